What follows belongs to an exercise in optimizing a design on an open flow for small area, a short achievable clock period and few clock cycles; a production flow would make more cautious choices.
Only simulation tests tie the RTL to the original design; equivalence was not proved.
Runs are listed by start time; runs that overlapped did not see each other's results, and the first one shown may already differ from the original design.
Some runs may be left out. An edit can pass the tests and still lose a function that they never use.
No activity file was given, so power comes from the tool's default toggle rates.

## flow/config.mk

```make
export PLATFORM = sky130hd
export DESIGN_NAME = cpu
export DESIGN_NICKNAME = cpu
export VERILOG_FILES = /design/flow/design.v
export SDC_FILE = /design/flow/constraint.sdc
export NUM_CORES = 4
export LEC_CHECK = 0
export CAP_MARGIN = 20
export CORE_MARGIN = 2
export CORE_UTILIZATION = 45
export PLACE_DENSITY = 0.6
export SLEW_MARGIN = 20
```

## flow/constraint.sdc

```tcl
create_clock -name core_clock -period 12.0 [get_ports {sysclk}]
set_input_delay 2.4000 -clock core_clock [delete_from_list [all_inputs] [get_ports {sysclk}]]
set_output_delay 2.4000 -clock core_clock [all_outputs]
set_load 0.01 [all_outputs]
```

## flow/design.v

```verilog
`timescale 1ns / 1ps
module fetch(
    input wire [31:0]next_pc,
    input wire clk,
    input wire en,
    input wire reset,
    output wire [31:0]imem_addr,
    input wire [31:0]imem_rdata,
    output reg [31:0]ir,
    output reg [31:0]pc1
    );
    assign imem_addr = next_pc;
    always@(posedge clk) if (en) begin
       ir <= imem_rdata;
        pc1 <= next_pc;
    end
endmodule
`timescale 1ns / 1ps
module decoder(
    input wire [31:0] ir,            
    input wire clk,
    input wire en,
    input wire [31:0] pc1,
    output reg [4:0] srcreg1_num,   
    output reg [4:0] srcreg2_num,   
    output reg [4:0] dstreg_num,    
    output reg signed [31:0] imm,           
    output reg [3:0] alucode,       
    output reg using_r2,   
    output reg using_pc,   
    output reg write_reg,        
    output reg [2:0] info_load,       
    output reg [1:0] info_store,      
    output reg [3:0] info_branch,     
    output reg [31:0] pc2
    );
    always @(posedge clk) if (en) begin
        pc2 <= pc1;
        case(ir[6:0])
        7'b0010011:begin
            if(ir[13:12]==2'b01)imm <= {{28{ir[24]}},ir[23:20]};
            else imm <={{20{ir[31]}},ir[31:20]};
            using_r2 <= 1'b0;  
            using_pc <= 1'b0;
            write_reg <=1'b1;
            info_load <= 3'b111;
            info_store <= 2'b00;
            info_branch <= 4'b0000;
            srcreg1_num <= ir[19:15];
            srcreg2_num <= 5'b00000;
            dstreg_num <= ir[11:7];
            case(ir[14:12])
                3'b000 : alucode<=4'b0000;
                3'b010 : alucode<=4'b0010;
                3'b011 : alucode<=4'b0011;
                3'b100 : alucode <= 4'b1001;
                3'b110 : alucode <= 4'b1000;
                3'b111 :alucode <= 4'b0111;
                3'b001 :alucode <= 4'b0100;
                3'b101 :alucode <= ir[30]?4'b0110:4'b0101;
                default:alucode <=4'b1011;
            endcase
        end
        7'b0110011:begin
            imm <= {32{1'b0}}; 
            using_r2 <= 1'b1;  
            using_pc <= 1'b0;
            write_reg <= 1'b1;
            info_load <= 3'b111;
            info_store <= 2'b00;
            info_branch <= 4'b0000;
            srcreg1_num <= ir[19:15];
            srcreg2_num <= ir[24:20];
            dstreg_num <= ir[11:7];
            case(ir[14:12])
                3'b000:begin
                    alucode<=ir[30]?4'b0001:4'b0000;
                end
                3'b010 : alucode<=4'b0010;
                3'b011 : alucode<=4'b0011;
                3'b100 : alucode <= 4'b1001;
                3'b110 : alucode <= 4'b1000;
                3'b111 :alucode <= 4'b0111;
                3'b001 :alucode <= 4'b0100;
                3'b101 :begin
                    alucode <= ir[30]?4'b0110:4'b0101;
                 end
                default:alucode <=4'b1011;
            endcase
        end
        7'b0110111:begin
            imm <= {ir[31:12],{12{1'b0}}};
            using_r2 <= 1'b0;  
            using_pc <= 1'b0;
            write_reg <= 1'b1;
            info_load <= 3'b111;
            info_store <= 2'b00;
            info_branch <= 4'b0000;
            srcreg1_num <= 5'b00000;
            srcreg2_num <= 5'b00000;
            dstreg_num <= ir[11:7];
            alucode <=4'b1010;
        end
        7'b0010111:begin
            imm <= {ir[31:12],{12{1'b0}}};
            using_r2 <= 1'b0;  
            using_pc <= 1'b1;
            write_reg <= 1'b1;
            info_load <= 3'b111;
            info_store <= 2'b00;
            info_branch <= 4'b0000;
            srcreg1_num <= 5'b00000;
            srcreg2_num <= 5'b00000;
            dstreg_num <= ir[11:7];
            alucode <=4'b0000; 
        end
        7'b1101111:begin
            imm <= {{12{ir[31]}},ir[19:12],ir[20],ir[30:21],{1'b0}};
            using_r2 <= 1'b0;  
            using_pc <= 1'b1;
            write_reg <= 1'b1;
            info_load <= 3'b111;
            info_store <= 2'b00;
            info_branch <= 4'b0111;
            srcreg1_num <= 5'b00000;
            srcreg2_num <= 5'b00000;
            dstreg_num <= ir[11:7];
            alucode <=4'b0000; 
        end
        7'b1100111:begin
            imm <= {{20{ir[31]}},ir[31:20]};
            using_r2 <= 1'b0;  
            using_pc <= 1'b0;
            write_reg <= 1'b1;
            info_load <= 3'b111;
            info_store <= 2'b00;
            info_branch <= 4'b0101;
            srcreg1_num <= ir[19:15];
            srcreg2_num <= 5'b00000;
            dstreg_num <= ir[11:7];
            alucode <= 4'b0000; 
        end
        7'b1100011:begin
            imm <= {{20{ir[31]}},ir[7],ir[30:25],ir[11:8],{1'b0}};
            using_r2 <= 1'b0;  
            using_pc <= 1'b1;
            write_reg <=1'b0;
            info_load <= 3'b111;
            info_store <= 2'b00;
            srcreg1_num <= ir[19:15];
            srcreg2_num <= ir[24:20];
            dstreg_num <= 5'b00000;
            alucode <= 4'b0000; 
            case(ir[14:12])
                3'b000: info_branch <=4'b0001; 
                3'b001: info_branch <=4'b0011;
                3'b100: info_branch <=4'b1001;
                3'b101: info_branch <= 4'b1011;
                3'b110:info_branch <= 4'b1101;
                3'b111:info_branch <= 4'b1111;
                default: info_branch <= 4'b0000;
            endcase
        end
        7'b0100011:begin
            imm <= {{20{ir[31]}},ir[31:25],ir[11:7]};
            using_r2 <= 1'b0;  
            using_pc <= 1'b0;
            write_reg <= 1'b0;
            info_load <= 3'b111;
            info_branch <= 4'b0000;
            srcreg1_num <= ir[19:15];
            srcreg2_num <= ir[24:20];
            dstreg_num <= 5'b00000;
            alucode <= 4'b0000; 
            case(ir[14:12])
                3'b000: info_store <=2'b01;
                3'b001: info_store <= 2'b10;
                3'b010:info_store <= 2'b11;
                default: info_store <= 2'b00;
            endcase
        end
        7'b0000011:begin
            imm <= {{20{ir[31]}},ir[31:20]};
            using_r2 <= 1'b0;  
            using_pc <= 1'b0;
            write_reg <= 1'b1;
            info_store <= 2'b00;
            info_branch <= 4'b0000;
            srcreg1_num <= ir[19:15];
            srcreg2_num <= 5'b00000;
            dstreg_num <= ir[11:7];
            alucode <=4'b0000; 
            info_load <= ir[14:12];
        end
        default:begin
            imm <= {{32{1'b0}}};
            using_r2 <= 1'b0;  
            using_pc <=1'b0;
            write_reg <= 1'b0;
            info_load <= 3'b111;
            info_store <= 2'b00;
            info_branch <= 4'b0000;
            alucode <= 4'b1011;
            srcreg1_num <= ir[19:15];
            srcreg2_num <= ir[24:20];
            dstreg_num <= ir[11:7];
        end
        endcase
    end
endmodule
`timescale 1ns / 1ps
module execute(
    input wire clk,
    input wire en,
    input wire [31:0]r1_data,
    input wire [31:0]r2_data,
    input wire [31:0]imm,  
    input wire [31:0]pc,
    input wire [3:0]alucode,
    input wire using_r2, 
    input wire using_pc, 
    input wire write_reg,
    input wire [2:0]info_load,
    input wire [1:0]info_store,
    input wire [3:0]info_branch,
    input wire [4:0]dstreg_addr,
    output reg [31:0] alu_result,
    output reg [31:0] next_pc,
    output reg [31:0]rs2E,
    output reg write_regE,
    output reg [2:0]info_loadE,
    output reg [1:0]info_storeE,
    output reg [4:0]dstreg_addrE
    );
    wire [31:0] ans;
    wire signal;
    wire [31:0]notbranch;
    wire [31:0]npc;
    assign notbranch = pc+4; 
    alu alu0(
        .r1(r1_data),
        .r2(r2_data),
        .imm(imm),
        .pc(pc),
        .alucode(alucode),
        .using_pc(using_pc),
        .using_r2(using_r2),
        .alu_result(ans)
    );
    gen_branch_signal gen_branch_signal0 (
        .info_branch(info_branch),
        .reg1(r1_data),
        .reg2(r2_data),
        .branch_signal(signal)
    );
    sequencer sequencer0 (
        .branch_signal(signal),
        .branch(ans),
        .notbranch(notbranch),
        .npc(npc)
    );
    always@(posedge clk) if (en) begin
        case(info_branch)
            4'b0111,4'b0101:alu_result <= notbranch;
            default:alu_result <= ans;
        endcase
        next_pc <= npc;
        rs2E <= r2_data;
        write_regE <= write_reg;
        info_loadE <= info_load;
        info_storeE <= info_store;
        dstreg_addrE <= dstreg_addr;
    end
endmodule
`timescale 1ns / 1ps
module alu(
    input wire [31:0]r1,
    input wire [31:0]r2,
    input wire [31:0]imm,  
    input wire [31:0]pc,
    input wire [3:0]alucode,
    input wire using_r2, 
    input wire using_pc, 
    output wire [31:0] alu_result
    );
    wire[31:0] x,y;
    assign x = using_pc ? pc : r1; 
    assign y = using_r2 ? r2 : imm; 
    assign alu_result = ans(x,y,alucode);
    function [31:0]ans;
        input [31:0] x,y;
        input [3:0]alucode;
        case(alucode)
            4'b0000: ans = x+y;
            4'b0001: ans= x-y;
            4'b0010: ans= ($signed(x) < $signed(y));
            4'b0011: ans = $unsigned(x)<$unsigned(y);
            4'b0100: ans = x<<y[4:0];
            4'b0101: ans = x>>y[4:0];
            4'b0110: ans = $signed(x)>>>$signed(y[4:0]); 
            4'b0111: ans = x&y;
            4'b1000: ans = x|y;
            4'b1001: ans = x^y;
            4'b1010: ans = y;
            default: ans = {32{1'b1}};
        endcase
    endfunction
endmodule
`timescale 1ns / 1ps
module gen_branch_signal(
    input wire [3:0]info_branch,
    input wire [31:0] reg1,
    input wire [31:0] reg2,
    output wire branch_signal
    );
    wire eq;
    wire sl;
    wire slu;
    assign eq = (reg1 == reg2);
    assign sl = ($signed(reg1)<$signed(reg2));
    assign slu = ($unsigned(reg1)<$unsigned(reg2));
    assign branch_signal = gen_signal(info_branch,eq,sl,slu);
    function gen_signal;
        input [3:0]info_branch;
        input eq;
        input sl;
        input slu;
        case(info_branch)
            4'b0001: gen_signal = eq;
            4'b0011: gen_signal = ~eq;
            4'b1001: gen_signal = sl;
            4'b1011: gen_signal = ~sl;
            4'b1101: gen_signal = slu;
            4'b1111: gen_signal = ~slu;
            4'b0111,4'b0101: gen_signal = 1'b1;
            default: gen_signal = 1'b0;
        endcase
    endfunction
endmodule
`timescale 1ns / 1ps
module sequencer(
    input wire branch_signal,
    input wire [31:0]branch,
    input wire [31:0]notbranch,
    output wire [31:0]npc
    );
    assign npc = branch_signal ? branch : notbranch;
endmodule
`timescale 1ns / 1ps
module datamem(
    input wire clk,
    input wire en,
    input wire [31:0]next_pc,
    input wire[2:0]info_load,
    input wire[1:0]info_store,
    input wire[31:0]alu_result,
    input wire[31:0]rs2,
    input wire write_reg,
    input wire [4:0]dst_addr,
    output wire [31:0]dmem_addr,
    input wire [31:0]dmem_rdata,
    output wire dmem_we,
    output reg [3:0]dmem_wmask,
    output reg [31:0]dmem_wdata,
    output reg [31:0]next_pcD,
    output reg [31:0]rd_data,
    output reg w_reg,
    output reg [31:0]branchD,
    output reg [4:0]dst_addrD
    );
    wire [1:0]addr_rem;  
    wire [31:0]addr_data;
    wire [31:0]load_data;
    assign addr_rem = alu_result[1:0]; 
    assign addr_data = dmem_rdata;
    assign dmem_addr = alu_result;
    assign dmem_we = en && (info_store != 2'b00);
    load load0(
        .addr_data(addr_data),
        .addr_rem(addr_rem),
        .alu_result(alu_result),
        .info_load(info_load),
        .data(load_data)
    );
    always @(*) begin
        dmem_wmask = 4'b0000;
        dmem_wdata = rs2;
        case(info_store)
            2'b01:begin
                case(addr_rem)
                    2'b00:begin dmem_wmask = 4'b0001; dmem_wdata = {24'h0, rs2[7:0]}; end
                    2'b01:begin dmem_wmask = 4'b0010; dmem_wdata = {16'h0, rs2[7:0], 8'h0}; end
                    2'b10:begin dmem_wmask = 4'b0100; dmem_wdata = {8'h0, rs2[7:0], 16'h0}; end
                    2'b11:begin dmem_wmask = 4'b1000; dmem_wdata = {rs2[7:0], 24'h0}; end
                    default:begin end
                endcase
            end
            2'b10:begin
                case(addr_rem)
                    2'b00:begin dmem_wmask = 4'b0011; dmem_wdata = {16'h0, rs2[15:0]}; end
                    2'b01:begin dmem_wmask = 4'b0110; dmem_wdata = {8'h0, rs2[15:0], 8'h0}; end
                    2'b10:begin dmem_wmask = 4'b1100; dmem_wdata = {rs2[15:0], 16'h0}; end
                    default:begin end
                endcase
            end
            2'b11:begin dmem_wmask = 4'b1111; dmem_wdata = rs2; end
            default:begin end
        endcase
    end
    always@(posedge clk) if (en) begin
        rd_data <= load_data;
        w_reg <= write_reg;
        branchD <= alu_result;
        dst_addrD<=dst_addr;
        next_pcD <= next_pc;
    end
endmodule
`timescale 1ns / 1ps
module load(
    input wire [31:0]addr_data,
    input wire [1:0]addr_rem,
    input wire [2:0]info_load,
    input wire [31:0]alu_result,
    output wire [31:0]data
    );
    assign data = load_data(addr_data,addr_rem,info_load,alu_result);
    function [31:0]load_data;
        input [31:0]data;
        input [1:0]mod_4;
        input [2:0]info_load;
        input [31:0]alu_result;
        case(info_load)
            3'b000:begin
                case(mod_4)
                    2'b00:load_data = {{24{data[7]}},data[7:0]};
                    2'b01: load_data = {{24{data[15]}},data[15:8]};
                    2'b10:load_data = {{24{data[23]}},data[23:16]};
                    2'b11:load_data = {{24{data[31]}},data[31:24]};
                    default:load_data = {{24{data[7]}},data[7:0]};
                endcase    
            end
            3'b100:begin
                case(mod_4)
                    2'b00:load_data = {{24{1'b0}},data[7:0]};
                    2'b01:load_data = {{24{1'b0}},data[15:8]};
                    2'b10:load_data = {{24{1'b0}},data[23:16]};
                    2'b11:load_data = {{24{1'b0}},data[31:24]};
                    default:load_data = {{24{data[7]}},data[7:0]};
                endcase
            end
            3'b001:begin
                case(mod_4)
                    2'b00:load_data = {{16{data[15]}},data[15:0]};
                    2'b01:load_data = {{16{data[23]}},data[23:8]};
                    2'b10:load_data = {{16{data[31]}},data[31:16]};
                    default:load_data = {{24{data[7]}},data[7:0]};
                endcase
            end
            3'b101:begin
                case(mod_4)
                    2'b00:load_data = {{16{1'b0}},data[15:0]};
                    2'b01:load_data = {{16{1'b0}},data[23:8]};
                    2'b10:load_data = {{16{1'b0}},data[31:16]};
                    default:load_data = {{24{data[7]}},data[7:0]};
                endcase
            end
            3'b010:load_data = data;
            default:load_data = alu_result;
        endcase
    endfunction
endmodule
`timescale 1ns / 1ps
module writeback(
    input wire clk,
    input wire en,
    input wire reset,
    input wire [31:0]branch,
    input wire w_reg,
    input wire [31:0]rd_data,
    input wire [4:0]dst_addr,
    input wire [31:0]next_pcD,
    output reg [31:0]next_pc,
    output reg [4:0]dstreg_addr,
    output reg write_reg,
    output reg [31:0]dstreg_data
    );
    always@(posedge clk) if (en) begin
        write_reg <= w_reg;
        dstreg_data <= rd_data;
        dstreg_addr <= dst_addr;
    end
    always@(posedge clk or negedge reset)begin
        if (reset==1'b0) next_pc <= 32'h00008000;
        else if (en) next_pc <= next_pcD;
    end
endmodule
`timescale 1ns / 1ps
module regfile(
        input wire clk,
        input wire [4:0] reg1_addr,
        input wire [4:0] reg2_addr,
        input wire [4:0] dstreg_addr,
        input wire write_reg,
        input wire [31:0] dstreg_data,
        output wire [31:0]reg1_data,
        output wire [31:0]reg2_data
    );
    reg [31:0]register[31:0];
    assign reg1_data = (reg1_addr == 5'b00000) ? 32'h00000000 : register[reg1_addr];
    assign reg2_data = (reg2_addr == 5'b00000) ? 32'h00000000 : register[reg2_addr];
    always@(posedge clk)begin
        if(write_reg)begin
            if(dstreg_addr==5'b00000)begin
            end
            else register[dstreg_addr]<=dstreg_data;
        end
        else begin end
    end
endmodule
`timescale 1ns / 1ps
module cpu(
    input wire sysclk,
    input wire cpu_resetn,
    output wire [31:0] imem_addr,
    input wire [31:0] imem_rdata,
    output wire [31:0] dmem_addr,
    input wire [31:0] dmem_rdata,
    output wire dmem_we,
    output wire [3:0] dmem_wmask,
    output wire [31:0] dmem_wdata
    );
    reg fclk,dclk,eclk,mclk,wclk;
    always@(posedge sysclk or negedge cpu_resetn)begin
        if(cpu_resetn==1'b0)begin
            fclk<=0;
            dclk<=0;
            eclk<=0;
            mclk<=0;
            wclk<=1;
        end
        else if(fclk==1)begin
            dclk <=1;
            fclk <= 0;
        end 
        else if(dclk==1)begin
            dclk <= 0;
            eclk <= 1;
        end
        else if(eclk==1)begin
            eclk<=0;
            mclk<=1;
        end
        else if(mclk ==1)begin
            mclk<=0;
            wclk<=1;
        end
        else begin
            wclk<=0;
            fclk<=1;
        end
    end
    wire f_en = ~(fclk | dclk | eclk | mclk);
    wire d_en = fclk;
    wire e_en = dclk;
    wire m_en = eclk;
    wire w_en = mclk;
    wire [31:0]next_pc;
    wire [31:0]ir;
    wire [31:0]pc1;
    fetch fetch0(
        .clk(sysclk),
        .en(f_en),
        .reset(cpu_resetn),
        .next_pc(next_pc),
        .imem_addr(imem_addr),
        .imem_rdata(imem_rdata),
        .ir(ir),
        .pc1(pc1)
    );
    wire [4:0]reg1_addr;
    wire [4:0]reg2_addr;
    wire [4:0]dstreg_addr;
    wire [31:0]imm;
    wire [3:0]alucode;
    wire using_r2;
    wire using_pc;
    wire write_reg;
    wire [2:0] info_load;
    wire [1:0] info_store;
    wire [3:0] info_branch;
    wire [31:0] pc2;
    decoder decoder0(
        .clk(sysclk),
        .en(d_en),
        .ir(ir),
        .pc1(pc1),
        .srcreg1_num(reg1_addr),
        .srcreg2_num(reg2_addr),
        .dstreg_num(dstreg_addr),
        .imm(imm),
        .alucode(alucode),
        .using_r2(using_r2),
        .using_pc(using_pc),
        .write_reg(write_reg),
        .info_load(info_load),
        .info_store(info_store),
        .info_branch(info_branch),
        .pc2(pc2)
    );
    wire [31:0]r1_data;
    wire [31:0]r2_data;
    wire [31:0]alu_result;
    wire [31:0]rs2E;
    wire write_regE;
    wire [2:0] info_loadE;
    wire [1:0] info_storeE;
    wire [4:0] dstreg_addrE;
    wire [31:0] next_pcE;
    execute execute0(
        .clk(sysclk),
        .en(e_en),
        .r1_data(r1_data),
        .r2_data(r2_data),
        .imm(imm),
        .pc(pc2),
        .alucode(alucode),
        .using_r2(using_r2),
        .using_pc(using_pc),
        .write_reg(write_reg), 
        .info_load(info_load), 
        .info_store(info_store), 
        .info_branch(info_branch), 
        .dstreg_addr(dstreg_addr),
        .alu_result(alu_result),
        .next_pc(next_pcE),
        .rs2E(rs2E), 
        .write_regE(write_regE), 
        .info_loadE(info_loadE), 
        .info_storeE(info_storeE), 
        .dstreg_addrE(dstreg_addrE)
    );
    wire [31:0]next_pcD;
    wire w_regD;
    wire [31:0]rd_dataD;
    wire [31:0]branchD;
    wire [4:0]dst_addrD;
    datamem datamem0(
        .clk(sysclk),
        .en(m_en),
        .info_load(info_loadE),
        .info_store(info_storeE),
        .alu_result(alu_result),
        .rs2(rs2E),
        .write_reg(write_regE), 
        .dst_addr(dstreg_addrE),
        .next_pc(next_pcE),
        .dmem_addr(dmem_addr),
        .dmem_rdata(dmem_rdata),
        .dmem_we(dmem_we),
        .dmem_wmask(dmem_wmask),
        .dmem_wdata(dmem_wdata),
        .next_pcD(next_pcD),
        .w_reg(w_regD),
        .rd_data(rd_dataD),
        .branchD(branchD), 
        .dst_addrD(dst_addrD)
    );
    wire [4:0]dstreg_addrW;
    wire w_regW;
    wire [31:0]dst_dataW;
    writeback writeback0(
        .reset(cpu_resetn),
        .clk(sysclk),
        .en(w_en),
        .branch(branchD),
        .w_reg(w_regD),
        .rd_data(rd_dataD),
        .dst_addr(dst_addrD),
        .next_pcD(next_pcD),
        .next_pc(next_pc),
        .dstreg_addr(dstreg_addrW),
        .write_reg(w_regW),
        .dstreg_data(dst_dataW)
    );
    regfile regfile0(
        .clk(sysclk),
        .reg1_addr(reg1_addr), 
        .reg2_addr(reg2_addr), 
        .dstreg_addr(dstreg_addrW),
        .write_reg(w_regW),
        .dstreg_data(dst_dataW),
        .reg1_data(r1_data), 
        .reg2_data(r2_data) 
    );
endmodule
```

## flow/run.sh

```bash
#!/bin/bash
# synth_recipe.tcl (not shown) runs the flow's synth.tcl, then flattens the netlist and writes it again
# the make line also repeats each setting of config.mk as NAME=value (left out here)
make -C /OpenROAD-flow-scripts/flow DESIGN_CONFIG=/design/flow/config.mk WORK_HOME=/design/flow/orfs CLKGATE_MAP_FILE= SYNTH_SCRIPT=/design/flow/synth_recipe.tcl finish
```

==> results of run 1 <==
[per-layer routing]
layer / part of all wire [%] / track usage (%) / vias up
met2: 43 / 48.7 / 3656
li1: - / - / 21451
met1: 40 / 47.5 / 27754
met5: 0.054 / 0 / -
met3: 12 / 9.46 / 608
met4: 5.0 / 14.8 / 8
[kinds of logic (layout without fill, tap and decap cells)]
family | after synthesis | count (layout) | synth area share (%)
other cells | 1 | 37 | 0.00497
compound gates | 1095 | 1095 | 10.3
mux | 1026 | 1026 | 20.2
simple gates | 1002 | 1002 | 6.27
buf+inv | 510 | 752 | 3.18
fa+ha+maj | 147 | 147 | 2.46
flops | 1444 | 1444 | 57.1
xor+xnor | 37 | 37 | 0.429
[final timing paths]
check / endpoint / slack (ns)
worst min register to register: writeback0.dstreg_data[13] / 0.41
worst min-delay path: writeback0.dstreg_data[13] / 0.41
min in group asynchronous: writeback0.next_pc[16] / 1.50
worst max-delay path: execute0.next_pc[20] / 3.92
worst max register to register: execute0.next_pc[20] / 3.92
max in group asynchronous: writeback0.next_pc[15] / 9.96
[critical path, stage by stage, from the launching register on]
cell and delay (ns):
sky130_fd_sc_hd__dfxtp_4 0.83, sky130_fd_sc_hd__buf_4 0.77, sky130_fd_sc_hd__mux4_2 0.61, sky130_fd_sc_hd__mux4_2 0.49, sky130_fd_sc_hd__mux2i_1 0.57, sky130_fd_sc_hd__nor2_1 0.27
sky130_fd_sc_hd__mux2i_1 0.33, sky130_fd_sc_hd__inv_1 0.10, sky130_fd_sc_hd__ha_1 0.43, sky130_fd_sc_hd__or4_1 0.62, sky130_fd_sc_hd__or4_1 0.57, sky130_fd_sc_hd__a211oi_1 0.26
sky130_fd_sc_hd__a211o_1 0.21, sky130_fd_sc_hd__a21oi_1 0.08, sky130_fd_sc_hd__nor2_1 0.11, sky130_fd_sc_hd__or3_1 0.12, sky130_fd_sc_hd__a32oi_1 0.09, sky130_fd_sc_hd__nor4_1 1.02
sky130_fd_sc_hd__mux2i_1 0.16
[stage by stage]
stage	setup slack (ns)	cells	utilization, %	area (um^2)	hold slack (ns)
3_5_place_dp	4.23	7451	47.9	79800	0.405
6_report	3.92	7744	51.0	85000	0.413
4_1_cts	4.19	7729	50.8	84800	0.411
3_3_place_gp	4.23	7451	47.9	79800	0.400
2_1_floorplan	3.09	5293	-	75600	0.400
5_1_grt	3.64	7739	51.0	85000	0.415
[cells in the mapped netlist, types with 28 or more instances]
master / number
sky130_fd_sc_hd__mux2i_1: 565
sky130_fd_sc_hd__o31ai_1: 28
sky130_fd_sc_hd__buf_1: 37
sky130_fd_sc_hd__a22o_1: 40
sky130_fd_sc_hd__o21ai_0: 102
sky130_fd_sc_hd__ha_1: 145
sky130_fd_sc_hd__buf_2: 89
sky130_fd_sc_hd__nand4_1: 36
sky130_fd_sc_hd__nand2_1: 318
sky130_fd_sc_hd__a21oi_1: 288
sky130_fd_sc_hd__mux4_2: 368
sky130_fd_sc_hd__mux2_2: 67
sky130_fd_sc_hd__and2_1: 44
sky130_fd_sc_hd__buf_4: 53
sky130_fd_sc_hd__nand3_1: 70
sky130_fd_sc_hd__dfrtp_1: 35
sky130_fd_sc_hd__o211ai_1: 34
sky130_fd_sc_hd__clkbuf_1: 159
sky130_fd_sc_hd__nor2b_1: 38
sky130_fd_sc_hd__nor3_1: 52
sky130_fd_sc_hd__a211oi_1: 30
sky130_fd_sc_hd__edfxtp_1: 1398
sky130_fd_sc_hd__a21o_1: 32
sky130_fd_sc_hd__inv_1: 146
sky130_fd_sc_hd__nor2_1: 288
sky130_fd_sc_hd__o221ai_1: 31
sky130_fd_sc_hd__a22oi_1: 184
sky130_fd_sc_hd__nor4_1: 29
[area by class of cell]
| class | instances | area [um^2] | share of cell area [%] |
|---|---|---|---|
| Inverter | 151 | 569 | 0.670 |
| Clock buffer | 193 | 4100 | 4.82 |
| Clock inverter | 85 | 867 | 1.02 |
| Antenna cell | 5 | 12.5 | 0.0147 |
| Tap cell | 2204 | 2760 | 3.24 |
| Sequential cell | 1444 | 43100 | 50.7 |
| Multi-Input combinational cell | 3339 | 30600 | 35.9 |
| Timing Repair Buffer | 323 | 3030 | 3.57 |
==> summary.txt, run 1 <==
The first global-routing pass estimated 401000 um of wire. The top cell type's share of synthesized area came out at 55.6%. The total overflow left after global routing is 0.

For the finished layout, the period the worst path requires is 8.08 ns. Derived from the worst setup path, the maximum achievable clock frequency is 124 MHz. The sum of net half-perimeters after detailed placement came out at 195000 um. The setup fix buffers added after clock tree synthesis is 0. The depth of the worst register-to-register path came out at 18. The pre-antenna-repair detailed-routing pass consisted of 8 iterations. The number of buffers created by CTS came out at 153. The register clock-pin slew on the reported worst setup and hold paths came out at 0.06 ns. The number of global-route vias before repair is 50.7k. The width of the chip is 414 um. The max-slew violation count is 0. The wire length per cell after detailed routing came out at 37.6 um. The final weighted congestion in routability-driven placement came out at 1.01. The total clock sinks came out at 1444. The root cell of the clock tree is sky130_fd_sc_hd__clkbuf_16. The tightest min-delay check is of the flop to flop type.

After synthesis, the share of flip-flops with an asynchronous set or reset is 2.49%. The sum of negative setup slack came out at 0 ns. 167 I/O pins were placed. The mean instance size in the synthesized netlist came out at 14.3 um^2. The number of standard-cell rows in the floorplan is 150. TritonCTS built the clock tree. The number of enable-type register cells in the synthesized netlist came out at 1398.

The largest net degree at the start of global routing came out at 118. The largest total area in the synthesized netlist belongs to sky130_fd_sc_hd__edfxtp_1. The core box area came out at 167000 um^2.

The clock passes through at most 3 buffers. The number of buffers added on ports is 166. The filler cells instantiated in the layout total 14.1k. The portion of the post-synthesis area used by sequential elements is 57.1%. The flow ran to the end and the layout has no timing, DRC or antenna violations. The number of antenna violations at the first check in global routing came out at 14. The maximum fanout along the worst path came out at 39. The most used flip-flop cell after synthesis is sky130_fd_sc_hd__edfxtp_1. For this block, the initial DRC count from the detailed router was 8402. STA classifies the critical path endpoint as a flop. The final-report hold violation count is 0. By area the synthesized netlist is led by sky130_fd_sc_hd__edfxtp_1 (56%), sky130_fd_sc_hd__mux4_2 (11%), sky130_fd_sc_hd__mux2i_1 (7.5%), sky130_fd_sc_hd__ha_1 (2.4%), sky130_fd_sc_hd__a21oi_1 (1.9%). The initial standard-cell utilization of the core is 45.2%. From synthesis to final layout, the design area changed by 12.7%. The number of cells produced by synthesis came out at 5262. The required time of the critical path came out at 12.49 ns. After synthesis, the netlist uses 106 different library cells. The post-route clock period utilization came out at 67.3%.

The number of flip-flops under the largest register name is 1024. The post-route clock skew came out at 0.0517 ns. The total number of yosys warnings is 10.

The clock reaches the later pin of the worst-skew pair after 0.81 ns. The H-tree depth is 4. In this run the most critical hold path is launched from datamem0.rd_data[13]. The register bit count reported by yosys is 1444. The overall die area came out at 171000 um^2. The final routed wirelength across all metal layers came out at 292000 um. The register with the most flip-flops is regfile0.register. The die boundary height is 414 um.

The count of unresolved DRC violations after routing came out at 0. The final route contains 53.5k vias. Once detail routing completed, the nets flagged for antenna violations numbered 0.

The library cells used most frequently in the layout, excluding fill and tap cells, are sky130_fd_sc_hd__edfxtp_1 (1398), sky130_fd_sc_hd__mux2i_1 (565), sky130_fd_sc_hd__mux4_2 (368), sky130_fd_sc_hd__nand2_1 (317), sky130_fd_sc_hd__a21oi_1 (287). Counting instances, the worst hold path has a depth of 0. By startpoint and endpoint, the worst setup path is classified as flop to flop. The total of max-cap violations came out at 0. The mean number of vias per cell came out at 6.91. For the pin with the worst max-slew slack, the measured transition is 1.28 ns. The fraction of layout cells with a size suffix above 1 came out at 17.4%. The total track usage is 33.7%. The count of hold buffers inserted by post-cts repair came out at 0. The normalized max-slew margin is 13.5%. Setup repair after global routing left no endpoint under its margin. The number of gates resized after CTS was 0. The synthesized netlist occupies a cell area of 75500 um^2.

The number of nets in the layout came out at 5625. The worst setup path is launched from a flop. The library cell used most frequently in the layout, excluding fill and tap cells, is sky130_fd_sc_hd__edfxtp_1. The setup-violating endpoint count in the final report came out at 0. The data arrival time of the critical path came out at 8.57 ns.
Testbench counts, summed over its fixed seeds: cycles 424,906.
Power of run 1 is not shown: the default activity estimate is doubtful for this run.
==> run 2: changes to the inputs <==
==> flow/design.v (replaced) <==
`timescale 1ns / 1ps
module cpu(
    input wire sysclk,
    input wire cpu_resetn,
    output wire [31:0] imem_addr,
    input wire [31:0] imem_rdata,
    output wire [31:0] dmem_addr,
    input wire [31:0] dmem_rdata,
    output wire dmem_we,
    output wire [3:0] dmem_wmask,
    output wire [31:0] dmem_wdata
    );
    reg [31:2] pc;               
    reg        x_wr;             
    reg        x_load;
    reg        x_store;
    reg        x_jump;           
    reg        x_br;             
    reg        x_alu;            
    reg        x_sub;
    reg        x_sra;
    reg        x_xpc;            
    reg        x_xrs;            
    reg        x_yimm;           
    reg        x_cimm;           
    reg        x_fwd1, x_fwd2;   
    reg [2:0]  x_f3;
    reg [4:0]  x_rd;
    reg [31:0] x_rs1v, x_rs2v, x_imm;
    reg [31:2] x_pc;
    reg        m_wr;
    reg        m_load;
    reg [2:0]  m_f3;
    reg [4:0]  m_rd;
    reg [31:0] m_res;
    reg        m_we;
    reg [3:0]  m_wmask;
    reg [31:0] m_wdata;
    assign imem_addr  = {pc, 2'b00};
    assign dmem_addr  = m_res;
    assign dmem_we    = m_we;
    assign dmem_wmask = m_wmask;
    assign dmem_wdata = m_wdata;
    wire [31:0] word = dmem_rdata;
    wire [15:0] half = m_res[1] ? word[31:16] : word[15:0];
    wire [7:0]  bytev = m_res[0] ? half[15:8] : half[7:0];
    wire [31:0] ldata = m_f3[1] ? word :
                        m_f3[0] ? {{16{~m_f3[2] & half[15]}}, half} :
                                  {{24{~m_f3[2] & bytev[7]}}, bytev};
    wire [31:0] wdat = m_load ? ldata : m_res;
    wire [31:0] ir = imem_rdata;
    wire [4:0] rs1 = ir[19:15];
    wire [4:0] rs2 = ir[24:20];
    wire [4:0] rd  = ir[11:7];
    wire [31:0] rf_q [0:31];
    assign rf_q[0] = 32'h0;
    genvar gi;
    generate
        for (gi = 1; gi < 32; gi = gi + 1) begin : g_rf
            reg [31:0] r;
            always @(posedge sysclk)
                if (m_wr && m_rd == gi) r <= wdat;
            assign rf_q[gi] = r;
        end
    endgenerate
    reg [31:0] rd1, rd2;
    integer k;
    always @(*) begin
        rd1 = 32'h0;
        rd2 = 32'h0;
        for (k = 1; k < 32; k = k + 1) begin
            rd1 = rd1 | ({32{rs1 == k}} & rf_q[k]);
            rd2 = rd2 | ({32{rs2 == k}} & rf_q[k]);
        end
    end
    wire byp1 = m_wr && (m_rd == rs1);
    wire byp2 = m_wr && (m_rd == rs2);
    wire [31:0] rs1_val = byp1 ? wdat : rd1;
    wire [31:0] rs2_val = byp2 ? wdat : rd2;
    wire [4:0] op = ir[6:2];
    wire [2:0] f3 = ir[14:12];
    wire op_lui   = (op == 5'b01101);
    wire op_auipc = (op == 5'b00101);
    wire op_jal   = (op == 5'b11011);
    wire op_jalr  = (op == 5'b11001);
    wire op_br    = (op == 5'b11000);
    wire op_load  = (op == 5'b00000);
    wire op_store = (op == 5'b01000);
    wire op_imm   = (op == 5'b00100);
    wire op_reg   = (op == 5'b01100);
    wire use_rs1 = ~(op_lui | op_auipc | op_jal);
    wire use_rs2 = op_br | op_store | op_reg;
    wire writes  = (op_lui | op_auipc | op_jal | op_jalr | op_load | op_imm | op_reg) && (rd != 5'd0);
    wire [31:0] imm_i = {{20{ir[31]}}, ir[31:20]};
    wire [31:0] imm_s = {{20{ir[31]}}, ir[31:25], ir[11:7]};
    wire [31:0] imm_b = {{20{ir[31]}}, ir[7], ir[30:25], ir[11:8], 1'b0};
    wire [31:0] imm_u = {ir[31:12], 12'h000};
    wire [31:0] imm_j = {{12{ir[31]}}, ir[19:12], ir[20], ir[30:21], 1'b0};
    wire [31:0] imm = (op_lui | op_auipc) ? imm_u :
                      op_jal   ? imm_j :
                      op_br    ? imm_b :
                      op_store ? imm_s : imm_i;
    wire [31:0] xa = x_fwd1 ? m_res : x_rs1v;    
    wire [31:0] xb = x_fwd2 ? m_res : x_rs2v;    
    wire [31:0] opx = ({32{x_xrs}} & xa) | ({32{x_xpc}} & {x_pc, 2'b00});
    wire [31:0] opy = x_yimm ? x_imm : xb;
    wire [31:0] sum = opx + (opy ^ {32{x_sub}}) + {31'h0, x_sub};
    wire [31:0] cb = x_cimm ? x_imm : xb;
    wire eq  = (xa == cb);
    wire ltu = (xa < cb);
    wire lt  = (xa[31] ^ cb[31]) ? xa[31] : ltu;
    wire [4:0] sh = opy[4:0];
    wire left = ~x_f3[2];
    function [31:0] rev32;
        input [31:0] v;
        integer i;
        for (i = 0; i < 32; i = i + 1) rev32[i] = v[31 - i];
    endfunction
    wire [31:0] shin = left ? rev32(xa) : xa;
    wire fill = x_sra & xa[31] & ~left;
    wire [63:0] shx = {{32{fill}}, shin} >> sh;
    wire [31:0] shout = left ? rev32(shx[31:0]) : shx[31:0];
    reg [31:0] alu_res;
    always @(*) begin
        case (x_f3)
            3'b000: alu_res = sum;
            3'b001: alu_res = shout;
            3'b010: alu_res = {31'h0, lt};
            3'b011: alu_res = {31'h0, ltu};
            3'b100: alu_res = xa ^ opy;
            3'b101: alu_res = shout;
            3'b110: alu_res = xa | opy;
            default: alu_res = xa & opy;
        endcase
    end
    wire [31:0] x_result = x_alu ? alu_res : x_jump ? {pc, 2'b00} : sum;
    wire bcond = x_f3[2] ? (x_f3[1] ? ltu : lt) : eq;
    wire redirect = x_jump | (x_br & (bcond ^ x_f3[0]));
    wire stall = x_load & x_wr & ((use_rs1 & (rs1 == x_rd)) | (use_rs2 & (rs2 == x_rd)));
    wire bubble = redirect | stall;
    wire [3:0] smask = x_f3[1] ? 4'b1111 :
                       x_f3[0] ? (sum[1] ? 4'b1100 : 4'b0011) :
                                 (4'b0001 << sum[1:0]);
    wire [31:0] sdata = x_f3[1] ? xb :
                        x_f3[0] ? {2{xb[15:0]}} : {4{xb[7:0]}};
    always @(posedge sysclk or negedge cpu_resetn) begin
        if (!cpu_resetn) begin
            pc <= 30'h00002000;
            x_wr <= 1'b0;
            x_load <= 1'b0;
            x_store <= 1'b0;
            x_jump <= 1'b0;
            x_br <= 1'b0;
            m_wr <= 1'b0;
            m_we <= 1'b0;
        end else begin
            if (redirect) pc <= sum[31:2];
            else if (!stall) pc <= pc + 30'd1;
            x_wr    <= ~bubble & writes;
            x_load  <= ~bubble & op_load;
            x_store <= ~bubble & op_store;
            x_jump  <= ~bubble & (op_jal | op_jalr);
            x_br    <= ~bubble & op_br;
            m_wr <= x_wr;
            m_we <= x_store;
        end
    end
    always @(posedge sysclk) begin
        x_alu  <= op_imm | op_reg;
        x_sub  <= op_reg & ir[30] & (f3 == 3'b000);
        x_sra  <= ir[30];
        x_xpc  <= op_auipc | op_jal | op_br;
        x_xrs  <= ~(op_lui | op_auipc | op_jal | op_br);
        x_yimm <= ~op_reg;
        x_cimm <= op_imm;
        x_fwd1 <= x_wr & (rs1 == x_rd);
        x_fwd2 <= x_wr & (rs2 == x_rd);
        x_f3   <= f3;
        x_rd   <= rd;
        x_rs1v <= rs1_val;
        x_rs2v <= rs2_val;
        x_imm  <= imm;
        x_pc   <= pc;
        m_load  <= x_load;
        m_f3    <= x_f3;
        m_rd    <= x_rd;
        m_res   <= x_result;
        m_wmask <= smask;
        m_wdata <= sdata;
    end
endmodule
==> run 2 against run 1 <==
Sequential share of layout area up 0.33 points. Critical path depth fell by 2. Hold slack worse by 0.060 ns. Wire length grew 3.5%. Non-clock buffer count grew 20. Synthesized area is 21% lower. Fmax grew 26%. Synthesized cell count fell by 8.2%. Largest cell class unchanged. Count of clock-buffer cells in the layout fell by 13. Setup slack gained 1.7 ns. Critical path type unchanged. Cell count down 12%.
==> summary.txt, run 2 <==
The startpoint of the lowest-slack hold path is x_store. The number of buffers created by CTS is 137. The number of enable-type register cells in the synthesized netlist is 992. The worst hold path terminates at m_we.

The maximum fanout along the worst path came out at 34. After Yosys synthesis, and, or, nand and nor cells account for 7.96% of the synthesized area. The final weighted congestion in routability-driven placement is 1.03. In the post-synthesis netlist, the cell with the most instances is sky130_fd_sc_hd__edfxtp_1. The register clock-pin slew on the reported worst setup and hold paths is 0.06 ns. The total number of yosys warnings is 1. The number of nets in the layout came out at 5152. The number of nets still failing antenna checks after routing is 0. The final routed wirelength across all metal layers is 302000 um.

The library cell used most frequently in the layout, excluding fill and tap cells, is sky130_fd_sc_hd__edfxtp_1. The number of cells produced by synthesis came out at 4830. The post-route cell area is 68800 um^2. For this run, the leading register cell type out of synthesis is sky130_fd_sc_hd__edfxtp_1. The worst setup path is of the flop to flop kind. The net switching share of the total power came out at 32.5%.

The number of different library cells in the post-synthesis netlist is 90. The largest net degree at the start of global routing came out at 53. TritonCTS built the clock tree. Setup repair after global routing left no endpoint under its margin. The proportion of register bits with asynchronous set or reset after synthesis came out at 2.96%. The total track usage is 43.3%.

The worst path uses 53.5% of the clock period. g_rf.r holds more flip-flops than any other register. The total internal power came out at 8730 uW. The post-route clock skew came out at 0.0538 ns. For this run the aggregate overflow at the end of global routing stands at 0. The number of antenna violations at the first check in global routing came to 9. The final-report hold violation count is 0. At the pin with the least slew margin, the transition time is 1.22 ns. The adder-cell share of the synthesized area came out at 2.70%. After synthesis, the largest family of logic cells by area is compound AO/OA/AOI/OAI gates. The data arrival time of the critical path is 7.11 ns. The overall via count from detail_route came out at 52.7k.

The area added between synthesis and finish is 15.7%. The clock latency on the worst-skew pair came out at 0.82 ns. The required time of the critical path came out at 12.70 ns. The H-tree depth is 4. Overall power consumption after layout is estimated at 12900 uW.

The number of global-route vias before repair came out at 48.9k. Of the total synthesized cell area, the portion taken by XOR and XNOR cells is 1.65%. The fraction of layout cells with a size suffix above 1 is 12.6%. The die boundary height is 368 um. The net load switching power is 4210 uW. The run finished with no timing, DRC or antenna violations.

The mean number of vias per cell is 7.71. The wire length per cell after detailed routing came out at 44.1 um. Buffers added to address setup during post-CTS repair amount to 0.

Of the post-synthesis cell area, the part taken by muxes is 5.68%. Summing the areas of all compound-gate instances in the mapped netlist gives 19.9% of the synthesized area. The instance area after placement came out at 64200 um^2. The count of hold buffers inserted by post-cts repair is 0. In this run the core area contains 133 standard-cell rows.

The die covers 135000 um^2. The power share of the sequential group is 44.9%. STA classifies the critical path startpoint as a flop. Adding up every negative setup slack in the final design gives 0 ns. The portion of the post-synthesis area used by sequential elements came out at 59.0%. The number of gates given a new drive strength after cts came out at 0. The path class of the tightest hold or removal check is flop to flop.

The count of unresolved DRC violations after routing came out at 0. After synthesis, the cell types taking the most area are sky130_fd_sc_hd__edfxtp_1 (50%), sky130_fd_sc_hd__dfxtp_1 (7.4%), sky130_fd_sc_hd__a22oi_1 (5.5%), sky130_fd_sc_hd__a221oi_1 (3.7%), sky130_fd_sc_hd__a22o_1 (3.5%). The number of buffers added on ports came out at 162. The setup-violating endpoint count in the final report came out at 0. The cell area after technology mapping came out at 59500 um^2.

The total clock sinks came out at 1249. The top cell type's share of synthesized area is 50.1%. In this run the clock root is driven by a sky130_fd_sc_hd__clkbuf_16. The highest clock frequency the design can meet is 156 MHz. The width of the chip came out at 368 um. The initial detailed-routing violation count came out at 11.1k. Counting instances in the post-synthesis netlist gives the leading cell types as sky130_fd_sc_hd__edfxtp_1 (992), sky130_fd_sc_hd__a22oi_1 (438), sky130_fd_sc_hd__nor2_1 (326), sky130_fd_sc_hd__clkbuf_1 (285), sky130_fd_sc_hd__a221oi_1 (254). The sort of element at the end of the critical path is a flop.

The total area inside the core boundary comes to 131000 um^2. Max-cap violations in this run came to 0. The depth of the worst register-to-register path is 16. The buffer levels on the longest clock path came out at 3.

The worst hold path passes through 0 cells. The register bit count reported by yosys is 1249. After legalization and detailed placement, the total HPWL measured 172000 um.

The maximum vdd ir drop came out at 0.142 mV. The number of placed I/O pins is 167. The leakage component of the power is 0.0231 uW. Cells fill 52.4% of the core in the end.

The number of flip-flops under the largest register name is 992. The global-route wire length before repair is 404000 um. Per report_power, the clock group accounts for 33.2% of the total. The normalized max-slew margin came out at 16.1%. The final worst hold slack is 0.352 ns. The max-slew violation count came to 0. The worst register-to-register path has a setup slack of 5.58 ns. The share of total power dissipated in combinational logic is 22.0%. For this design the ratio of total power to cell area is 188 nW/um^2.

Of all cell types, the one taking the most synthesized area is sky130_fd_sc_hd__edfxtp_1. The beginning of the worst register-to-register path is x_yimm. The top cell types in the final layout, fill and taps aside, are sky130_fd_sc_hd__edfxtp_1 (992), sky130_fd_sc_hd__a22oi_1 (438), sky130_fd_sc_hd__a221oi_1 (254), sky130_fd_sc_hd__a22o_1 (238), sky130_fd_sc_hd__nor2_1 (233). The first-pass detailed-route iteration total came out at 15. The worst path in the final design needs a cycle of 6.42 ns, including I/O delays and setup. The end of the worst register-to-register path is m_res[24].

The initial standard-cell utilization of the core is 45.3%. The mean instance size in the synthesized netlist came out at 12.3 um^2.
-- run 2: changes by cell type in the layout (fill, tap and decap cells not counted), moves of 56 or more --
cell and delta:
sky130_fd_sc_hd__edfxtp_1 -406, sky130_fd_sc_hd__a22oi_1 +254, sky130_fd_sc_hd__dfxtp_1 +211, sky130_fd_sc_hd__nand4_1 +105, sky130_fd_sc_hd__a221oi_1 +233, sky130_fd_sc_hd__a21oi_1 -98
sky130_fd_sc_hd__nand2_1 -104, sky130_fd_sc_hd__mux2i_1 -370, sky130_fd_sc_hd__a22o_1 +198, sky130_fd_sc_hd__nand3_1 +56, sky130_fd_sc_hd__mux4_2 -335, sky130_fd_sc_hd__nor2_4 +56
sky130_fd_sc_hd__a222oi_1 +57
-- run 2: worst max path at each step --
stage | start | to | slack, ns | cells past startpoint
final | x_yimm | m_res[24] | 5.58 | 16
after floorplan | imem_rdata[6] | pc[18] | 7.42 | 9
after global routing | x_yimm | m_res[24] | 5.40 | 16
after detailed placement | imem_rdata[20] | x_rs2v[17] | 5.84 | 8
after global placement | imem_rdata[20] | x_rs2v[17] | 5.85 | 8
after CTS | x_yimm | m_res[24] | 5.88 | 16
-- run 2: worst max-delay path, cell delays in order (launching register included) --
cell,delay [ns]
sky130_fd_sc_hd__dfxtp_1,0.93
sky130_fd_sc_hd__clkinv_1,0.35
sky130_fd_sc_hd__buf_4,0.40
sky130_fd_sc_hd__mux2i_4,0.21
sky130_fd_sc_hd__buf_4,0.46
sky130_fd_sc_hd__inv_2,0.43
sky130_fd_sc_hd__xnor2_1,0.24
sky130_fd_sc_hd__ha_1,0.39
sky130_fd_sc_hd__nor2b_1,0.17
sky130_fd_sc_hd__o31a_1,0.33
sky130_fd_sc_hd__o211a_1,0.35
sky130_fd_sc_hd__nor2_1,0.13
sky130_fd_sc_hd__o22ai_1,0.10
sky130_fd_sc_hd__o41ai_1,0.81
sky130_fd_sc_hd__or4b_2,0.64
sky130_fd_sc_hd__o211a_1,0.16
sky130_fd_sc_hd__o21ai_0,0.15
-- run 2: metrics by stage --
step	cells	setup WS (ns)
3_5_place_dp	6574	5.84
5_1_grt	6826	5.40
4_1_cts	6826	5.88
6_report	6836	5.58
2_1_floorplan	4831	7.42
3_3_place_gp	6573	5.85
-- run 2: cell type report --
cell class                 count  area (um^2)
antenna                       10         25.0
inverter                     108          405
timing repair buffer         343         2990
clock inverter                72          835
multi-input combinational   3119        23500
clock buffer                 180         3720
sequential                  1249        35100
tap                         1755         2200
fill                       11079        62500
-- run 2: power by group through the flow --
stage | sequential [uW] | combinational [uW] | clock, uW
after floorplan | 5740 | 1340 | 0
after global placement | 5870 | 2690 | 0
after detailed placement | 5870 | 2710 | 0
after CTS | 5780 | 2720 | 4280
after global routing | 5810 | 2950 | 4480
final | 5810 | 2840 | 4290
-- run 2: cells by family after synthesis --
family / after synthesis
buf+inv: 463
other cells: 1
mux: 288
simple gates: 1007
compound gates: 1582
fa+ha+maj: 128
xor+xnor: 112
flops: 1249
-- run 2: per-layer routing --
| layer | vias up | share of wire, % | track usage, % |
|---|---|---|---|
| li1 | 19788 | - | - |
| met1 | 25357 | 33 | 52.4 |
| met2 | 5813 | 40 | 61.4 |
| met3 | 1723 | 17 | 19.1 |
| met4 | 34 | 9.4 | 30.3 |
| met5 | - | 0.29 | 2.42 |
Testbench counts for the RTL of run 2, summed over its fixed seeds: cycles 94,921.
==> run 3: changes to the inputs <==
==> flow/flow/run.sh (new file) <==
#!/bin/bash
# Standard ORFS layout (standard.sh, unchanged synthesis), with the
# timing repair asked to leave extra setup slack so that the layout is
# optimised for speed, not merely to meet the 12 ns constraint, and a
# sparser placement for faster detailed routing.
set -euo pipefail
bash standard.sh SETUP_SLACK_MARGIN=8.0 CORE_UTILIZATION=35 PLACE_DENSITY=0.5 finish > standard.log 2>&1
==> flow/standard.sh (new file) <==
#!/bin/bash
# synth_recipe.tcl (not shown) runs the flow's synth.tcl, then flattens the netlist and writes it again
# the make line also repeats each setting of config.mk as NAME=value (left out here)
make -C /OpenROAD-flow-scripts/flow DESIGN_CONFIG=/design/flow/config.mk WORK_HOME=/design/flow/orfs CLKGATE_MAP_FILE= SYNTH_SCRIPT=/design/flow/synth_recipe.tcl "${@:-finish}"
--- a/flow/config.mk
+++ b/flow/config.mk
@@ -9,4 +9,4 @@
 export CORE_MARGIN = 2
-export CORE_UTILIZATION = 45
-export PLACE_DENSITY = 0.6
+export CORE_UTILIZATION = 35
+export PLACE_DENSITY = 0.5
 export SLEW_MARGIN = 20
removed: flow/run.sh
==> run 3 against run 2 <==
Non-clock buffer count is 256 higher. Clock skew grew 0.0021 ns. Total power rose by 4.6%. Clock power grew 3%. Die area is 28% higher.
==> summary.txt, run 3 <==
The run finished with no timing, DRC or antenna violations. The signal on the critical path passes through clkbuf_4 -> or2_4 -> nor2_4 -> buf_8 -> buf_8 -> a22oi_1 -> nand4_1 -> nor3_1 -> a21oi_1. Summed over all cells, the static leakage comes to 0.0253 uW. The sum of negative setup slack is 0 ns. The top cell types in the final layout, fill and taps aside, are sky130_fd_sc_hd__edfxtp_1 (992), sky130_fd_sc_hd__a22oi_1 (438), sky130_fd_sc_hd__buf_4 (318), sky130_fd_sc_hd__a221oi_1 (246), sky130_fd_sc_hd__a22o_1 (238). The finished layout holds 7571 standard cells, fillers aside. Along the worst path, the maximum fanout reaches 15. Summing all multi-input logic gate instances after layout gives 24900 um^2. The number of buffers created by CTS came out at 137.

The length of routed met2 wiring is 135000 um. The most frequent standard cell in the layout excluding fill and tap cells is sky130_fd_sc_hd__edfxtp_1. The die covers 173000 um^2.

After detailed routing, the wire length on met1 is 122000 um. The shortest period the worst path allows is 4.10 ns. The final-report hold violation count is 0. The core box area came out at 169000 um^2. Setup repair after global routing could not meet its margin everywhere. The synthesized design spends more area on one cell type than any other, namely sky130_fd_sc_hd__edfxtp_1.

The setup slack of the critical path after layout came out at 7.90 ns. The max-slew violation count came to 0. The number of antenna violations at the first check in global routing was 24. The commonest cells after synthesis are sky130_fd_sc_hd__edfxtp_1 (992), sky130_fd_sc_hd__a22oi_1 (438), sky130_fd_sc_hd__nor2_1 (326), sky130_fd_sc_hd__clkbuf_1 (285), sky130_fd_sc_hd__a221oi_1 (254). The fraction of synthesized cell area in xor and xnor cells is 1.65%. The origin of the worst setup path is imem_rdata[23]. The data arrival time of the critical path is 4.78 ns. The area fraction in compound gates after synthesis is 19.9%. The mean instance size in the synthesized netlist is 12.3 um^2. The total placed cells including tap cells came out at 7039.

The actual slew at the worst max-slew pin is 1.27 ns. The count of nets left with antenna violations once routing finished came out at 0. The die is 416 um wide. The maximum vdd ir drop is 0.118 mV.

The wire length per cell after detailed routing came out at 44.8 um. Counting along the longest clock path gives a buffer depth of 3. The register with the most flip-flops in the layout has 992 of them. On the critical path, the stage with the largest delay is an instance of sky130_fd_sc_hd__or2_4. The startpoint-to-endpoint class of the critical path is input pin to flop. Counting distinct cell types in the post-synthesis netlist gives 90. The first global-routing pass estimated 444000 um of wire.

The cell area after technology mapping came out at 59500 um^2. The total power per unit cell area is 183 nW/um^2. The fraction of layout cells with a size suffix above 1 came out at 22.0%. The worst setup timing slack at the placement stage came out at 5.43 ns. The storage element area came out at 35300 um^2. After detailed routing, the number of vias per cell comes to 7.18. At the end of routability-driven placement, the weighted congestion stood at 0.996. The mux contribution to synthesized area came out at 5.68%. The highest clock frequency the design can meet came out at 244 MHz. CTS built an H-tree with a depth of 4. The number of placed I/O pins came out at 167. Global routing finished with a remaining overflow of 0. The post-route clock period utilization came out at 34.2%.

The register clock-pin slew on the reported worst setup and hold paths is 0.06 ns. The total of max-cap violations came out at 0. Summed over its instances, the top area cell type makes up 50.1% of the synthesized netlist area.

The count of unresolved DRC violations after routing came out at 0. The endpoint identified for the worst register-to-register timing path is m_res[30]. The register with the most flip-flops is g_rf.r. For this run, the leading register cell type out of synthesis is sky130_fd_sc_hd__edfxtp_1. In this run the vertical extent of the chip is 416 um. After detailed routing, no signal wire sits above met5. Across every metal layer, demand over resource in global routing totals 37.6%. After synthesis the netlist holds a flip-flop and latch count of 1249. The total number of yosys warnings is 1.

The adder-cell share of the synthesized area came out at 2.70%. The number of buffers added on ports came out at 162. The startpoint identified for the worst register-to-register timing path is x_fwd1.

The total power consumption of the routed design is 13500 uW. At the end of the flow, the number of nets in the layout was 5417. The most critical setup path has its endpoint at x_rs2v[23]. The initial detailed-routing violation count came out at 10.9k. The required time of the critical path is 12.67 ns. The total clock sinks is 1249. The most common cell type on the critical path is sky130_fd_sc_hd__buf_8. Detailed routing inserted a total of 54.4k vias. The sort of element at the end of the critical path is a flop. The number of standard-cell rows in the floorplan came out at 151. The tree is rooted in a sky130_fd_sc_hd__clkbuf_16. The initial standard-cell utilization of the core is 35.2%. Synthesis handed over a netlist of 4830 instances.

STA classifies the critical path startpoint as an input pin. The portion of the post-synthesis area used by sequential elements is 59.0%. The post-route clock skew came out at 0.0559 ns.

The sum of net half-perimeters after detailed placement came out at 186000 um. The path class of the tightest hold or removal check is flop to flop. The setup-violating endpoint count in the final report is 0.

The first-pass detailed-route iteration total came out at 12. For the worst-skew pair, the clock arrives at the later sink with an insertion delay of 0.83 ns. The number of fillers in the final layout came out at 15.5k. The setup slack of the worst register-to-register path came out at 8.00 ns. The total met3 wirelength after detailed routing came out at 56100 um. The count of hold buffers inserted by post-cts repair came out at 0. The number of global-route vias before repair came out at 49.6k.

Yosys attributes the largest share of cell area to sky130_fd_sc_hd__edfxtp_1 (50%), sky130_fd_sc_hd__dfxtp_1 (7.4%), sky130_fd_sc_hd__a22oi_1 (5.5%), sky130_fd_sc_hd__a221oi_1 (3.7%), sky130_fd_sc_hd__a22o_1 (3.5%). The largest net degree at the start of global routing came out at 50. By area, the combinational part of the netlist is dominated by compound AO/OA/AOI/OAI gates.

The basic-gate share of the synthesized area counting and, or, nand and nor cells came out at 7.96%. The number of enable-type register cells in the synthesized netlist came out at 992. The area added between synthesis and finish is 24.4%. The peak per-stage delay on the critical path is 0.38 ns. TritonCTS built the clock tree. The proportion of register bits with asynchronous set or reset after synthesis is 2.96%. The final routed wirelength across all metal layers is 339000 um. Among all cell types in the netlist, the one instantiated most often is sky130_fd_sc_hd__edfxtp_1. The worst pin sits at a relative slew slack of 15.2%. The depth of the worst register-to-register path is 18.
-- run 3: cell counts after synthesis --
Identical to the previous run, type by type.
-- run 3: final cells by class --
| class | instances | area share [%] |
|---|---|---|
| multi-input combinational | 3124 | 33.6 |
| timing repair buffer | 599 | 8.03 |
| clock buffer | 184 | 5.05 |
| timing repair inverter | 4 | 0.0507 |
| clock inverter | 71 | 1.18 |
| antenna | 14 | 0.0473 |
| sequential | 1249 | 47.6 |
| tap | 2218 | 3.75 |
| inverter | 108 | 0.654 |
-- run 3: kinds of logic (layout without fill, tap and decap cells) --
kind of cell    after synthesis  in the layout
simple gates               1007           1009
other cells                   1             16
buf+inv                     463            966
fa+ha+maj                   128            128
compound gates             1582           1585
xor+xnor                    112            112
flops                      1249           1249
mux                         288            288
-- run 3: worst min-delay path by stage --
stage	from	endpoint	slack, ns	cells after the start
after CTS	x_store	m_we	0.35	0
after global routing	x_store	m_we	0.36	0
final	x_store	m_we	0.34	0
after floorplan	x_f3[0]	m_f3[0]	0.33	0
after detailed placement	x_store	m_we	0.34	0
after global placement	x_store	m_we	0.33	0
-- run 3: through the flow --
step	utilization (%)	instance area [um^2]	hold WS (ns)
after detailed placement	38.3	64800	0.336
after global routing	43.8	74000	0.364
final	43.8	74000	0.343
after floorplan	-	59900	0.329
after global placement	38.3	64800	0.332
after CTS	43.0	72700	0.348
-- run 3: routing by layer --
layer / vias to the layer above / global-route usage, %
li1: 20363 / -
met1: 27138 / 48.5
met2: 5476 / 52.8
met3: 1383 / 15.7
met4: 20 / 21.4
met5: - / 0
-- run 3: what timing repair did --
action,CTS,global route
gates cloned,15,4
pin swaps,73,50
setup buffers,171,73
gates resized for setup,579,159
setup endpoints to repair,825,241
-- run 3: critical path: cells and delay by family --
| kind | cells | cell delay, ns |
|---|---|---|
| and+or+nand+nor | 4 | 0.92 |
| buffers and inverters | 3 | 0.87 |
| AOI/OAI and AO/OA | 2 | 0.50 |
-- run 3: power breakdown --
| part | switching (uW) | internal (uW) | total, uW |
|---|---|---|---|
| Combinational | 2250 | 1110 | 3360 |
| Sequential | 314 | 5460 | 5770 |
| Clock | 1940 | 2470 | 4410 |
| Total | 4500 | 9040 | 13500 |
==> run 4: changes to the inputs <==
--- a/flow/design.v
+++ b/flow/design.v
@@ -13,2 +13,4 @@
     reg [31:2] pc;               
+    reg        fix;              
+    reg        fix_inc;          
     reg        x_wr;             
@@ -18,2 +20,3 @@
     reg        x_br;             
+    reg        x_binv;           
     reg        x_alu;            
@@ -98,3 +101,10 @@
     wire [31:0] imm_j = {{12{ir[31]}}, ir[19:12], ir[20], ir[30:21], 1'b0};
-    wire [31:0] imm = (op_lui | op_auipc) ? imm_u :
+    wire bpred = op_br & ir[31] & ir[30] & ir[7];
+    wire jpred = op_jal & ~ir[31] & ~ir[30] & ~ir[20] & (ir[19:12] == 8'h00);
+    wire fpred = bpred | jpred;
+    wire [8:0]  blo = {1'b0, pc[9:2]} + {1'b0, ir[29:25], ir[3] ? ir[24:22] : ir[11:9]};
+    wire [31:2] btgt = {pc[31:10], blo[7:0]};
+    wire [31:10] pchfix = fix_inc ? pc[31:10] + 22'd1 : pc[31:10] - 22'd1;
+    wire [31:0] imm = fpred ? 32'd4 :
+                      (op_lui | op_auipc) ? imm_u :
                       op_jal   ? imm_j :
@@ -137,5 +147,5 @@
     wire bcond = x_f3[2] ? (x_f3[1] ? ltu : lt) : eq;
-    wire redirect = x_jump | (x_br & (bcond ^ x_f3[0]));
+    wire redirect = x_jump | (x_br & (bcond ^ x_binv));
     wire stall = x_load & x_wr & ((use_rs1 & (rs1 == x_rd)) | (use_rs2 & (rs2 == x_rd)));
-    wire bubble = redirect | stall;
+    wire bubble = redirect | fix | stall;
     wire [3:0] smask = x_f3[1] ? 4'b1111 :
@@ -148,2 +158,4 @@
             pc <= 30'h00002000;
+            fix <= 1'b0;
+            fix_inc <= 1'b0;
             x_wr <= 1'b0;
@@ -157,3 +169,8 @@
             if (redirect) pc <= sum[31:2];
-            else if (!stall) pc <= pc + 30'd1;
+            else if (fix) pc <= {pchfix, pc[9:2]};
+            else if (stall) pc <= pc;
+            else if (fpred) pc <= btgt;
+            else pc <= pc + 30'd1;
+            fix <= ~redirect & ~fix & ~stall & fpred & (blo[8] ^ ~ir[3]);
+            fix_inc <= ir[3];
             x_wr    <= ~bubble & writes;
@@ -161,3 +178,3 @@
             x_store <= ~bubble & op_store;
-            x_jump  <= ~bubble & (op_jal | op_jalr);
+            x_jump  <= ~bubble & (op_jalr | (op_jal & ~jpred));
             x_br    <= ~bubble & op_br;
@@ -171,2 +188,3 @@
         x_sra  <= ir[30];
+        x_binv <= f3[0] ^ bpred;
         x_xpc  <= op_auipc | op_jal | op_br;
==> run 4 against run 3 <==
Sequential share of layout area decreased by 1.3 points. Core utilization increased by 0.18 points. Clock skew down 0.025 ns. Critical endpoint is now x_rs2v[26].
==> summary.txt, run 4 <==
By instance count, the leading cell after synthesis is sky130_fd_sc_hd__edfxtp_1. The first-pass detailed-route iteration total came out at 11. The worst register-to-register path ends at m_res[4]. The number of buffers added on ports came out at 162. The core box area is 174000 um^2. In the layout the commonest cells are sky130_fd_sc_hd__edfxtp_1 (992), sky130_fd_sc_hd__a22oi_1 (437), sky130_fd_sc_hd__buf_4 (337), sky130_fd_sc_hd__nor2_1 (282), sky130_fd_sc_hd__a221oi_1 (243). Averaged over all synthesized cells, the footprint is 12.0 um^2. Fill cells in the final layout number 16.0k. The fraction of layout cells with a size suffix above 1 came out at 22.2%. The largest net degree at the start of global routing is 59. In this run the most critical hold path is launched from x_store. After synthesis the cells add up to 61100 um^2. For this run, the number of Yosys warnings is 1. The class of the tightest hold or removal check is flop to flop.

The biggest area contributor in the post-synthesis netlist is sky130_fd_sc_hd__edfxtp_1. The number of buffers created by CTS is 139. For flop-to-flop paths, the worst setup slack is 7.90 ns. After detailed routing, the number of remaining DRC violations is 0. The total of max-cap violations came out at 0. The final routed wirelength across all metal layers is 346000 um. The synthesized design contains 1252 register bits. The worst-case IR drop observed on VDD is 0.0993 mV. The final weighted congestion in routability-driven placement came out at 0.983.

At the pin with the least slew margin, the transition time is 1.28 ns. Ranked by total cell area, the synthesized netlist is headed by sky130_fd_sc_hd__edfxtp_1 (49%), sky130_fd_sc_hd__dfxtp_1 (7.2%), sky130_fd_sc_hd__a22oi_1 (5.4%), sky130_fd_sc_hd__a221oi_1 (3.6%), sky130_fd_sc_hd__a22o_1 (3.4%). The clock latency on the worst-skew pair is 0.81 ns. The peak per-stage delay on the critical path came out at 0.45 ns.

The setup slack of the critical path after layout is 7.90 ns. Once detail routing completed, the nets flagged for antenna violations numbered 0. For this design, the slowest cell found on the critical path is sky130_fd_sc_hd__buf_4. The total track usage came out at 37.3%. The number of antenna violations at the first check in global routing was 16. Summing the sequential cell areas from Yosys gives 57.6% of the chip area. The overall via count from detail_route came out at 56.6k. The most frequent standard cell in the layout excluding fill and tap cells is sky130_fd_sc_hd__edfxtp_1.

The proportion of register bits with asynchronous set or reset after synthesis came out at 3.12%. For the worst setup path, the data required time is 12.67 ns. The hold path depth is 0. The highest clock frequency the design can meet came out at 244 MHz. The worst register-to-register path begins at x_fwd2. In the synthesized netlist, the cells that appear most often are sky130_fd_sc_hd__edfxtp_1 (992), sky130_fd_sc_hd__a22oi_1 (437), sky130_fd_sc_hd__nor2_1 (390), sky130_fd_sc_hd__clkbuf_1 (304), sky130_fd_sc_hd__a21oi_1 (254). The area taken by multi-input logic gates came out at 26800 um^2. Counting flops with a built-in enable in the synthesized netlist gives 992. After synthesis, the netlist uses 91 different library cells. Across the routed clock network, the largest skew measured is 0.0305 ns. The die is 422 um tall. The data arrival time of the critical path came out at 4.77 ns. For this configuration, the core starts out at a cell density of 35.2%.

The shortest period the worst path allows is 4.10 ns. Setup repair after global routing could not meet its margin everywhere. The worst setup path is launched from an input pin. The register clock-pin slew on the reported worst setup and hold paths is 0.06 ns.

Dividing the detail-routed wire length by the instance count gives 43.5 um. The H-tree depth is 4. The final-report hold violation count came out at 0. The leakage component of the power came out at 0.0262 uW.

The total power per unit cell area is 185 nW/um^2. The number of placed I/O pins came out at 167. Among the stages of the critical path, the cell type that occurs most often is sky130_fd_sc_hd__buf_8. The top cell type's share of synthesized area came out at 48.8%. The sum of net half-perimeters after detailed placement is 191000 um. The root buffer cell chosen for the clock tree is sky130_fd_sc_hd__clkbuf_16.

The number of nets in the layout is 5721. Clock tree synthesis found a total of 1252 sinks. The number of flip-flops under the largest register name is 992. No sink is reached through more buffers than the 3 on the longest clock path. Measured against its own limit, the worst slew margin works out to 14.6%. Registers take 35400 um^2. The sum of negative setup slack is 0 ns. The area added between synthesis and finish came out at 25.0%.

For hold timing, the worst endpoint is m_we. The initial detailed-routing violation count is 10.8k. The critical path in this run is classified as input pin to flop. The max-slew violation count came to 0. The dominant register cell in the synthesized netlist is sky130_fd_sc_hd__edfxtp_1.

Of the available clock period, the critical path in the final layout requires 34.2%. The cell count after synthesis came out at 5108. The clock tree from TritonCTS is done.

The critical path goes through dlygate4sd2_1 -> buf_8 -> or2_4 -> nor2_4 -> buf_4 -> buf_8 -> a221oi_2 -> nand4_1 -> nor3_1 -> a21oi_1. g_rf.r holds more flip-flops than any other register. The number of global-route vias before repair is 52.4k. For this run the aggregate overflow at the end of global routing stands at 0. The flow ran to the end and the layout has no timing, DRC or antenna violations.

The overall die area is 178000 um^2. Using the TritonRoute via totals, the vias-per-cell ratio works out to 7.11. The number of standard-cell rows in the floorplan is 153. Setup violations remaining at the end of the flow were counted as 0.

Of all nets on the critical path, the largest fanout is 18. Prior to clock tree synthesis, the placed netlist has a worst setup slack of 5.38 ns. The width of the chip came out at 422 um. The first global-routing pass estimated 455000 um of wire. The sort of element at the end of the critical path is a flop.

The depth of the worst register-to-register path is 12.
## run 4: cell types whose count changed after synthesis, moves of 19 or more
cell and change:
sky130_fd_sc_hd__clkbuf_1 +19, sky130_fd_sc_hd__xnor2_1 +20, sky130_fd_sc_hd__nand2_1 +31, sky130_fd_sc_hd__a21oi_1 +40
sky130_fd_sc_hd__a211oi_1 +20, sky130_fd_sc_hd__nor2_1 +64, sky130_fd_sc_hd__nand4_1 +19, sky130_fd_sc_hd__ha_1 +28
sky130_fd_sc_hd__mux2i_1 -43
## run 4: cells by family (layout without fill, tap and decap cells)
kind of cell	after synthesis	count (layout)	share of synthesized area, %
xor gates and xnor gates	118	118	1.69
buffers and inverters	485	989	3.07
DFF	1252	1252	57.6
AOI/OAI and AO/OA	1699	1700	20.7
other	1	15	0.00614
and+or+nand+nor	1142	1143	8.75
muxes	253	253	4.92
adders and majority gates	158	158	3.27
## run 4: worst max-delay path: cells and delay by family
family,cells,cell delay (ns)
and+or+nand+nor,4,0.62
buffers and inverters,4,1.24
AOI/OAI and AO/OA,2,0.45
## run 4: timing repair
| item | 4_1_cts | 5_1_grt |
|---|---|---|
| resized for setup | 640 | 160 |
| setup buffers | 190 | 66 |
| pin swaps | 91 | 77 |
| hold buffers | 0 | 0 |
| gates cloned | 20 | 3 |
| setup endpoints to repair | 539 | 128 |
## run 4: how the worst max path moves through the flow
stage,startpoint,to,slack (ns),cells after the start
after floorplan,imem_rdata[3],pc[8],7.56,13
after global placement,imem_rdata[15],x_rs1v[0],5.41,9
after detailed placement,imem_rdata[15],x_rs1v[0],5.38,9
after CTS,imem_rdata[4],pc[28],7.87,11
after global routing,x_fwd2,m_res[31],7.85,14
final,imem_rdata[24],x_rs2v[26],7.90,10
## run 4: layout make-up
| cell class | instances | share of cell area [%] |
|---|---|---|
| Tap cell | 2325 | 3.81 |
| Timing Repair Buffer | 608 | 7.87 |
| Clock buffer | 182 | 4.97 |
| Multi-Input combinational cell | 3374 | 35.1 |
| Timing Repair inverter | 4 | 0.0361 |
| Clock inverter | 77 | 1.22 |
| Antenna cell | 13 | 0.0426 |
| Sequential cell | 1252 | 46.3 |
| Inverter | 118 | 0.625 |
## run 4: stage by stage
| stage | total power [uW] | hold slack, ns | cell area, um^2 | instances | util, % |
|---|---|---|---|---|---|
| global placement | 9000 | 0.338 | 66600 | 7400 | 38.4 |
| floorplan | 7430 | 0.326 | 61800 | 5109 | - |
| finish | 14100 | 0.358 | 76300 | 7953 | 44.0 |
| detailed placement | 9030 | 0.346 | 66700 | 7402 | 38.4 |
| global route | 14400 | 0.362 | 76300 | 7944 | 43.9 |
| CTS | 13800 | 0.360 | 75100 | 7871 | 43.2 |
## run 4: report_power, final
| group | internal [uW] | total [uW] | switching, uW |
|---|---|---|---|
| clock | 2600 | 4520 | 1920 |
| sequential | 5460 | 5790 | 331 |
| combinational | 1300 | 3780 | 2490 |
| total | 9350 | 14100 | 4740 |
## run 4: routing by layer
layer | up-vias | wire length [um] | GRT usage [%] | share of wire (%)
met2 | 5703 | 141000 | 53.2 | 41
met1 | 27828 | 120000 | 45.2 | 35
met5 | - | 360 | 1.02 | 0.10
li1 | 21405 | - | - | -
met3 | 1629 | 53700 | 16.1 | 16
met4 | 16 | 30900 | 25.3 | 8.9
Testbench counts for the RTL of run 4, summed over its fixed seeds: cycles 90,631.
==> run 5: changes to the inputs <==
--- a/flow/design.v
+++ b/flow/design.v
@@ -106,3 +106,6 @@
     wire [31:2] btgt = {pc[31:10], blo[7:0]};
-    wire [31:10] pchfix = fix_inc ? pc[31:10] + 22'd1 : pc[31:10] - 22'd1;
+    wire [31:10] hinv = {22{fix & ~fix_inc}};
+    wire [31:2] inc_in = fix ? {pc[31:10] ^ hinv, 8'hff} : pc;
+    wire [31:2] pcinc = inc_in + 30'd1;
+    wire [31:10] pchfix = pcinc[31:10] ^ hinv;
     wire [31:0] imm = fpred ? 32'd4 :
@@ -172,3 +175,3 @@
             else if (fpred) pc <= btgt;
-            else pc <= pc + 30'd1;
+            else pc <= pcinc;
             fix <= ~redirect & ~fix & ~stall & fpred & (blo[8] ^ ~ir[3]);
==> run 5 against run 4 <==
Still clean on timing, DRC and antenna. Design area decreased by 1.6%. Core utilization decreased by 0.12 points. Sequential cell count unchanged. First-iteration DRC count decreased by 0.72%. Clock power decreased by 2%. Register-to-register slack got worse by 0.096 ns. Setup slack got worse by 0.21 ns. Count of clock-buffer cells in the layout increased by 3. Total power decreased by 1.2%. Non-clock buffer count decreased by 18. Critical path type unchanged. Largest cell class unchanged.
==> summary.txt, run 5 <==
The number of flip-flops under the largest register name is 992. The number of buffers created by CTS came out at 140. The path class of the tightest hold or removal check is flop to flop.

For this run, the leading register cell type out of synthesis is sky130_fd_sc_hd__edfxtp_1. For flop-to-flop paths, the worst setup slack is 7.80 ns. The clock latency on the worst-skew pair came out at 0.83 ns. The number of different library cells used by synthesis comes to 88.

The top cell type's share of synthesized area came out at 49.4%. The core region is 171000 um^2. The clock tree from TritonCTS is done.

The fraction of synthesized cell area in xor and xnor cells is 1.69%. The area fraction in compound gates after synthesis came out at 20.1%. The library cell with the largest summed area after synthesis is sky130_fd_sc_hd__edfxtp_1. The flow ran to the end and the layout has no timing, DRC or antenna violations. The highest clock frequency the design can meet came out at 232 MHz. The mean number of vias per cell is 7.10. sky130_fd_sc_hd__edfxtp_1 is the most common cell in the netlist. The worst hold path terminates at m_we. The post-route clock skew came out at 0.0590 ns. The count of hold buffers inserted by post-cts repair is 0. The portion of synthesized area spent on multiplexers is 5.52%. The worst register-to-register path ends at m_res[15]. The initial standard-cell utilization of the core is 35.2%. The maximum vdd ir drop is 0.126 mV. The post-route cell area is 75100 um^2. The setup-violating endpoint count in the final report came out at 0.

The post-route clock period utilization is 35.9%. By count the netlist is led by sky130_fd_sc_hd__edfxtp_1 (992), sky130_fd_sc_hd__a22oi_1 (450), sky130_fd_sc_hd__nor2_1 (351), sky130_fd_sc_hd__clkbuf_1 (289), sky130_fd_sc_hd__a22o_1 (263). Yosys attributes the largest share of cell area to sky130_fd_sc_hd__edfxtp_1 (49%), sky130_fd_sc_hd__dfxtp_1 (7.3%), sky130_fd_sc_hd__a22oi_1 (5.6%), sky130_fd_sc_hd__a22o_1 (3.8%), sky130_fd_sc_hd__a221oi_1 (3.6%). After detailed routing, the number of remaining DRC violations is 0. Leaving out fill and tap cells, the most frequent cell in the layout is sky130_fd_sc_hd__edfxtp_1. The actual slew at the worst max-slew pin came out at 1.27 ns. The number of nets in the layout came out at 5488. Pin placement for this block handled 167 I/O pins.

Including well taps, the total number of placed cells is 7199. The initial detailed-routing violation count came out at 10.8k. The total number of yosys warnings came out at 1. In the synthesized netlist, the number of instances is 4920. For this run, the number of standard cells in the final layout without fillers is 7727. The total power per unit cell area is 185 nW/um^2. The number of buffers added on ports is 162.

The required time of the critical path came out at 12.70 ns. The buffer levels on the longest clock path is 3. The instance area after placement came out at 65700 um^2. After clock tree synthesis, the clock-pin slew on the worst setup and hold paths is 0.05 ns. The signal on the critical path passes through buf_12 -> mux2_4 -> ha_4 -> fa_2 -> a21o_1 -> a21oi_2 -> nor2b_1 -> o21a_1 -> or3_4 -> a21oi_2 -> a21oi_1 -> mux2_4 -> mux2_4. Counting flops per register, the top entry is g_rf.r. The proportion of register bits with asynchronous set or reset after synthesis is 3.12%. The most common cell type on the critical path is sky130_fd_sc_hd__mux2_4. The overall via count from detail_route came out at 54.9k.

The wire length per cell after detailed routing is 44.2 um. For the final routed database, the setup TNS stands at 0 ns. The routed design has 342000 um of wire. The worst register-to-register path has a depth of 17. The basic-gate share of the synthesized area counting and, or, nand and nor cells came out at 8.35%. The startpoint of the lowest-slack hold path is x_store. The sum of net half-perimeters after detailed placement came out at 188000 um. The final weighted congestion in routability-driven placement came out at 1.02.

The data arrival time of the critical path came out at 5.02 ns. The floorplan step set the die width to 419 um. The fraction of layout cells with a size suffix above 1 came out at 22.7%. The peak per-stage delay on the critical path came out at 0.37 ns. The dominant combinational cell family by area after synthesis is compound AO/OA/AOI/OAI gates. The number of nets still failing antenna checks after routing came out at 0. The H-tree depth came out at 4. The number of antenna violations at the first check in global routing came out at 26. The number of global-route vias before repair came out at 50.8k. The largest net degree at the start of global routing is 52. The mean instance size in the synthesized netlist is 12.2 um^2. The final-report hold violation count was 0. The normalized max-slew margin came out at 15.6%. The max-slew violation count is 0.

The portion of the post-synthesis area used by sequential elements is 58.4%. The cell area after technology mapping is 60300 um^2. The area added between synthesis and finish is 24.7%. The tool flagged a number of max-cap violations equal to 0. Summed over all cells, the static leakage comes to 0.0258 uW. In the layout the commonest cells are sky130_fd_sc_hd__edfxtp_1 (992), sky130_fd_sc_hd__a22oi_1 (450), sky130_fd_sc_hd__buf_4 (318), sky130_fd_sc_hd__a22o_1 (262), sky130_fd_sc_hd__nor2_1 (248). The global-route wire length before repair is 450000 um. The adder-cell share of the synthesized area is 2.87%. Setup repair after global routing could not meet its margin everywhere. STA classifies the critical path endpoint as a flop. The shortest period the worst path allows is 4.31 ns. The hold path depth came out at 0.

The total clock sinks came out at 1252. The cell sitting at the root of the clock tree is a sky130_fd_sc_hd__clkbuf_16. The number of enable-type register cells in the synthesized netlist is 992. The total track usage came out at 37.7%. The first-pass detailed-route iteration total came out at 10. The total overflow left after global routing is 0. The startpoint-to-endpoint class of the critical path is input pin to flop. The worst setup path is launched from an input pin. The register bit count reported by yosys came out at 1252. For this design, the slowest cell found on the critical path is sky130_fd_sc_hd__fa_2. The beginning of the worst register-to-register path is x_fwd2. The die is 419 um tall. The maximum fanout along the worst path is 6.

The die covers 176000 um^2. The number of standard-cell rows in the floorplan came out at 152.
-- run 5: cell types whose count changed in the layout (fill, tap and decap cells not counted), sizes merged, moves of 18 or more --
cell | before | now
a211oi | 38 | 13
a21oi | 254 | 232
a22o | 239 | 263
ha | 155 | 135
inv | 123 | 96
nand2 | 244 | 201
nor2 | 390 | 351
nor3 | 106 | 88
o21ai | 163 | 118
-- run 5: power by group --
part	internal (uW)	leakage (uW)	switching (uW)
logic	1240	0.0123	2440
registers	5470	0.0112	342
clock network	2480	0.00224	1940
-- run 5: layout make-up --
type | count | area, um^2
clock inverter | 71 | 811
timing repair buffer | 590 | 5840
timing repair inverter | 2 | 15.0
antenna | 18 | 45.0
inverter | 98 | 405
sequential | 1252 | 35300
clock buffer | 185 | 3810
multi-input combinational | 3201 | 26000
tap | 2310 | 2890
fill | 15777 | 96200
-- run 5: kinds of logic (layout without fill, tap and decap cells) --
family,Yosys count,after routing
AOI/OAI and AO/OA,1613,1613
buffers and inverters,469,946
and+or+nand+nor,1052,1053
adders and majority gates,137,137
xor gates and xnor gates,116,116
muxes,280,280
other,1,20
DFF,1252,1252
-- run 5: worst max-delay path: cells and delay by family --
| family | cells | cell delay (ns) |
|---|---|---|
| compound gates | 5 | 0.73 |
| simple gates | 2 | 0.40 |
| buf+inv | 1 | 0.12 |
| fa+ha+maj | 2 | 0.54 |
| mux | 3 | 0.83 |
-- run 5: worst max path at each step --
stage | from | to | slack [ns]
after floorplan | imem_rdata[3] | pc[8] | 7.07
after global placement | imem_rdata[3] | pc[30] | 5.44
after detailed placement | imem_rdata[3] | pc[30] | 5.39
after CTS | imem_rdata[9] | pc[8] | 7.76
after global routing | imem_rdata[3] | pc[8] | 7.63
final | imem_rdata[3] | pc[8] | 7.69
-- run 5: metal layers --
| layer | up-vias | GRT usage [%] | routed length, um |
|---|---|---|---|
| met5 | - | 0.167 | 200 |
| met4 | 22 | 26.1 | 31400 |
| met3 | 1723 | 14.1 | 51100 |
| met2 | 5624 | 54.8 | 141000 |
| met1 | 26893 | 46.2 | 118000 |
| li1 | 20604 | - | - |
-- run 5: what timing repair did --
| action | in CTS | in global routing |
|---|---|---|
| resized for setup | 658 | 138 |
| endpoints found under the setup margin | 479 | 211 |
| pin swaps | 84 | 58 |
| cloned | 16 | 2 |
| buffers inserted | 190 | 46 |
-- run 5: per-stage QoR --
stage | power (uW) | utilization, % | worst slack [ns] | hold WS, ns
3_3_place_gp | 8870 | 38.3 | 5.44 | 0.339
5_1_grt | 14200 | 43.8 | 7.63 | 0.377
3_5_place_dp | 8880 | 38.3 | 5.39 | 0.350
6_report | 13900 | 43.8 | 7.69 | 0.362
4_1_cts | 13600 | 43.2 | 7.76 | 0.362
2_1_floorplan | 7240 | - | 7.07 | 0.331
Testbench counts for the RTL of run 5, summed over its fixed seeds: cycles 90,631.
==> run 6: changes to the inputs <==
--- a/flow/design.v
+++ b/flow/design.v
@@ -106,6 +106,3 @@
     wire [31:2] btgt = {pc[31:10], blo[7:0]};
-    wire [31:10] hinv = {22{fix & ~fix_inc}};
-    wire [31:2] inc_in = fix ? {pc[31:10] ^ hinv, 8'hff} : pc;
-    wire [31:2] pcinc = inc_in + 30'd1;
-    wire [31:10] pchfix = pcinc[31:10] ^ hinv;
+    wire [31:10] pchfix = fix_inc ? pc[31:10] + 22'd1 : pc[31:10] - 22'd1;
     wire [31:0] imm = fpred ? 32'd4 :
@@ -175,3 +172,3 @@
             else if (fpred) pc <= btgt;
-            else pc <= pcinc;
+            else pc <= pc + 30'd1;
             fix <= ~redirect & ~fix & ~stall & fpred & (blo[8] ^ ~ir[3]);
==> flow/flow/run.sh (replaced) <==
#!/bin/bash
# Standard ORFS layout (standard.sh, unchanged synthesis), with the
# timing repair asked to leave extra setup slack so that the layout is
# optimised for speed, not merely to meet the 12 ns constraint, a sparser
# placement for faster detailed routing, and larger clock-tree sink
# clusters (fewer clock buffers).
set -euo pipefail
bash standard.sh SETUP_SLACK_MARGIN=8.0 CORE_UTILIZATION=35 PLACE_DENSITY=0.5 \
    CTS_CLUSTER_SIZE=30 CTS_CLUSTER_DIAMETER=80 finish > standard.log 2>&1
==> run 6 against run 5 <==
Still clean on timing, DRC and antenna. Setup slack gained 0.16 ns. Fmax grew 3.8%. Register-to-register slack gained 0.07 ns. Cell count grew 1.7%. Critical path type unchanged.
==> summary.txt, run 6 <==
Summed over all nets, the half-perimeter wirelength after detailed placement is 191000 um. Using the TritonRoute via totals, the vias-per-cell ratio works out to 7.10. After detailed placement, the design holds a cell count of 7402. The number of buffers added on ports came out at 162. The highest clock frequency the design can meet came out at 241 MHz.

The area added between synthesis and finish is 22.4%. Pin placement for this block handled 167 I/O pins. The detailed router used layers up to and including met5. The final cell count without fillers is 7862. The largest net degree at the start of global routing is 59.

The total number of yosys warnings came out at 1. The net switching share of the total power came out at 36.6%. The met1 layer wirelength in the final routing came out at 119000 um. The register clock-pin slew on the reported worst setup and hold paths came out at 0.10 ns. The number of antenna violations at the first check in global routing came to 16. Setup violations remaining at the end of the flow were counted as 0. Of all cell types, the one taking the most synthesized area is sky130_fd_sc_hd__edfxtp_1. The internal power of the cells totals 8120 uW.

A synthesized cell averages 12.0 um^2. The sort of element at the end of the critical path is a flop. The die boundary height is 422 um. The global-route wire length before repair came out at 452000 um. The most frequent standard cell in the layout excluding fill and tap cells is sky130_fd_sc_hd__edfxtp_1. The setup slack of the worst register-to-register path is 7.87 ns. In the routed design, unresolved DRC markers number 0. Counting along the longest clock path gives a buffer depth of 3. The number of enable-type register cells in the synthesized netlist is 992. The number of different library cells in the post-synthesis netlist came out at 91. Sequential cells account for 45.0% of the total power.

The peak per-stage delay on the critical path came out at 0.45 ns. The count of hold buffers inserted by post-cts repair is 0. The routed layout has 55.8k vias. The register with the most flip-flops in the layout has 992 of them. Setup repair after global routing could not meet its margin everywhere.

The total clock sinks is 1252. The signal on the critical path passes through buf_4 -> nand2b_4 -> buf_4 -> nor2_4 -> buf_8 -> a221oi_1 -> nand4_1 -> nor3_4 -> a21oi_4. After detailed placement, the total cell area comes to 66700 um^2. The shortest period the worst path allows is 4.16 ns. The total power per unit cell area is 171 nW/um^2. The fraction of layout cells with a size suffix above 1 came out at 21.7%. The leakage component of the power came out at 0.0254 uW. The worst setup path is launched from an input pin. Counting instances in the post-synthesis netlist gives the leading cell types as sky130_fd_sc_hd__edfxtp_1 (992), sky130_fd_sc_hd__a22oi_1 (437), sky130_fd_sc_hd__nor2_1 (390), sky130_fd_sc_hd__clkbuf_1 (304), sky130_fd_sc_hd__a21oi_1 (254). The max-slew violation count came out at 0. The number of nets still failing antenna checks after routing is 0. The post-route clock period utilization is 34.6%. The run finished with no timing, DRC or antenna violations. The H-tree depth is 3. For the pin with the worst max-slew slack, the measured transition is 1.28 ns.

The worst hold path begins at x_store. The depth of the worst register-to-register path is 16. The portion of the post-synthesis area used by sequential elements came out at 57.6%. The root cell of the clock tree is sky130_fd_sc_hd__clkbuf_16. The total of max-cap violations came out at 0. The worst register-to-register path begins at x_fwd2. The clock tree from TritonCTS is done.

sky130_fd_sc_hd__edfxtp_1 is the most common cell in the netlist. The number of fillers in the final layout is 16.1k. The core box area is 174000 um^2. The library cells used most frequently in the layout, excluding fill and tap cells, are sky130_fd_sc_hd__edfxtp_1 (992), sky130_fd_sc_hd__a22oi_1 (437), sky130_fd_sc_hd__buf_4 (361), sky130_fd_sc_hd__nor2_1 (282), sky130_fd_sc_hd__a221oi_1 (240). For this block, the routed nets add up to 345000 um of wire. The dominant register cell in the synthesized netlist is sky130_fd_sc_hd__edfxtp_1. The final-report hold violation count came out at 0.

In this run the cell area of the synthesized design comes to 61100 um^2. The number of global-route vias before repair is 51.7k. The length of routed met2 wiring is 139000 um. The number of cells produced by synthesis came out at 5108.

The combinational fraction of design power came out at 30.1%. Of the post-synthesis cell area, the dominant cell type holds 48.8%. Among all stages on the critical path, the largest delay is contributed by sky130_fd_sc_hd__buf_8. The initial standard-cell utilization of the core came out at 35.2%.

The overall die area is 178000 um^2. Per report_power, the clock group accounts for 24.8% of the total. More flip-flops sit in one register than any other, and that register is g_rf.r.

The clock latency on the worst-skew pair is 0.79 ns. The post-route clock skew came out at 0.0733 ns. Global routing used 36.9% of the available tracks across all layers. By area the synthesized netlist is led by sky130_fd_sc_hd__edfxtp_1 (49%), sky130_fd_sc_hd__dfxtp_1 (7.2%), sky130_fd_sc_hd__a22oi_1 (5.4%), sky130_fd_sc_hd__a221oi_1 (3.6%), sky130_fd_sc_hd__a22o_1 (3.4%). The overflow left after global routing is 0. The worst hold path passes through 0 cells. Counting flops and latches in the post-synthesis netlist gives 1252. Along the worst path, the maximum fanout reaches 24. The data arrival time of the critical path is 4.77 ns. Total power for the finished layout comes to 12800 uW. The pre-antenna-repair detailed-routing pass consisted of 13 iterations.

The final weighted congestion in routability-driven placement is 0.983. The sum of negative setup slack came out at 0 ns. For the worst setup path, the data required time is 12.62 ns. For this design the total switching power over the nets is 4690 uW. The total met3 wirelength after detailed routing is 53900 um. With fillers left out, the area of the finished cells amounts to 74800 um^2. Across the VDD grid, the largest voltage drop is 0.130 mV. The setup slack of the critical path after layout is 7.84 ns. The startpoint-to-endpoint class of the critical path is input pin to flop. The worst setup timing slack at the placement stage is 5.38 ns. The number of standard-cell rows in the floorplan is 153. Among the stages of the critical path, the cell type that occurs most often is sky130_fd_sc_hd__buf_4. The initial detailed-routing violation count came out at 10.8k. The worst hold path terminates at m_we. The proportion of register bits with asynchronous set or reset after synthesis came out at 3.12%. In this run the tightest slew margin relative to its limit is 14.9%. The number of buffers created by CTS is 75. The end of the worst register-to-register path is m_res[31]. The die is 422 um wide. The net count of the finished layout is 5690. The tightest min-delay check is of the flop to flop type. The wire length per cell after detailed routing is 43.9 um.
[run 6: changes by cell type after synthesis, moves of 18 or more]
cell / previous run / this run
sky130_fd_sc_hd__nor3_1: 88 / 106
sky130_fd_sc_hd__a211oi_1: 13 / 36
sky130_fd_sc_hd__ha_1: 135 / 155
sky130_fd_sc_hd__o21ai_0: 115 / 160
sky130_fd_sc_hd__nor2_1: 351 / 390
sky130_fd_sc_hd__a22o_1: 263 / 239
sky130_fd_sc_hd__inv_1: 92 / 111
sky130_fd_sc_hd__nand2_1: 201 / 244
sky130_fd_sc_hd__a21oi_1: 232 / 254
[run 6: final cells by class]
| class | instances | area (um^2) | area share (%) |
|---|---|---|---|
| repair inverters | 4 | 27.5 | 0.0368 |
| clock inverters | 58 | 930 | 1.24 |
| clock buffers | 81 | 1900 | 2.54 |
| diodes | 9 | 22.5 | 0.0301 |
| repair buffers | 640 | 6330 | 8.46 |
| multi-input cells | 3375 | 26800 | 35.9 |
| flip-flops and latches | 1252 | 35400 | 47.3 |
| inverters | 118 | 477 | 0.637 |
| well taps | 2325 | 2910 | 3.89 |
[run 6: how the worst max path moves through the flow]
stage	start	to	slack, ns	cells after the start
finish	imem_rdata[15]	x_rs1v[0]	7.84	9
floorplan	imem_rdata[3]	pc[8]	7.56	13
global placement	imem_rdata[15]	x_rs1v[0]	5.41	9
detailed placement	imem_rdata[15]	x_rs1v[0]	5.38	9
global route	x_fwd2	m_res[31]	7.77	15
CTS	x_fwd2	m_res[30]	7.89	17
[run 6: metrics by stage]
stage               hold WS, ns  utilization (%)
global placement          0.338             38.4
CTS                       0.370             42.1
global route              0.372             43.1
finish                    0.366             43.1
detailed placement        0.346             38.4
floorplan                 0.326                -
[run 6: metal layers]
layer | track usage (%) | vias up
met3 | 15.1 | 1565
met2 | 52.9 | 5474
met5 | 0.672 | -
met1 | 45.2 | 27515
met4 | 25.0 | 18
li1 | - | 21265
[run 6: repair_timing]
| item | CTS | global route |
|---|---|---|
| endpoints found under the hold margin | 0 | 0 |
| buffers inserted | 190 | 95 |
| setup endpoints to repair | 572 | 208 |
| cloned | 16 | 11 |
| resized for setup | 660 | 174 |
| pin swaps | 99 | 107 |
[run 6: cell families after synthesis]
logic type	after synthesis	synth area share [%]
AO/OA/AOI/OAI	1699	20.7
AND/OR/NAND/NOR	1142	8.75
adder cells (fa/ha/maj)	158	3.27
multiplexers	253	4.92
flip-flops	1252	57.6
other	1	0.00614
buffers and inverters	485	3.07
XOR/XNOR	118	1.69
[run 6: worst max-delay path, delay by kind of cell]
kind            cells  cell delay, ns
compound gates      2            0.55
simple gates        4            0.96
buf+inv             3            0.80
[run 6: power by group through the flow]
stage	clock [uW]	sequential, uW	combinational, uW
final	3180	5770	3860
after CTS	3170	5750	3530
after detailed placement	0	5960	3070
after floorplan	0	5740	1690
after global placement	0	5960	3040
after global routing	3310	5770	4020
Testbench counts for the RTL of run 6, summed over its fixed seeds: cycles 90,631.

[static timing again, ports no longer ideal]
In the flow no input, the clock included, has a driving cell. The finished layouts below were timed again as built, in two steps.
Step 1 assumes that a clkbuf_16 drives the clock port and a buf_2 every other input.
Step 2 times the ports against the registers' clock, not the clock port: input delays grow and output delays shrink by t, the midpoint of the rising clock arrivals with the driver on.
Slacks: ideal / step 1 / step 2; pairs: ideal / step 1.
run | t, ns | slack for setup (ns) | worst setup path after step 2 | cell pins on the clock port's net
run 1 | 0.879 | 3.924 / 3.924 / 3.924 | register to register | 1
run 2 | 0.873 | 5.584 / 5.584 / 5.368 | input to register | 1
run 3 | 0.879 | 7.897 / 7.945 / 7.073 | input to register | 1
run 4 | 0.876 | 7.896 / 7.826 / 6.950 | input to register | 1
run 5 | 0.883 | 7.688 / 7.716 / 6.833 | input to register | 1
run 6 | 0.837 | 7.845 / 7.718 / 6.881 | input to register | 1
After both steps setup and hold are still met in every run listed. For run 6, which loses most, drivers alone change the setup slack by -0.127 ns; drivers and shift together by -0.964 ns.
